Context: an optimization exercise on an open-source flow, tuned for small area. The choices shown serve that exercise and are no tape-out recipe.
RTL that was checked went through simulation tests only; none was proved equivalent to the original.
Runs are listed by start time; runs that overlapped did not see each other's results, and the first one shown may already differ from the original design.
The series may have gaps, and a smaller design here may also do less where the tests do not look.
No functional check of the RTL was part of runs 5 and 6.
The clock cells of runs 4 to 9 come from the design's own scripts or RTL, not from TritonCTS.
The flow treats the clock pin as an ideal source. Dropping or thinning the clock tree relies on that and would not hold on a real chip.
Power and IR drop assume default switching activity.

==> design/flow/config.mk <==
export PLATFORM = sky130hd
export DESIGN_NAME = main_fpga
export DESIGN_NICKNAME = main_fpga
export VERILOG_FILES = /design/flow/design.v
export SDC_FILE = /design/flow/constraint.sdc
export NUM_CORES = 4
export LEC_CHECK = 0
export CAP_MARGIN = 20
export CORE_MARGIN = 2
export CORE_UTILIZATION = 40
export SLEW_MARGIN = 20
==> design/flow/constraint.sdc <==
create_clock -name core_clock -period 10.0 [get_ports {clk}]
set_input_delay 2.0000 -clock core_clock [delete_from_list [all_inputs] [get_ports {clk}]]
set_output_delay 2.0000 -clock core_clock [all_outputs]
set_load 0.01 [all_outputs]
==> design/flow/design.v <==
`timescale 1ns / 1ps
module main_fpga (
    input clk,
    input rst,
    input btnCenter,
    input btnTop,
    input btnBottom,
    input btnLeft,
    input btnRight,
    input [15:0] sw,
    output [3:0] ssSel,
    output [7:0] ssDisp,
    output [15:0] led
);
    parameter arg0_str = 16'b0000110010111010;
    parameter arg1_str = 16'b0001110010111010;
    parameter op_str = 16'b1110000111010101;
    parameter res_str = 16'b1110010111011011;
    parameter TURN_CYCLES = 2000;
    reg [31:0] counter;
    reg [15:0] gbuf;
    reg [1:0] state;
    reg blinker;
    reg reset;
    reg player_win_temp;
    reg game_over_temp;
    reg [1:0] player_in;
    wire [1:0] comp_in_temp;
    reg [1:0] comp_in;
    wire game_over;
    wire player_win;
    reg [5:0] total;   
    assign led = 16'b0000100110011001;
    led_renderer renderer (
        .graphics(gbuf),
        .clk(clk),
        .rst(rst),
        .segSel(ssSel),
        .seg(ssDisp)
    );
    RandomNumberGenerator random_num (
                .clk(clk),
                .reset(reset),
                .random_number(comp_in_temp)
     );
    always @(posedge clk) begin
        if (rst) begin
        reset <= 1;
        player_in = 0;
        comp_in =0;
        player_win_temp = 0;
        game_over_temp = 0;
        total = 0;
        counter = 0;
        gbuf[3:0]   <= 4'b1111;
        gbuf[7:4]   <= 4'b1111;
        gbuf[11:8]  <= (total / 10);
        gbuf[15:12] <= (total % 10);
        state = 0;
        blinker = 0;
        end else
        if (reset) begin
            counter = 0;
            blinker = 0;
            state = 0;
            reset <= 0;
            total=0;
            player_in =0;
            comp_in =0;
            player_win_temp =0;
            game_over_temp =0;
        end else begin
            counter = counter + 1;
            blinker = counter[24];
            if ((state == 0) && btnCenter&&(!game_over_temp)) begin
                player_in = 2;
                total = total + player_in;   
                state = 1;
                if(total>=31) begin
                player_win_temp = 0;
                game_over_temp = 1;
                end
                counter = 0; 
            end else if ((state == 0) && btnLeft&&(!game_over_temp)) begin
                player_in = 1;
                total = total + player_in;   
                state = 1;
                if(total>=31) begin
                player_win_temp = 0;
                game_over_temp = 1;
                end
                counter = 0; 
            end else if ((state == 0) && btnRight&&(!game_over_temp)) begin
                player_in = 3;
                total = total + player_in;   
                state = 1;
                if(total>=31) begin
                player_win_temp = 0;
                game_over_temp = 1;
                end
                counter = 0; 
            end
            if (state == 1 && counter >= TURN_CYCLES &&(!game_over_temp)) begin
                total = total + comp_in_temp;
                if(total>=31) begin
                player_win_temp = 1;
                game_over_temp = 1;
                end
                state =  0;
                counter = 0;   
            end
            if (game_over_temp && player_win_temp) begin
                gbuf[3:0]   <= 4'b1011; 
                gbuf[7:4]   <= 4'b1100; 
                gbuf[11:8]  <= 1; 
                gbuf[15:12] <= 4'b1110; 
                if(counter>= TURN_CYCLES)begin
                reset <= 1;
                end
            end
            else if(game_over_temp && !player_win_temp) begin
                gbuf[3:0]   <= 4'b1010; 
                gbuf[7:4]   <= 0; 
                gbuf[11:8]  <= 5; 
                gbuf[15:12] <= 4'b1101; 
                if(counter>= TURN_CYCLES)begin
                reset <= 1;
                end
            end
            else begin
                gbuf[3:0]   <= 4'b1111;
                gbuf[7:4]   <= 4'b1111;
                gbuf[11:8]  <= (total / 10);
                gbuf[15:12] <= (total % 10);
            end
        end
    end
endmodule
module led_renderer (
    input [15:0] graphics,
    input clk,
    input rst,
    output reg [3:0] segSel,
    output reg [7:0] seg
);
  parameter REFRESH_CYCLES = 100;
  integer counter;
  wire [7:0] res0, res1, res2, res3;
  bcd_to_7seg pos0 (
      .bcd(graphics[3:0]),
      .seg(res0)
  );
  bcd_to_7seg pos1 (
      .bcd(graphics[7:4]),
      .seg(res1)
  );
  bcd_to_7seg pos2 (
      .bcd(graphics[11:8]),
      .seg(res2)
  );
  bcd_to_7seg pos3 (
      .bcd(graphics[15:12]),
      .seg(res3)
  );
  always @(posedge clk) begin
    if (rst) begin
    counter <= 0;
    segSel <= 14;
    seg <= 8'b11111111;
    end else begin
    counter <= counter + 1;
    if (counter == REFRESH_CYCLES) begin
      counter <= 0;
      case (segSel)
        14: begin
          segSel <= 13;
          seg <= res1;
        end
        13: begin
          segSel <= 11;
          seg <= res2;
        end
        11: begin
          segSel <= 7;
          seg <= res3;
        end
        7: begin
          segSel <= 14;
          seg <= res0;
        end
      endcase
    end
    end
  end
endmodule
module bcd_to_7seg (
    input [3:0] bcd,
    output reg [7:0] seg
);
  always @(*) begin
    case (bcd)
      4'b0000: seg = 8'b11000000;   
      4'b0001: seg = 8'b11111001;   
      4'b0010: seg = 8'b10100100;   
      4'b0011: seg = 8'b10110000;   
      4'b0100: seg = 8'b10011001;   
      4'b0101: seg = 8'b10010010;   
      4'b0110: seg = 8'b10000010;   
      4'b0111: seg = 8'b11111000;   
      4'b1000: seg = 8'b10000000;   
      4'b1001: seg = 8'b10010000;   
      4'b1010: seg = 8'b11000111;   
      4'b1011: seg = 8'b11000011;   
      4'b1100: seg = 8'b11100001;   
      4'b1101: seg = 8'b10000110;   
      4'b1110: seg = 8'b11001000;   
      4'b1111: seg = 8'b11111111;   
      default: seg = 8'b11111111;
    endcase
  end
endmodule
module RandomNumberGenerator (
  input clk,
  input reset,
  output reg [1:0] random_number
);
  reg [1:0] lfsr;
  always @(posedge clk) begin
    if (reset) begin
      lfsr <= 2'b11;
      random_number <= 0;
    end else begin
      if (lfsr == 2'b00) begin
        lfsr <= 2'b11;
        random_number <= 2'b11;
      end else begin
        lfsr <= {lfsr[0], lfsr[1] ^ lfsr[0]};
        random_number <= {lfsr[0], lfsr[1] ^ lfsr[0]};
      end
    end
  end
endmodule
==> design/flow/run.sh <==
#!/bin/bash
# synth_recipe.tcl (not shown) runs the flow's synth.tcl, then flattens the netlist and writes it again
# the make line also repeats each setting of config.mk as NAME=value (left out here)
make -C /OpenROAD-flow-scripts/flow DESIGN_CONFIG=/design/flow/config.mk WORK_HOME=/design/flow/orfs CLKGATE_MAP_FILE= SYNTH_SCRIPT=/design/flow/synth_recipe.tcl finish
==> flow_summary.ini, run 1 <==
[outcome]
status = timing/DRC/antenna clean

[grt]
grt_pass1_vias = 5242
gr-total-overflow = 0
grtUsageTotal_pct = 16.2
grt_max_degree = 33
grt_first_pass_wirelength_um = 26000
antenna_found_initial = 0

[clocking]
cts_resized = 0
cts.sinks = 122
htreeDepth = 4
cts_buffers = 17
hold_buffers = 0
clk_pin_slew_ns = 0.06
cts_setup_buffers = 0
clock-root-buffer = clkbuf_16
cts_buffer_depth = 2
worstSkewPairLatency_ns = 0.42
cts_tree = yes

[worst_setup_path]
crit_path_max_fanout = 18
worst-setup-path-type = in2reg
cp-end-kind = flip-flop
critPathRequiredTime_ns = 10.30
cp.arrival_ns = 8.07
start_kind = primary input

[floorplan]
rows = 49
start_util_pct = 40.6
die_h_um = 139
coreArea_um2 = 17900
die_w_um = 139
dieArea_um2 = 19300
io_pins = 51

[power]
power_leakage_nw = 2.96
powerDensity_nw_per_um2 = 157
vdd_ir_drop_max_mv = 0.127

[drt]
routedWlPerCell_um = 14.0
viasPerCell = 5.30
drtIter0Drc = 335
antenna_left = 0
vias = 5735
drt-total-wl_um = 15200
drtPass1Iterations = 5
drc = 0

[logic_synthesis]
ys_async_sr_fraction_pct = 0
yosysUniqueCellTypes = 92
syn-instance-count = 853
synth-main-ff-cell = dfxtp_1
ys_seq_elements = 122
netlist_area_um2 = 7270
ys_warn_count = 4
syn_avg_cell_area_um2 = 8.52
synth-edff-count = 0
ys_seq_area_share_pct = 33.6

[final_layout]
final_cell_mix = dfxtp_1, nor2_1, nand2_1
finalNonFillerCells = 1083
layout_commonest_cell = dfxtp_1
n_antenna_cell = 0
fillers = 1775
area_growth_pct = 10.3
final_util_pct = 44.8
fin_nets = 894
drive_gt1_share_pct = 10.2

[timing]
slew_headroom_pct = 31.2
finClkSkew_ns = 0.00860
finalHoldViolations = 0
worst_slack_ns = 2.22
setup_violations = 0
max_freq_ghz = 0.129
timing.final.crit_period_ns = 7.78
tightest_slew_ns = 1.02
tns_ns = 0
grt_setup_unrepaired = no
slew_viol_final = 0
fin_crit_sh_pct = 77.8

[place]
hpwl_um = 10800
place_ws_ns = 1.82
portBuffers = 15
dp.cells = 1051
gp_congestion = 0.828

[worst_hold_path]
min_path_type = reg2reg

[run]
drv_cap = 0
[through the flow]
| step | hold slack, ns | instance area, um^2 | power [mW] |
|---|---|---|---|
| 2_1_floorplan | 0.396 | 7330 | 0.618 |
| 3_3_place_gp | 0.415 | 7410 | 0.637 |
| 3_5_place_dp | 0.414 | 7410 | 0.637 |
| 4_1_cts | 0.429 | 8020 | 1.28 |
| 5_1_grt | 0.452 | 8020 | 1.32 |
| 6_report | 0.424 | 8020 | 1.26 |
[kinds of logic after synthesis]
kind of cell | share of synthesized area, %
and+or+nand+nor | 25.6
AOI/OAI and AO/OA | 16.4
DFF | 33.6
other | 0.103
buffers and inverters | 7.43
xor gates and xnor gates | 7.95
adders and majority gates | 5.27
muxes | 3.61
[critical path, cell delays in order]
cell and delay (ns):
clkdlybuf4s50_1 0.72, nor2_1 0.20, a31oi_1 0.06, o31ai_1 0.49
inv_1 0.16, ha_1 0.31, a21o_1 0.12, nand2_2 0.13
a211oi_1 0.45, o211ai_1 0.21, and2_1 0.22, ha_1 0.27
and2b_2 0.22, a311o_1 0.34, o211ai_1 0.10, a21boi_0 0.37
ha_1 0.30, nand2_1 0.06, o41ai_1 0.08, a31oi_2 0.66
mux4_2 0.58
[layout make-up]
class | count | area, um^2 | share of cell area [%]
clock inverter | 14 | 169 | 2.11
clock buffer | 18 | 439 | 5.48
multi-input combinational | 640 | 4340 | 54.2
inverter | 40 | 150 | 1.87
timing repair buffer | 20 | 188 | 2.34
sequential | 122 | 2440 | 30.5
tap | 229 | 287 | 3.57
[cell usage after synthesis (5+ instances only)]
cell,n,area [um^2]
a21oi_1,33,165
xor2_1,36,315
o21ba_2,5,50.1
a211o_1,6,52.6
nand3_1,34,170
ha_1,29,363
and2_1,9,56.3
nor2_1,90,338
mux2i_1,15,150
a31oi_1,9,56.3
and4_1,12,105
o21ai_0,27,135
a21o_1,5,37.5
xnor2_1,30,263
dfxtp_1,122,2440
nor4_1,15,93.8
nor2b_1,11,68.8
nor3_1,24,120
inv_1,40,150
buf_4,23,173
o31ai_1,7,52.6
clkbuf_1,32,120
or3_1,8,50.1
nand4_1,21,131
mux2_2,8,90.1
and3_1,10,62.6
o211ai_1,8,60.1
nand2_1,60,225
[power by group]
part           switching, mW  internal [mW]  leakage [nW]
Sequential            0.0122          0.505         0.993
Clock                  0.236          0.399         0.297
Combinational         0.0669         0.0428          1.67
Total                  0.315          0.947          2.96
[final timing paths]
kind	start	to	slack, ns	depth (start not counted)
worst max-delay path	btnCenter	renderer.res3[0]	2.22	21
worst min register to register	random_num.lfsr[0]	random_num.lfsr[0]	0.42	1
worst min-delay path	random_num.lfsr[0]	random_num.lfsr[0]	0.42	1
worst max register to register	counter[6]	renderer.res3[0]	3.60	18
[registers in the layout (all words and copies together), names as in the netlist]
name / count
counter: 32
renderer.counter: 32
gbuf: 9
renderer.res2: 7
renderer.res3: 7
renderer.seg: 7
total: 6
renderer.res1: 5
renderer.res0: 4
renderer.segSel: 4
random_num.lfsr: 2
random_num.random_number: 2
state: 2
game_over_temp: 1
player_win_temp: 1
reset: 1
[layer usage]
metal  share of wire (%)  routed length (um)  track usage, %  up-vias
met4                 1.4                 205            5.90        0
met1                  51                7730            22.6     2666
met3                 2.4                 368            3.31       13
met2                  45                6870            24.9       64
li1                    -                   -               -     2992
met5                   0                   0               0        -
==> run 2, diff against run 1 <==
==> design/flow/design.v (replaced) <==
`timescale 1ns / 1ps
module main_fpga (
    input clk,
    input rst,
    input btnCenter,
    input btnTop,
    input btnBottom,
    input btnLeft,
    input btnRight,
    input [15:0] sw,
    output [3:0] ssSel,
    output [7:0] ssDisp,
    output [15:0] led
);
    assign led = 16'b0000100110011001;
    reg [1:0] th;      
    reg [3:0] tu;      
    reg S;             
    reg [10:0] C;      
    reg [1:0] g;       
    localparam [10:0] T_SEED = 11'd10;
    localparam [10:0] T_MASK = 11'h3FB;
    wire P1 = ~(g[1] | g[0]);                    
    wire P2 = tu[3] & tu[1];                     
    wire th3 = th[1] & th[0];
    wire over = th3 & ~tu[3] & ~tu[2] & (tu[1] | tu[0]);    
    wire show = th3 & (tu[3] | tu[2] | tu[1] | tu[0]);      
    wire win = ~S;
    wire btn = btnCenter | btnLeft | btnRight;
    wire [1:0] n = {btnCenter | ~btnLeft, ~btnCenter};
    wire tdone = ~|(C & T_MASK);
    wire press = btn & ~P1 & ~over & (~S | P2);
    wire comp = S & ~over & tdone;
    wire timeout = over & tdone;
    wire [1:0] add = ({2{press}} & n) | ({2{comp}} & g);
    wire s0 = tu[0] ^ add[0];
    wire c0 = tu[0] & add[0];
    wire s1 = tu[1] ^ add[1] ^ c0;
    wire c1 = (tu[1] & add[1]) | (c0 & (tu[1] | add[1]));
    wire s2 = tu[2] ^ c1;
    wire c2 = tu[2] & c1;
    wire s3 = tu[3] ^ c2;
    wire carry = s3 & (s2 | s1);                 
    wire [3:0] nu = carry ? {2'b00, s2, s0} : {s3, s2, s1, s0};
    wire [1:0] nh = {th[1] ^ (th[0] & carry), th[0] ^ carry};
    wire gz = tu[1] | tu[0];                     
    always @(posedge clk) begin
        if (rst) begin
            th <= 0;
            tu <= 0;
            S <= 0;
            g <= 0;
        end else begin
            th <= nh;
            tu <= P1 ? {gz, 1'b0, gz, 1'b0} : nu;
            S <= press | (S & ~comp & ~P2);
            g <= timeout ? 2'b00 : {g[0] | ~g[1], ~(g[1] & g[0])};
        end
        C <= (press | comp) ? T_SEED : {C[9:0], C[10] ^ C[1]};
    end
    reg [6:0] rc;      
    reg [1:0] pos;     
    reg [3:0] code;    
    localparam [6:0] R_SEED = 7'd25;
    wire step = ~|rc[4:0];
    wire [1:0] np = {pos[0], ~pos[1]};
    reg [3:0] dg;
    always @* begin
        case (np)
            2'b00: dg = show ? {3'b101, win} : 4'hF;
            2'b01: dg = show ? {win, win, 2'b00} : 4'hF;
            2'b11: dg = show ? {1'b0, ~win, 1'b0, 1'b1} : {2'b00, th};
            default: dg = show ? {2'b11, win, ~win} : tu;
        endcase
    end
    always @(posedge clk) begin
        if (rst) begin
            rc <= R_SEED;
            pos <= 0;
            code <= 4'hF;
        end else begin
            rc <= step ? R_SEED : {rc[5:0], rc[6] ^ rc[0]};
            if (step) begin
                pos <= np;
                code <= dg;
            end
        end
    end
    assign ssSel = {~pos[1] | pos[0], ~(pos[1] & pos[0]), pos[1] | ~pos[0], pos[1] | pos[0]};
    assign ssDisp[7] = 1'b1;
    assign ssDisp[0] = (code[3] & ~code[2] & code[1]) | (code[2] & ~code[1] & ~code[0]) | (code[3] & code[1] & code[0]) | (~code[3] & ~code[2] & ~code[1] & code[0]);
    assign ssDisp[1] = (code[2] & ~code[1] & code[0]) | (code[3] & ~code[2] & code[1]) | (code[3] & code[2] & code[0]) | (~code[3] & code[2] & code[1] & ~code[0]);
    assign ssDisp[2] = (code[3] & code[2] & code[0]) | (~code[2] & code[1] & ~code[0]);
    assign ssDisp[3] = (code[3] & code[2] & code[1]) | (code[2] & code[1] & code[0]) | (~code[3] & ~code[2] & ~code[1] & code[0]) | (~code[3] & code[2] & ~code[1] & ~code[0]);
    assign ssDisp[4] = (~code[3] & code[0]) | (~code[2] & ~code[1] & code[0]) | (~code[3] & code[2] & ~code[1]) | (code[2] & code[1] & code[0]);
    assign ssDisp[5] = (~code[3] & ~code[2] & code[0]) | (code[2] & code[1] & code[0]) | (~code[3] & ~code[2] & code[1]) | (code[3] & code[2] & ~code[1] & ~code[0]);
    assign ssDisp[6] = (code[3] & code[1]) | (~code[3] & ~code[2] & ~code[1]) | (code[3] & code[2] & ~code[0]) | (code[2] & code[1] & code[0]);
endmodule
==> run 2 against run 1 <==
Still clean. Synthesized cell count is 77% lower. Via count decreased by 78%. Sequential share of layout area increased by 5.7 points. Final cell count decreased by 76%. Hold slack got worse by 0.010 ns. Die area fell by 76%. Flip-flop and latch count fell by 89. Global-route usage fell by 1.2 points. Utilization up 1.3 points. Sequential power down about 70%.
==> flow_summary.ini, run 2 <==
[outcome]
status = timing/DRC/antenna clean

[logic_synthesis]
yosys.area.top_type = dfxtp_1
synthTopCellsByCount = dfxtp_1, buf_4, nor2b_1
yosysMostFrequentCell = dfxtp_1
ys_warn_count = 1
yosys.area.top_type_share_pct = 40.2
ys_seq_area_share_pct = 40.2
netlist_area_um2 = 1640
syn_avg_cell_area_um2 = 8.42
syn-instance-count = 195
ys_seq_elements = 33
synth_area_leaders = dfxtp_1, buf_4, nor2b_1, a21oi_1, o21ai_0
synth-edff-count = 0
yosysUniqueCellTypes = 41
ys_async_sr_fraction_pct = 0
synth-main-ff-cell = dfxtp_1

[timing]
tightest_slew_ns = 0.745
fin_crit_sh_pct = 44.6
slew_headroom_pct = 49.9
worst_slack_ns = 5.54
slew_viol_final = 0
max_freq_ghz = 0.224
finClkSkew_ns = 0.00265
timing.final.crit_period_ns = 4.46
grt_setup_unrepaired = no
finalHoldViolations = 0
tns_ns = 0
setup_violations = 0

[final_layout]
fin_nets = 233
final_cell_mix = dfxtp_1, conb_1, nor2b_1
drive_gt1_share_pct = 6.28
layout_commonest_cell = dfxtp_1
fillers = 409
n_antenna_cell = 0
top_register = C
area_growth_pct = 11.4
largest_register_ffs = 11
reg_top3 = C x11, rc x7

[drt]
drtIter0Drc = 30
drc = 0
drtPass1Iterations = 4
antenna_left = 0
viasPerCell = 4.99
drt-total-wl_um = 2970
routedWlPerCell_um = 11.5
vias = 1283

[place]
gp_congestion = 0.867
place_ws_ns = 5.24
portBuffers = 15
hpwl_um = 2220

[clocking]
worstSkewPairLatency_ns = 0.28
clock-root-buffer = clkbuf_8
cts_setup_buffers = 0
cts.sinks = 33
cts_buffers = 5
cts_tree = yes
cts_buffer_depth = 2
htreeDepth = 2
cts_resized = 0
clk_pin_slew_ns = 0.06
hold_buffers = 0

[worst_setup_path]
worst-setup-path-type = in2reg
crit_end = tu[3]
cp.arrival_ns = 4.66
cp-end-kind = flip-flop
r2r-start = th[0]
worstRegToRegCells = 11
rrSetupSlack_ns = 6.96
crit_path_max_fanout = 3
start_kind = primary input
critPathRequiredTime_ns = 10.20
r2r_end = tu[1]
critPathLaunch = btnCenter

[floorplan]
die_w_um = 68.1
io_pins = 51
die_h_um = 68.1
dieArea_um2 = 4630
rows = 23
coreArea_um2 = 3970
start_util_pct = 41.3

[power]
powerDensity_nw_per_um2 = 157
vdd_ir_drop_max_mv = 0.0997
power_leakage_nw = 0.727

[run]
drv_cap = 0

[grt]
antenna_found_initial = 0
grt_max_degree = 22
grt_pass1_vias = 1124
grt_first_pass_wirelength_um = 5110
grtUsageTotal_pct = 15.0
gr-total-overflow = 0

[worst_hold_path]
min_path_type = reg2reg
run 2: changes by cell type after synthesis, moves of 14 or more:
cell      before  now
a21oi_1       33   14
clkbuf_1      32    7
dfxtp_1      122   33
ha_1          29    3
inv_1         40    6
mux2i_1       15    1
nand2_1       60   12
nand3_1       34    1
nand4_1       21    2
nor2_1        90   15
nor3_1        24    8
o21ai_0       27   12
xnor2_1       30    4
xor2_1        36    0
run 2: kinds of logic (layout without fill, tap and decap cells):
kind of cell / count (synthesis) / count (layout) / share of synthesized area, %
other: 2 / 17 / 0.457
AOI/OAI and AO/OA: 43 / 43 / 16.4
muxes: 2 / 2 / 1.30
buffers and inverters: 32 / 29 / 11.4
DFF: 33 / 33 / 40.2
and+or+nand+nor: 75 / 75 / 24.6
xor gates and xnor gates: 4 / 4 / 2.13
adders and majority gates: 4 / 4 / 3.51
run 2: final cells by class:
type | count | area, um^2 | share of cell area (%)
clock inverters | 2 | 10.0 | 0.547
inverters | 6 | 22.5 | 1.23
multi-input cells | 145 | 851 | 46.5
well taps | 50 | 62.6 | 3.42
repair buffers | 15 | 150 | 8.21
flip-flops and latches | 33 | 661 | 36.1
clock buffers | 6 | 72.6 | 3.97
run 2: worst min-delay path by stage:
stage	startpoint	end	slack, ns	depth (start not counted)
finish	C[2]	C[3]	0.41	1
CTS	C[2]	C[3]	0.42	1
floorplan	C[2]	C[3]	0.39	1
detailed placement	C[2]	C[3]	0.41	1
global placement	C[2]	C[3]	0.40	1
global route	C[2]	C[3]	0.43	1
run 2: routing by layer:
metal	routed length [um]	global-route usage, %	part of all wire, %	vias up
met5	0	0	0	-
met4	59	6.75	2.0	0
met3	136	4.93	4.6	5
met2	1440	23.9	48	30
met1	1330	18.3	45	588
li1	-	-	-	660
run 2: metrics by stage:
stage               power, mW  instance area, um^2  util (%)  cells  hold slack [ns]
finish                  0.288                 1830      46.1    257            0.414
global route            0.305                 1830      46.1    257            0.427
CTS                     0.293                 1830      46.1    257            0.421
detailed placement      0.197                 1750      44.0    249            0.409
global placement        0.195                 1750      44.0    249            0.401
floorplan               0.191                 1700         -    210            0.393
run 2: worst max-delay path, stage by stage:
cell             delay (ns)
clkdlybuf4s50_1        0.50
nor3_1                 0.06
or3_1                  0.31
or2_2                  0.31
o2bb2ai_1              0.17
ha_1                   0.18
fa_1                   0.45
or4_1                  0.54
a21oi_1                0.15
run 2: report_power, final:
part           leakage, nW  switching (mW)  total [mW]  internal (mW)
sequential           0.272         0.00960       0.154          0.144
clock               0.0450          0.0458      0.0939         0.0481
combinational        0.410          0.0209      0.0396         0.0187
total                0.727          0.0763       0.288          0.211
==> run 3, diff against run 2 <==
--- a/design/flow/design.v
+++ b/design/flow/design.v
@@ -43,19 +43,19 @@
     wire carry = s3 & (s2 | s1);                 
     wire [3:0] nu = carry ? {2'b00, s2, s0} : {s3, s2, s1, s0};
     wire [1:0] nh = {th[1] ^ (th[0] & carry), th[0] ^ carry};
-    wire gz = tu[1] | tu[0];                     
     always @(posedge clk) begin
-        if (rst) begin
-            th <= 0;
-            tu <= 0;
-            S <= 0;
-            g <= 0;
+        if (P1) begin
+            th <= 2'd3;
+            tu <= 4'd10;
         end else begin
             th <= nh;
-            tu <= P1 ? {gz, 1'b0, gz, 1'b0} : nu;
-            S <= press | (S & ~comp & ~P2);
-            g <= timeout ? 2'b00 : {g[0] | ~g[1], ~(g[1] & g[0])};
+            tu <= nu;
         end
+        S <= press | (S & ~comp & ~P2);
+        if (rst)
+            g <= 0;
+        else
+            g <= (timeout & ~P1) ? 2'b00 : {g[0] | ~g[1], ~(g[1] & g[0])};
         C <= (press | comp) ? T_SEED : {C[9:0], C[10] ^ C[1]};
     end
     reg [6:0] rc;      
==> design/flow/flow/run.sh (new file) <==
#!/bin/bash
# Layout flow: the standard ORFS flow (standard.sh) with
#  - port buffers of the smallest buffer cell;
#  - one clock-tree cluster for the few registers, no dummy loads.
set -euo pipefail
W=$(pwd)
F=$W/flow

# synthesis script: ORFS synth.tcl with its abc call using flow/area.abc
sed -e "s#log_cmd abc {\*}\$abc_args#log_cmd abc -script $F/area.abc {*}\$lib_args {*}\$lib_dont_use_args#" \
  "$FLOW_HOME/scripts/synth.tcl" > "$W/synth_area.tcl"
grep -q "area.abc" "$W/synth_area.tcl"
sed -e "s#\$::env(SCRIPTS_DIR)/synth.tcl#$W/synth_area.tcl#" synth_recipe.tcl > "$W/synth_recipe_area.tcl"
grep -q "synth_area.tcl" "$W/synth_recipe_area.tcl"

ARGS=(
  SYNTH_SCRIPT="$W/synth_recipe_area.tcl"
  ADDER_MAP_FILE=
  BUFFER_PORTS_ARGS="-buffer_cell sky130_fd_sc_hd__buf_1"
  CTS_ARGS="-sink_clustering_enable -repair_clock_nets -sink_clustering_size 50 -sink_clustering_max_diameter 300 -dont_use_dummy_load -buf_list {sky130_fd_sc_hd__clkbuf_4 sky130_fd_sc_hd__clkbuf_8}"
)
bash standard.sh "${ARGS[@]}" finish > "$W/standard_finish.log" 2>&1
==> design/flow/flow/area.abc (new file) <==
strash
dch -f
amap
topo
==> design/flow/standard.sh (new file) <==
#!/bin/bash
# synth_recipe.tcl (not shown) runs the flow's synth.tcl, then flattens the netlist and writes it again
# the make line also repeats each setting of config.mk as NAME=value (left out here)
make -C /OpenROAD-flow-scripts/flow DESIGN_CONFIG=/design/flow/config.mk WORK_HOME=/design/flow/orfs CLKGATE_MAP_FILE= SYNTH_SCRIPT=/design/flow/synth_recipe.tcl "${@:-finish}"
removed: design/flow/run.sh
==> run 3 against run 2 <==
Still clean. Combinational power rose to 3.0 times the previous value. Sequential power grew 27%. Non-clock buffer count unchanged. Clock skew is 0.0054 ns higher. Power is 39% higher. Hold slack gained 0.0023 ns. Clock power fell by 9.1%. Via count fell by 3.2%. Routed wire length down 10%. Sequential share of layout area rose by 4.3 points. Largest cell class unchanged.
==> flow_summary.ini, run 3 <==
[grt]
antenna_found_initial = 0
grt_pass1_vias = 1092
grtUsageTotal_pct = 13.7
grt_first_pass_wirelength_um = 4570
gr-total-overflow = 0
grt_max_degree = 13

[logic_synthesis]
ys_warn_count = 1
ys_seq_area_share_pct = 43.4
synth_area_leaders = dfxtp_1, buf_4, clkinv_1, nor2_1, o21ai_0
yosysUniqueCellTypes = 28
synth-main-ff-cell = dfxtp_1
syn_avg_cell_area_um2 = 7.85
ys_seq_elements = 33
yosys.area.top_type_share_pct = 43.4
yosys.area.top_type = dfxtp_1
netlist_area_um2 = 1520
synth-edff-count = 0
syn-instance-count = 194
synthTopCellsByCount = dfxtp_1, clkinv_1, nor2_1
yosysMostFrequentCell = dfxtp_1
ys_async_sr_fraction_pct = 0

[worst_setup_path]
critPathMaxStageDelay_ns = 0.25
worst-setup-path-type = in2reg
crit_end = th[0]
path_buf_inv = 3
critPathRequiredTime_ns = 10.20
r2r-start = tu[3]
rrSetupSlack_ns = 7.22
start_kind = primary input
cp.arrival_ns = 4.01
critPathLaunch = btnCenter
cp-end-kind = flip-flop
crit_cells = 15
worstRegToRegCells = 16
crit_path_max_fanout = 3
cp_slowest_cell = nor3_1
path_cells = buf_1 -> nor3_1 -> nor3_1 -> clkinv_1 -> o22ai_1 -> nand2_1 -> nand2_1 -> o21ai_0 -> nor2_1 -> nor2_1 -> a21oi_1 -> nor2_1 -> nand2_1 -> clkinv_1 -> o21ai_0
crit_family = simple AND/OR/NAND/NOR gates
r2r_end = th[0]

[drt]
routedWlPerCell_um = 10.2
top_layer = met4
route.met3.wl_um = 137
drc = 0
drt-total-wl_um = 2660
met2WireLength_um = 1120
drtPass1Iterations = 4
vias = 1242
antenna_left = 0
viasPerCell = 4.78
drtIter0Drc = 136
wl_met1_um = 1380

[timing]
setup_violations = 0
tightest_slew_ns = 0.847
worst_slack_ns = 6.19
fin_crit_sh_pct = 38.1
finalHoldViolations = 0
finClkSkew_ns = 0.00807
slew_viol_final = 0
slew_headroom_pct = 42.8
tns_ns = 0
max_freq_ghz = 0.262
grt_setup_unrepaired = no
timing.final.crit_period_ns = 3.81

[clocking]
cts_resized = 0
cts_buffers = 5
cts_buffer_depth = 2
hold_buffers = 0
cts_setup_buffers = 0
cts.sinks = 33
cts_tree = yes
worstSkewPairLatency_ns = 0.28
clk_pin_slew_ns = 0.06
clock-root-buffer = clkbuf_8
htreeDepth = 2

[floorplan]
die_w_um = 65.7
io_pins = 51
start_util_pct = 41.6
die_h_um = 65.7
rows = 22
coreArea_um2 = 3660
dieArea_um2 = 4320

[final_layout]
largest_register_ffs = 11
reg_top3 = C x11, rc x7
layout_commonest_cell = dfxtp_1
drive_gt1_share_pct = 2.36
final_util_pct = 44.7
n_antenna_cell = 0
final_cell_mix = dfxtp_1, clkinv_1, nor2_1
fin_nets = 237
top_register = C
stdcell_area_um2 = 1640
area_growth_pct = 7.48

[power]
power_leakage_nw = 0.620
vdd_ir_drop_max_mv = 0.145
powerDensity_nw_per_um2 = 244
total_power_mw = 0.399

[place]
gp_congestion = 0.813
hpwl_um = 2000
place_ws_ns = 5.94
portBuffers = 15
place_area_um2 = 1570

[worst_hold_path]
min_path_type = reg2reg
worstHoldStart = C[2]

[outcome]
status = timing/DRC/antenna clean

[run]
drv_cap = 0
-- run 3: final cells by class --
class,count,area [um^2]
Clock buffer,5,68.8
Sequential cell,33,661
Timing Repair Buffer,15,56.3
Multi-Input combinational cell,134,697
Fill cell,395,2020
Inverter,25,93.8
Tap cell,48,60.1
-- run 3: power breakdown --
| part | internal [mW] | total, mW | switching, mW |
|---|---|---|---|
| registers | 0.170 | 0.195 | 0.0253 |
| logic | 0.0453 | 0.118 | 0.0726 |
| clock network | 0.0447 | 0.0854 | 0.0407 |
-- run 3: through the flow --
stage,std cells,hold WS (ns)
6_report,260,0.416
5_1_grt,260,0.449
4_1_cts,260,0.421
3_5_place_dp,255,0.418
3_3_place_gp,255,0.396
2_1_floorplan,209,0.394
-- run 3: routing by layer --
layer,GRT usage [%],up-vias
li1,-,660
met1,17.9,558
met2,20.5,21
met3,5.82,3
met4,3.91,0
met5,0,-
-- run 3: worst min-delay path by stage --
stage / endpoint / slack, ns / cells past startpoint
floorplan: C[3] / 0.39 / 1
global placement: C[3] / 0.40 / 1
detailed placement: C[3] / 0.42 / 1
CTS: C[3] / 0.42 / 1
global route: C[3] / 0.45 / 1
finish: C[3] / 0.42 / 1
-- run 3: cells by family after synthesis --
| logic type | synth area share (%) |
|---|---|
| AND/OR/NAND/NOR | 21.2 |
| AO/OA/AOI/OAI | 20.4 |
| buffers and inverters | 14.5 |
| flip-flops | 43.4 |
| other | 0.493 |
==> run 4, diff against run 3 <==
--- a/design/flow/flow/run.sh
+++ b/design/flow/flow/run.sh
@@ -1,7 +1,12 @@
 #!/bin/bash
 # Layout flow: the standard ORFS flow (standard.sh) with
+#  - synthesis as standard, but ABC maps for area (flow/area.abc) and no
+#    adder extraction;
+#  - one tie cell for all constant outputs (flow/ties.tcl);
 #  - port buffers of the smallest buffer cell;
-#  - one clock-tree cluster for the few registers, no dummy loads.
+#  - one clock buffer for the few registers in place of the H-tree
+#    (flow/cts_single.tcl).
+# Each tool's output goes to the ORFS logs under orfs/logs and to *.log here.
 set -euo pipefail
 W=$(pwd)
 F=$W/flow
@@ -16,7 +21,8 @@
 ARGS=(
   SYNTH_SCRIPT="$W/synth_recipe_area.tcl"
   ADDER_MAP_FILE=
+  POST_FLOORPLAN_TCL="$F/ties.tcl"
   BUFFER_PORTS_ARGS="-buffer_cell sky130_fd_sc_hd__buf_1"
-  CTS_ARGS="-sink_clustering_enable -repair_clock_nets -sink_clustering_size 50 -sink_clustering_max_diameter 300 -dont_use_dummy_load -buf_list {sky130_fd_sc_hd__clkbuf_4 sky130_fd_sc_hd__clkbuf_8}"
+  PRE_CTS_TCL="$F/cts_single.tcl"
 )
 bash standard.sh "${ARGS[@]}" finish > "$W/standard_finish.log" 2>&1
==> design/flow/flow/cts_single.tcl (new file) <==
# Clock tree for a design with few registers: one clock buffer drives every
# register clock pin; the clock port drives only that buffer. Replaces
# clock_tree_synthesis in ORFS's cts.tcl (sourced there as PRE_CTS_TCL).
proc clock_tree_synthesis { args } {
  set block [ord::get_db_block]
  set db [ord::get_db]
  set clk_net [$block findNet clk]
  set master [$db findMaster sky130_fd_sc_hd__clkbuf_16]
  set buf [odb::dbInst_create $block $master clkbuf_0_clk]
  set leaf [odb::dbNet_create $block clknet_0_clk]
  $leaf setSigType CLOCK
  $clk_net setSigType CLOCK
  set sx 0; set sy 0; set n 0
  foreach it [$clk_net getITerms] {
    set inst [$it getInst]
    set box [$inst getBBox]
    set sx [expr {$sx + ([$box xMin] + [$box xMax]) / 2}]
    set sy [expr {$sy + ([$box yMin] + [$box yMax]) / 2}]
    incr n
    $it disconnect
    $it connect $leaf
  }
  [$buf findITerm A] connect $clk_net
  [$buf findITerm X] connect $leaf
  $buf setLocation [expr {$sx / $n}] [expr {$sy / $n}]
  $buf setPlacementStatus PLACED
  puts "cts_single: clkbuf_0_clk drives $n clock pins"
}
==> design/flow/flow/ties.tcl (new file) <==
# One tie cell for all constant outputs: the first conb_1 drives every net
# that any tie cell drove, through its HI or LO pin. Sourced as POST_FLOORPLAN_TCL.
proc merge_ties {} {
  set block [ord::get_db_block]
  set keep ""
  set n 0
  foreach inst [$block getInsts] {
    if { [[$inst getMaster] getName] ne "sky130_fd_sc_hd__conb_1" } { continue }
    incr n
    if { $keep eq "" } { set keep $inst; continue }
    foreach pin {HI LO} {
      set net [[$inst findITerm $pin] getNet]
      if { $net eq "NULL" || $net eq "" } { continue }
      [$inst findITerm $pin] disconnect
      set knet [[$keep findITerm $pin] getNet]
      if { $knet eq "NULL" || $knet eq "" } {
        [$keep findITerm $pin] connect $net
      } else {
        foreach it [$net getITerms] { $it disconnect; $it connect $knet }
        foreach bt [$net getBTerms] { $bt disconnect; $bt connect $knet }
        odb::dbNet_destroy $net
      }
    }
    odb::dbInst_destroy $inst
  }
  puts "merge_ties: $n tie cells merged into one"
}
merge_ties
==> run 4 against run 3 <==
Largest power group unchanged. Global-route usage is 2.3 points lower. Combinational power hardly changed. Synthesized cell count stayed put. Register-to-register slack better by 0.08 ns. Critical endpoint unchanged. Still clean. Clock power is 41% lower. Power is 9.3% lower.
==> flow_summary.ini, run 4 <==
[place]
hpwl_um = 1860
place_area_um2 = 1510
dp.cells = 239
gp_congestion = 0.776
portBuffers = 15
place_ws_ns = 5.98

[grt]
antenna_found_initial = 0
gr-total-overflow = 0
grt_max_degree = 34
grt_first_pass_wirelength_um = 4130
grt_pass1_vias = 988
grtUsageTotal_pct = 11.4

[timing]
tns_ns = 0
setup_violations = 0
slew_viol_final = 0
hold_slack_ns = 0.434
finalHoldViolations = 0
worst_slack_ns = 6.15
max_freq_ghz = 0.259
tightest_slew_ns = 0.869
fin_crit_sh_pct = 38.5
timing.final.crit_period_ns = 3.85
finClkSkew_ns = 0.00797
slew_headroom_pct = 41.3
grt_setup_unrepaired = no

[final_layout]
layout_commonest_cell = dfxtp_1
finalNonFillerCells = 240
multi_input_area_um2 = 637
top_register = C
n_antenna_cell = 0
final_util_pct = 41.9
largest_register_ffs = 11
drive_gt1_share_pct = 0.521
seqCellArea_um2 = 661
reg_top3 = C x11, rc x7
stdcell_area_um2 = 1530
final_cell_mix = dfxtp_1, clkinv_1, nor2_1
area_growth_pct = 0.657
fillers = 381
fin_nets = 218

[logic_synthesis]
yosysMostFrequentCell = dfxtp_1
ys_seq_area_share_pct = 43.4
ys_seq_elements = 33
syn_avg_cell_area_um2 = 7.85
ys_async_sr_fraction_pct = 0
yosysUniqueCellTypes = 28
synth-edff-count = 0
synth_area_leaders = dfxtp_1, buf_4, clkinv_1, nor2_1, o21ai_0
synth-main-ff-cell = dfxtp_1
ys_warn_count = 1
netlist_area_um2 = 1520
syn-instance-count = 194
synthTopCellsByCount = dfxtp_1, clkinv_1, nor2_1
yosys.area.top_type = dfxtp_1
yosys.area.top_type_share_pct = 43.4

[drt]
routedWlPerCell_um = 9.93
viasPerCell = 4.85
drc = 0
drtPass1Iterations = 4
antenna_left = 0
drtIter0Drc = 49
vias = 1163
drt-total-wl_um = 2380

[worst_hold_path]
worstHoldStart = C[2]
min_path_cells = 1
min_path_type = reg2reg

[floorplan]
dieArea_um2 = 4320
die_w_um = 65.7
io_pins = 51
rows = 22
start_util_pct = 41.6
die_h_um = 65.7
coreArea_um2 = 3660

[clocking]
cts_setup_buffers = 0
worstSkewPairLatency_ns = 0.18
clk_pin_slew_ns = 0.12
hold_buffers = 0
cts_resized = 0

[worst_setup_path]
critPathRequiredTime_ns = 10.11
start_kind = primary input
r2r-start = tu[3]
rrSetupSlack_ns = 7.30
cp-end-kind = flip-flop
cp.arrival_ns = 3.97
worst-setup-path-type = in2reg
worstRegToRegCells = 16
critPathLaunch = btnCenter
crit_path_max_fanout = 3

[outcome]
status = timing/DRC/antenna clean

[power]
vdd_ir_drop_max_mv = 0.139
powerDensity_nw_per_um2 = 236
power_leakage_nw = 0.545
total_power_mw = 0.362

[run]
drv_cap = 0
run 4: logic make-up after synthesis:
logic type      count (synthesis)  synth area share (%)
simple gates                   69                  21.2
compound gates                 48                  20.4
buf+inv                        42                  14.5
flops                          33                  43.4
other cells                     2                 0.493
run 4: critical path: stages:
cell      delay (ns)
buf_1           0.12
nor3_1          0.07
nor3_1          0.23
clkinv_1        0.15
o22ai_1         0.25
nand2_1         0.13
nand2_1         0.07
o21ai_0         0.11
nor2_1          0.18
nor2_1          0.06
a21oi_1         0.21
nor2_1          0.10
nand2_1         0.10
clkinv_1        0.08
o21ai_0         0.14
run 4: power by group:
part           internal, mW  switching, mW
clock                0.0187         0.0319
sequential            0.170         0.0233
combinational        0.0454         0.0725
total                 0.234          0.128
run 4: path summary, 6_finish.rpt:
| check | to |
|---|---|
| max | th[0] |
| max reg2reg | th[0] |
| min reg2reg | C[3] |
| min | C[3] |
run 4: final cells by class:
| cell class | count | area share (%) |
|---|---|---|
| well taps | 48 | 3.92 |
| repair buffers | 15 | 3.67 |
| inverters | 25 | 6.12 |
| flip-flops and latches | 33 | 43.1 |
| multi-input cells | 118 | 41.6 |
| plain buffers | 1 | 1.63 |
run 4: metal layers:
metal / vias to the layer above / share of wire [%] / track usage [%]
met5: - / 0 / 0
met4: 0 / 1.3 / 1.30
met3: 2 / 4.4 / 1.20
met2: 17 / 43 / 19.9
met1: 500 / 51 / 15.4
li1: 644 / - / -
==> run 5, diff against run 4 <==
--- a/design/flow/design.v
+++ b/design/flow/design.v
@@ -67,17 +67,17 @@
     reg [3:0] dg;
     always @* begin
         case (np)
-            2'b00: dg = show ? {3'b101, win} : 4'hF;
-            2'b01: dg = show ? {win, win, 2'b00} : 4'hF;
-            2'b11: dg = show ? {1'b0, ~win, 1'b0, 1'b1} : {2'b00, th};
-            default: dg = show ? {2'b11, win, ~win} : tu;
+            2'b00: dg = show ? (win ? 4'd6 : 4'd0) : 4'd4;
+            2'b01: dg = show ? (win ? 4'd10 : 4'd0) : 4'd1;
+            2'b11: dg = show ? (win ? 4'd1 : 4'd7) : {2'b00, th};
+            default: dg = show ? (win ? 4'd10 : 4'd12) : tu;
         endcase
     end
     always @(posedge clk) begin
         if (rst) begin
             rc <= R_SEED;
             pos <= 0;
-            code <= 4'hF;
+            code <= 4'd4;
         end else begin
             rc <= step ? R_SEED : {rc[5:0], rc[6] ^ rc[0]};
             if (step) begin
@@ -88,11 +88,11 @@
     end
     assign ssSel = {~pos[1] | pos[0], ~(pos[1] & pos[0]), pos[1] | ~pos[0], pos[1] | pos[0]};
     assign ssDisp[7] = 1'b1;
-    assign ssDisp[0] = (code[3] & ~code[2] & code[1]) | (code[2] & ~code[1] & ~code[0]) | (code[3] & code[1] & code[0]) | (~code[3] & ~code[2] & ~code[1] & code[0]);
-    assign ssDisp[1] = (code[2] & ~code[1] & code[0]) | (code[3] & ~code[2] & code[1]) | (code[3] & code[2] & code[0]) | (~code[3] & code[2] & code[1] & ~code[0]);
-    assign ssDisp[2] = (code[3] & code[2] & code[0]) | (~code[2] & code[1] & ~code[0]);
-    assign ssDisp[3] = (code[3] & code[2] & code[1]) | (code[2] & code[1] & code[0]) | (~code[3] & ~code[2] & ~code[1] & code[0]) | (~code[3] & code[2] & ~code[1] & ~code[0]);
-    assign ssDisp[4] = (~code[3] & code[0]) | (~code[2] & ~code[1] & code[0]) | (~code[3] & code[2] & ~code[1]) | (code[2] & code[1] & code[0]);
-    assign ssDisp[5] = (~code[3] & ~code[2] & code[0]) | (code[2] & code[1] & code[0]) | (~code[3] & ~code[2] & code[1]) | (code[3] & code[2] & ~code[1] & ~code[0]);
-    assign ssDisp[6] = (code[3] & code[1]) | (~code[3] & ~code[2] & ~code[1]) | (code[3] & code[2] & ~code[0]) | (code[2] & code[1] & code[0]);
+    assign ssDisp[0] = (~pos[1] & ~pos[0]) | (~code[3] & ~code[2] & ~code[1] & code[0]) | (~pos[1] & code[3]) | (~code[3] & code[2] & ~code[1] & ~code[0]);
+    assign ssDisp[1] = (~pos[1] & ~pos[0]) | (pos[0] & code[2]) | (~pos[1] & code[0]) | (code[3] & code[2]) | (code[2] & ~code[1] & code[0]) | (code[2] & code[1] & ~code[0]);
+    assign ssDisp[2] = (~pos[1] & ~pos[0] & ~code[1]) | (~code[3] & ~code[2] & code[1] & ~code[0]) | (code[3] & code[2]) | (~pos[1] & code[0]);
+    assign ssDisp[3] = (~code[3] & ~code[2] & ~code[1] & code[0]) | (~code[3] & code[2] & ~code[1] & ~code[0]) | (~pos[0] & code[3] & code[1]) | (~pos[0] & code[2] & code[1] & code[0]);
+    assign ssDisp[4] = (code[0]) | (~code[3] & code[2] & ~code[1]);
+    assign ssDisp[5] = (~code[3] & ~code[2] & code[0]) | (pos[0] & code[1] & ~code[0]) | (~code[3] & ~code[2] & code[1]) | (~pos[1] & code[2] & ~code[1]) | (~pos[0] & code[1] & code[0]);
+    assign ssDisp[6] = (~code[3] & ~code[2] & ~code[1]) | (~pos[1]) | (code[3] & code[1]) | (~pos[0] & code[2] & code[1] & code[0]);
 endmodule
==> design/flow/flow/cts_single.tcl (replaced) <==
# Clock tree for a design with few registers: the clock port drives one small
# inverter, which drives one large inverter, which drives every register clock
# pin. Replaces clock_tree_synthesis in ORFS's cts.tcl (sourced as PRE_CTS_TCL;
# cts.tcl then legalizes the placement and repairs timing as usual).
proc clock_tree_synthesis { args } {
  set block [ord::get_db_block]
  set db [ord::get_db]
  set clk_net [$block findNet clk]
  set leaf [odb::dbNet_create $block clknet_0_clk]
  set mid [odb::dbNet_create $block clknet_1_clk]
  $leaf setSigType CLOCK
  $mid setSigType CLOCK
  $clk_net setSigType CLOCK
  set sx 0; set sy 0; set n 0
  foreach it [$clk_net getITerms] {
    set box [[$it getInst] getBBox]
    set sx [expr {$sx + ([$box xMin] + [$box xMax]) / 2}]
    set sy [expr {$sy + ([$box yMin] + [$box yMax]) / 2}]
    incr n
    $it disconnect
    $it connect $leaf
  }
  set x [expr {$sx / $n}]
  set y [expr {$sy / $n}]
  set i1 [odb::dbInst_create $block [$db findMaster sky130_fd_sc_hd__inv_2] clkinv_1_clk]
  set i0 [odb::dbInst_create $block [$db findMaster sky130_fd_sc_hd__inv_16] clkinv_0_clk]
  [$i1 findITerm A] connect $clk_net
  [$i1 findITerm Y] connect $mid
  [$i0 findITerm A] connect $mid
  [$i0 findITerm Y] connect $leaf
  foreach i [list $i1 $i0] {
    $i setLocation $x $y
    $i setPlacementStatus PLACED
  }
  puts "cts_single: clkinv_0_clk drives $n clock pins"
}
==> run 5 against run 4 <==
Synthesized area decreased by 0.41%. Routed wire length up 11%. Largest power group unchanged. Maximum frequency up 3.7%. Utilization decreased by 0.20 points. Highest routed layer unchanged. Clock skew down 0.0053 ns.
==> flow_summary.ini, run 5 <==
[worst_setup_path]
worst-setup-path-type = in2reg
cp_slowest_cell = o21ai_0
critPathMaxStageDelay_ns = 0.31
critPathLaunch = btnCenter
path_buf_inv = 2
worstRegToRegCells = 15
cp-end-kind = flip-flop
crit_path_max_fanout = 4
start_kind = primary input
cp.arrival_ns = 3.79
r2r-start = C[8]
rrSetupSlack_ns = 7.43
critPathRequiredTime_ns = 10.07
r2r_end = th[0]
cpMostUsedCell = nor2_1
crit_family = simple AND/OR/NAND/NOR gates
path_cells = buf_1 -> nor3_1 -> nor2_1 -> nand3_1 -> o21ai_0 -> nor2_1 -> o21ai_0 -> nand2_1 -> nor2_1 -> a21oi_1 -> clkinv_1 -> nand2_1 -> nor2_1 -> a21oi_1 -> or2_0

[final_layout]
n_antenna_cell = 0
final_cell_mix = dfxtp_1, clkinv_1, nor2_1
drive_gt1_share_pct = 1.04
fin_nets = 219
area_growth_pct = 0.577
reg_top3 = C x11, rc x7
fillers = 380
layout_commonest_cell = dfxtp_1
final_util_pct = 41.7
largest_register_ffs = 11
top_register = C
finalNonFillerCells = 241

[timing]
finClkSkew_ns = 0.00268
finalHoldViolations = 0
max_freq_ghz = 0.269
fin_crit_sh_pct = 37.2
tns_ns = 0
grt_setup_unrepaired = no
setup_violations = 0
hold_slack_ns = 0.428
timing.final.crit_period_ns = 3.72
slew_viol_final = 0

[drt]
viasPerCell = 4.97
drtIter0Drc = 55
drtPass1Iterations = 4
drc = 0
antenna_left = 0
drt-total-wl_um = 2650
routedWlPerCell_um = 11.0
vias = 1197

[grt]
grtUsageTotal_pct = 13.1
grt_max_degree = 34
gr-total-overflow = 0
grt_first_pass_wirelength_um = 4750
grt_pass1_vias = 1138
antenna_found_initial = 0

[logic_synthesis]
synth-edff-count = 0
synth-main-ff-cell = dfxtp_1
synthTopCellsByCount = dfxtp_1, clkinv_1, nor2_1
yosysMostFrequentCell = dfxtp_1
ys_seq_area_share_pct = 43.6
yosysUniqueCellTypes = 29
netlist_area_um2 = 1520
ys_async_sr_fraction_pct = 0
synth-xor-area-share_pct = 0
synth_top_family_by_area = simple AND/OR/NAND/NOR gates
synth_area_leaders = dfxtp_1, buf_4, clkinv_1, nor2_1, o21ai_0
yosys.area.top_type = dfxtp_1
synthMuxAreaShare_pct = 0
synth_fa_ha_area_share_pct = 0
ys_seq_elements = 33
yosys.area.top_type_share_pct = 43.6
syn_avg_cell_area_um2 = 7.82
syn-instance-count = 194
yosys.area_share.simple_pct = 21.3
synth_compound_area_share_pct = 19.8
ys_warn_count = 1

[worst_hold_path]
min_path_type = reg2reg
whs_endpoint = C[3]
worstHoldStart = C[2]
min_path_cells = 1

[clocking]
clk_pin_slew_ns = 0.10
cts_resized = 0
worstSkewPairLatency_ns = 0.18
hold_buffers = 0
cts_setup_buffers = 0

[floorplan]
coreArea_um2 = 3660
rows = 22
io_pins = 51
die_w_um = 65.6
dieArea_um2 = 4300
start_util_pct = 41.4
die_h_um = 65.6

[place]
hpwl_um = 2060
gp_congestion = 0.836
portBuffers = 15
dp.cells = 239

[power]
vdd_ir_drop_max_mv = 0.107
power_leakage_nw = 0.546
powerDensity_nw_per_um2 = 234

[outcome]
status = timing/DRC/antenna clean

[run]
drv_cap = 0
## run 5: cell types whose count changed after synthesis, moves of 2 or more
cell	change
o31ai_1	-3
o32a_1	-2
o22ai_1	+2
or2_0	-4
o221ai_1	+4
a221o_1	-2
or3_1	+2
o21a_1	-2
o311ai_0	-2
nand2_1	+3
a21oi_1	-6
## run 5: cell families after synthesis
logic type	Yosys count
buffers and inverters	43
AOI/OAI and AO/OA	45
and+or+nand+nor	71
other	2
DFF	33
## run 5: how the worst max path moves through the flow
stage	cells after the start	end	slack [ns]
final	15	th[0]	6.28
after global routing	15	th[0]	5.99
after CTS	15	th[0]	6.05
after detailed placement	15	th[0]	6.07
after global placement	15	th[0]	6.08
after floorplan	14	th[0]	6.45
## run 5: cell type report
cell class,count,area (um^2),area share [%]
inverters,28,121,7.96
repair buffers,15,56.3,3.69
flip-flops and latches,33,661,43.3
well taps,48,60.1,3.94
multi-input cells,117,627,41.1
## run 5: power breakdown
group	switching (mW)	internal, mW	leakage (nW)
clock network	0.0432	0.00777	0.0140
logic	0.0718	0.0420	0.258
registers	0.0216	0.170	0.274
total	0.137	0.220	0.546
## run 5: routing by layer
layer	GRT usage, %	vias up	wire length [um]
met5	0	-	0
met4	2.60	0	20
met3	0.685	4	94
met2	21.7	14	1160
met1	18.9	530	1370
li1	-	649	-
## run 5: stage by stage
stage / setup slack [ns] / power (mW) / area (um^2)
6_report: 6.28 / 0.356 / 1530
5_1_grt: 5.99 / 0.394 / 1530
4_1_cts: 6.05 / 0.352 / 1530
3_5_place_dp: 6.07 / 0.310 / 1500
3_3_place_gp: 6.08 / 0.309 / 1500
2_1_floorplan: 6.45 / 0.290 / 1570
==> run 6, diff against run 5 <==
==> design/flow/design.v (replaced) <==
`timescale 1ns / 1ps
module main_fpga (
    input clk,
    input rst,
    input btnCenter,
    input btnTop,
    input btnBottom,
    input btnLeft,
    input btnRight,
    input [15:0] sw,
    output [3:0] ssSel,
    output [7:0] ssDisp,
    output [15:0] led
);
    assign led = 16'b0000100110011001;
    reg [1:0] th;      
    reg [3:0] tu;      
    reg S;             
    reg [10:0] C;      
    reg [1:0] g;       
    localparam [10:0] T_SEED = 11'd10;
    localparam [10:0] T_MASK = 11'h3FB;
    wire P1 = ~(g[1] | g[0]);                    
    wire P2 = tu[3] & tu[1];                     
    wire th3 = th[1] & th[0];
    wire over = th3 & ~tu[3] & ~tu[2] & (tu[1] | tu[0]);    
    wire show = th3 & (tu[3] | tu[2] | tu[1] | tu[0]);      
    wire win = ~S;
    wire btn = btnCenter | btnLeft | btnRight;
    wire [1:0] n = {btnCenter | ~btnLeft, ~btnCenter};
    wire tdone = ~|(C & T_MASK);
    wire press = btn & ~P1 & ~over & (~S | P2);
    wire comp = S & ~over & tdone;
    wire timeout = over & tdone;
    wire [1:0] add = ({2{press}} & n) | ({2{comp}} & g);
    wire s0 = tu[0] ^ add[0];
    wire c0 = tu[0] & add[0];
    wire s1 = tu[1] ^ add[1] ^ c0;
    wire c1 = (tu[1] & add[1]) | (c0 & (tu[1] | add[1]));
    wire s2 = tu[2] ^ c1;
    wire c2 = tu[2] & c1;
    wire s3 = tu[3] ^ c2;
    wire carry = s3 & (s2 | s1);                 
    wire [3:0] nu = carry ? {2'b00, s2, s0} : {s3, s2, s1, s0};
    wire [1:0] nh = {th[1] ^ (th[0] & carry), th[0] ^ carry};
    always @(posedge clk) begin
        if (P1) begin
            th <= 2'd3;
            tu <= 4'd10;
        end else begin
            th <= nh;
            tu <= nu;
        end
        S <= press | (S & ~comp & ~P2);
        if (rst)
            g <= 0;
        else
            g <= (timeout & ~P1) ? 2'b00 : {g[0] | ~g[1], ~(g[1] & g[0])};
        C <= (press | comp) ? T_SEED : {C[9:0], C[10] ^ C[1]};
    end
    localparam [1:0] G0O = 2'd3;
    localparam [1:0] G0W = 2'd0;
    localparam [1:0] G0L = 2'd2;
    localparam [1:0] G1O = 2'd1;
    localparam [1:0] G1W = 2'd0;
    localparam [1:0] G1L = 2'd2;
    localparam [2:0] G2L = 3'd5;
    localparam [3:0] G3W = 4'd12;
    localparam [3:0] G3L = 4'd14;
    reg [6:0] rc;      
    reg [4:0] J;       
    localparam [6:0] R_SEED = 7'd25;
    wire step = ~|rc[4:0];
    wire d3 = J[4];
    wire d2 = ~J[4] & J[3];
    wire d1 = ~J[4] & ~J[3] & J[2];
    wire d0 = ~J[4] & ~J[3] & ~J[2];
    reg [4:0] nj;
    always @* begin
        if (d0)
            nj = {3'b001, show ? (win ? G1W : G1L) : G1O};
        else if (d1)
            nj = {2'b01, show ? (win ? 3'd1 : G2L) : {1'b0, th}};
        else if (d2)
            nj = {1'b1, show ? (win ? G3W : G3L) : tu};
        else
            nj = {3'b000, show ? (win ? G0W : G0L) : G0O};
    end
    always @(posedge clk) begin
        if (rst) begin
            rc <= R_SEED;
            J <= {3'b000, G0O};
        end else begin
            rc <= step ? R_SEED : {rc[5:0], rc[6] ^ rc[0]};
            if (step)
                J <= nj;
        end
    end
    assign ssSel = {~d3, ~d2, ~d1, ~d0};
    assign ssDisp[7] = 1'b1;
    assign ssDisp[0] = (~J[4] & ~J[3] & ~J[2]) | (~J[4] & ~J[3] & ~J[1]) | (~J[3] & J[2] & ~J[1] & ~J[0]) | (~J[4] & ~J[2] & ~J[1] & J[0]) | (~J[3] & ~J[2] & ~J[1] & J[0]);
    assign ssDisp[1] = (J[2] & ~J[1] & J[0]) | (~J[4] & ~J[3] & ~J[2]) | (J[4] & J[2] & J[1] & ~J[0]);
    assign ssDisp[2] = (~J[2] & J[1] & ~J[0]) | (~J[4] & ~J[3] & J[0]) | (J[4] & J[3] & J[1]);
    assign ssDisp[3] = (~J[4] & ~J[3] & J[0]) | (J[4] & J[2] & ~J[1] & ~J[0]) | (J[2] & J[1] & J[0]) | (~J[4] & ~J[2] & ~J[1] & J[0]) | (~J[3] & ~J[2] & ~J[1] & J[0]);
    assign ssDisp[4] = (J[0]) | (J[4] & ~J[3] & J[2] & ~J[1]);
    assign ssDisp[5] = (J[1] & J[0]) | (~J[4] & ~J[3] & J[2] & ~J[1]) | (~J[4] & J[3] & J[1]) | (~J[3] & ~J[2] & J[0]) | (J[4] & ~J[2] & J[1]) | (~J[4] & ~J[2] & J[0]);
    assign ssDisp[6] = (~J[4] & ~J[3]) | (~J[4] & ~J[2] & ~J[1]) | (~J[3] & ~J[2] & ~J[1]) | (J[2] & J[1] & J[0]) | (J[4] & J[3] & J[2] & ~J[1]);
endmodule
==> run 6 against run 5 <==
Clock skew rose by 0.00051 ns. Final cell count fell by 1.7%. Synthesized area fell by 1.9%. Sequential power barely moved. Clock power fell by 2%. Sequential share of layout area fell by 0.51 points. Combinational power barely moved. Routed wire length rose by 5.7%. Flip-flop and latch count fell by 1.
==> flow_summary.ini, run 6 <==
[outcome]
status = timing/DRC/antenna clean

[power]
pwr-share-clk_pct = 14.2
p_seq_share_pct = 54.0
netSwitchingPower_mw = 0.135
pwr-share-comb_pct = 31.8
powerDensity_nw_per_um2 = 235
internal_power_mw = 0.217
switching_share_pct = 38.3
vdd_ir_drop_max_mv = 0.103
power_leakage_nw = 0.531

[drt]
vias = 1209
routedWlPerCell_um = 11.8
drtPass1Iterations = 4
drtIter0Drc = 36
drt-total-wl_um = 2800
antenna_left = 0
viasPerCell = 5.10
drc = 0

[final_layout]
seqCellArea_um2 = 641
largest_register_ffs = 11
area_growth_pct = 0.589
final_util_pct = 41.5
multi_input_area_um2 = 611
final_cell_mix = dfxtp_1, clkinv_1, nor2_1
fin_nets = 215
fillers = 388
top_register = C
finalNonFillerCells = 237
n_antenna_cell = 0
drive_gt1_share_pct = 1.06
reg_top3 = C x11, rc x7, J x5
layout_commonest_cell = dfxtp_1

[timing]
timing.final.crit_period_ns = 3.93
fin_crit_sh_pct = 39.3
setup_violations = 0
slew_headroom_pct = 53.0
finalHoldViolations = 0
tightest_slew_ns = 0.697
max_freq_ghz = 0.255
finClkSkew_ns = 0.00319
grt_setup_unrepaired = no
tns_ns = 0
slew_viol_final = 0
hold_slack_ns = 0.433

[place]
dp.cells = 235
portBuffers = 15
gp_congestion = 0.822
hpwl_um = 2260

[grt]
grt_first_pass_wirelength_um = 4880
antenna_found_initial = 0
gr-total-overflow = 0
grtUsageTotal_pct = 13.9
grt_max_degree = 33
grt_pass1_vias = 1202

[logic_synthesis]
ys_seq_elements = 32
yosysMostFrequentCell = dfxtp_1
synth-edff-count = 0
ys_seq_area_share_pct = 43.1
syn_avg_cell_area_um2 = 7.83
synth-main-ff-cell = dfxtp_1
netlist_area_um2 = 1490
synthTopCellsByCount = dfxtp_1, clkinv_1, nor2_1
synth_area_leaders = dfxtp_1, buf_4, clkinv_1, nor2_1, o21ai_0
ys_async_sr_fraction_pct = 0
syn-instance-count = 190
ys_warn_count = 1
yosys.area.top_type_share_pct = 43.1
yosys.area.top_type = dfxtp_1
yosysUniqueCellTypes = 31

[worst_hold_path]
min_path_type = reg2reg
min_path_cells = 2
whs_endpoint = rc[2]
worstHoldStart = rc[1]

[worst_setup_path]
critPathRequiredTime_ns = 10.10
path_cells = buf_1 -> nor3_1 -> nor3_1 -> clkinv_1 -> o22ai_1 -> nand2_1 -> nand2_1 -> o21ai_0 -> nor2_1 -> nor2_1 -> a21oi_1 -> nor2_1 -> nand2_1 -> clkinv_1 -> o221ai_1
rrSetupSlack_ns = 7.23
worstRegToRegCells = 15
r2r_end = th[1]
start_kind = primary input
crit_path_max_fanout = 3
cp_slowest_cell = o22ai_1
cp.arrival_ns = 4.03
cp-end-kind = flip-flop
worst-setup-path-type = in2reg
r2r-start = C[1]
critPathMaxStageDelay_ns = 0.27

[clocking]
worstSkewPairLatency_ns = 0.17
clk_pin_slew_ns = 0.09
cts_resized = 0
hold_buffers = 0
cts_setup_buffers = 0

[floorplan]
start_util_pct = 41.3
io_pins = 51
coreArea_um2 = 3610
die_h_um = 65.0
rows = 22
die_w_um = 65.0
dieArea_um2 = 4220

[run]
drv_cap = 0
[run 6: cell types whose count changed after synthesis, moves of 2 or more]
cell | before | now
nand2_1 | 19 | 15
a21oi_1 | 6 | 9
o21ai_0 | 15 | 12
clkinv_1 | 26 | 28
nor2_1 | 25 | 23
o221ai_1 | 5 | 3
[run 6: how the worst max path moves through the flow]
| stage | start | depth (start not counted) | slack, ns | to |
|---|---|---|---|---|
| after floorplan | btnLeft | 14 | 6.36 | th[1] |
| after global placement | btnCenter | 15 | 6.03 | th[1] |
| after detailed placement | btnCenter | 15 | 5.93 | th[1] |
| after CTS | btnCenter | 15 | 5.91 | th[1] |
| after global routing | btnCenter | 15 | 5.72 | th[0] |
| final | btnCenter | 15 | 6.07 | th[1] |
[run 6: area by class of cell]
type,instances,share of cell area [%]
Tap cell,48,4.01
Timing Repair Buffer,15,3.76
Inverter,30,8.61
Multi-Input combinational cell,112,40.8
Sequential cell,32,42.8
[run 6: through the flow]
step                setup slack (ns)  area, um^2  power (mW)
finish                          6.07        1500       0.352
global route                    5.72        1500       0.383
CTS                             5.91        1500       0.348
detailed placement              5.93        1470       0.306
global placement                6.03        1470       0.297
floorplan                       6.36        1540       0.282
[run 6: kinds of logic (layout without fill, tap and decap cells)]
logic type	count (synthesis)	count (layout)	share of synthesized area, %
compound gates	46	46	20.4
buf+inv	45	45	15.6
flops	32	32	43.1
other cells	2	1	0.505
simple gates	65	65	20.4
[run 6: power by group through the flow]
stage / Sequential [mW] / Combinational (mW) / Clock [mW]
CTS: 0.194 / 0.114 / 0.0403
detailed placement: 0.194 / 0.112 / 0
global placement: 0.191 / 0.107 / 0
floorplan: 0.185 / 0.0969 / 0
global route: 0.196 / 0.129 / 0.0580
finish: 0.190 / 0.112 / 0.0498
[run 6: layer usage]
layer	global-route usage (%)	part of all wire, %
met3	1.04	4.1
met5	0	0
met1	16.4	46
met4	2.66	1.2
met2	27.2	49
[run 6: critical path, delay by kind of cell]
kind / cells / cell delay [ns]
AO/OA/AOI/OAI: 4 / 0.72
AND/OR/NAND/NOR: 8 / 0.97
buffers and inverters: 3 / 0.34
==> run 7, diff against run 6 <==
--- a/design/flow/design.v
+++ b/design/flow/design.v
@@ -23,8 +23,8 @@
     wire P1 = ~(g[1] | g[0]);                    
     wire P2 = tu[3] & tu[1];                     
     wire th3 = th[1] & th[0];
-    wire over = th3 & ~tu[3] & ~tu[2] & (tu[1] | tu[0]);    
-    wire show = th3 & (tu[3] | tu[2] | tu[1] | tu[0]);      
+    wire over = th3 & ~tu[3] & (tu[1] | tu[0]);   
+    wire show = th3 & (tu[3] | tu[1] | tu[0]);    
     wire win = ~S;
     wire btn = btnCenter | btnLeft | btnRight;
     wire [1:0] n = {btnCenter | ~btnLeft, ~btnCenter};
@@ -98,11 +98,45 @@
     end
     assign ssSel = {~d3, ~d2, ~d1, ~d0};
     assign ssDisp[7] = 1'b1;
-    assign ssDisp[0] = (~J[4] & ~J[3] & ~J[2]) | (~J[4] & ~J[3] & ~J[1]) | (~J[3] & J[2] & ~J[1] & ~J[0]) | (~J[4] & ~J[2] & ~J[1] & J[0]) | (~J[3] & ~J[2] & ~J[1] & J[0]);
-    assign ssDisp[1] = (J[2] & ~J[1] & J[0]) | (~J[4] & ~J[3] & ~J[2]) | (J[4] & J[2] & J[1] & ~J[0]);
-    assign ssDisp[2] = (~J[2] & J[1] & ~J[0]) | (~J[4] & ~J[3] & J[0]) | (J[4] & J[3] & J[1]);
-    assign ssDisp[3] = (~J[4] & ~J[3] & J[0]) | (J[4] & J[2] & ~J[1] & ~J[0]) | (J[2] & J[1] & J[0]) | (~J[4] & ~J[2] & ~J[1] & J[0]) | (~J[3] & ~J[2] & ~J[1] & J[0]);
-    assign ssDisp[4] = (J[0]) | (J[4] & ~J[3] & J[2] & ~J[1]);
-    assign ssDisp[5] = (J[1] & J[0]) | (~J[4] & ~J[3] & J[2] & ~J[1]) | (~J[4] & J[3] & J[1]) | (~J[3] & ~J[2] & J[0]) | (J[4] & ~J[2] & J[1]) | (~J[4] & ~J[2] & J[0]);
-    assign ssDisp[6] = (~J[4] & ~J[3]) | (~J[4] & ~J[2] & ~J[1]) | (~J[3] & ~J[2] & ~J[1]) | (J[2] & J[1] & J[0]) | (J[4] & J[3] & J[2] & ~J[1]);
+    wire dn_00;
+    wire dn_01;
+    wire dn_02;
+    wire dn_03;
+    wire dn_04;
+    wire dn_05;
+    wire dn_06;
+    wire dn_07;
+    wire dn_08;
+    wire dn_09;
+    wire dn_10;
+    wire dn_11;
+    wire dn_12;
+    wire dn_13;
+    wire dn_14;
+    wire dn_15;
+    wire dn_16;
+    assign dn_00 = (~(J[0]));
+    assign dn_01 = (~(J[2]));
+    assign dn_02 = (~(J[1]));
+    assign dn_03 = (~(dn_01)&~(dn_02));
+    assign dn_04 = ((J[4])&(dn_00)&(dn_03));
+    assign dn_05 = (~(J[3])&~(J[4]));
+    assign dn_06 = (~(dn_05));
+    assign dn_07 = (~(J[3])) | (~(J[4]));
+    assign dn_08 = (~(J[2])&~(J[1]));
+    assign dn_09 = (~(dn_07)&~(J[0])&~(dn_05)) | (~(dn_07)&~(dn_03)&~(dn_05)) | (~(dn_08)&~(J[0])&~(dn_05)) | (~(dn_08)&~(dn_03)&~(dn_05));
+    assign dn_10 = (~(dn_00)&~(dn_09));
+    assign dn_11 = (~(J[1])&~(dn_10)) | (~(dn_06)&~(dn_10));
+    assign dn_12 = (~(dn_05)&~(dn_10));
+    assign dn_13 = (~(J[2])) | (~(dn_02));
+    assign ssDisp[5] = (~(dn_12)&~(dn_13)) | (~(dn_04)&~(dn_11));
+    assign dn_14 = (~(J[3])&~(dn_01)) | (~(J[3])&~(dn_00)) | (~(J[4])&~(dn_01)) | (~(J[4])&~(dn_00));
+    assign ssDisp[2] = (~(dn_00)&~(dn_06)) | (~(dn_02)&~(dn_14));
+    assign dn_15 = (~(J[4])) | (~(dn_00)) | (~(J[2])) | (~(dn_02));
+    assign ssDisp[3] = (~(dn_00)&~(dn_09)) | (~(dn_15));
+    assign dn_16 = (~(dn_01)&~(dn_04)) | (~(dn_05)&~(dn_04));
+    assign ssDisp[1] = (~(dn_00)&~(dn_13)) | (~(dn_16));
+    assign ssDisp[0] = (~(J[3])&~(dn_15)) | (~(dn_03)&~(dn_12));
+    assign ssDisp[6] = (~(dn_07)&~(dn_13)) | (~(dn_09));
+    assign ssDisp[4] = (~(J[3])&~(dn_15)) | (~(dn_00));
 endmodule
==> run 7 against run 6 <==
Critical path type unchanged. Maximum frequency is 2.3% lower. Clock power is 4% higher. Largest power group unchanged. Die area fell by 2.7%. Sequential power about the same. Still clean. Clock skew is 0.0034 ns higher.
==> flow_summary.ini, run 7 <==
[outcome]
status = timing/DRC/antenna clean

[worst_setup_path]
cp_slowest_cell = a221o_1
start_kind = primary input
worst-setup-path-type = in2reg
cp-end-kind = flip-flop
critPathMaxStageDelay_ns = 0.34
rrSetupSlack_ns = 7.15
crit_end = th[1]
worstRegToRegCells = 14
path_cells = buf_1 -> nor3_1 -> nor2_1 -> nand3_1 -> o21ai_0 -> nand2_1 -> o21ai_0 -> nand2_1 -> o21ai_0 -> nor2b_1 -> nor2_1 -> nand2_1 -> clkinv_1 -> a221o_1
cp.arrival_ns = 4.09
critPathRequiredTime_ns = 10.07
critPathLaunch = btnCenter
crit_path_max_fanout = 4
r2r-start = C[1]
r2r_end = th[1]

[final_layout]
reg_top3 = C x11, rc x7, J x5
seqCellArea_um2 = 641
area_growth_pct = 0.433
fin_nets = 209
final_cell_mix = dfxtp_1, clkinv_1, nor2_1
layout_commonest_cell = dfxtp_1
multi_input_area_um2 = 583
largest_register_ffs = 11
final_util_pct = 42.5
top_register = C
fillers = 360
drive_gt1_share_pct = 1.09
stdcell_area_um2 = 1450
n_antenna_cell = 0

[timing]
tns_ns = 0
setup_violations = 0
finalHoldViolations = 0
fin_crit_sh_pct = 40.2
slew_viol_final = 0
timing.final.crit_period_ns = 4.02
grt_setup_unrepaired = no
max_freq_ghz = 0.249
finClkSkew_ns = 0.00661
worst_slack_ns = 5.98

[drt]
routedWlPerCell_um = 11.2
antenna_left = 0
vias = 1163
drtPass1Iterations = 4
drtIter0Drc = 52
drc = 0
viasPerCell = 5.08
drt-total-wl_um = 2570

[grt]
grt_busiest_layer = met2
met3_usage_pct = 0.704
antenna_found_initial = 0
grt_first_pass_wirelength_um = 4650
gr-total-overflow = 0
grt_pass1_vias = 1097
met2_usage_pct = 23.3
grtUsageTotal_pct = 13.2
grtUsageMet1_pct = 18.6
grt_max_degree = 33

[clocking]
clk_pin_slew_ns = 0.10
cts_setup_buffers = 0
worstSkewPairLatency_ns = 0.18
cts_resized = 0
hold_buffers = 0

[logic_synthesis]
ys_async_sr_fraction_pct = 0
ys_warn_count = 1
synthTopCellsByCount = dfxtp_1, clkinv_1, nor2_1
ys_seq_elements = 32
synth_area_leaders = dfxtp_1, buf_4, clkinv_1, nor2_1, o21ai_0
yosys.area.top_type = dfxtp_1
yosysMostFrequentCell = dfxtp_1
syn_avg_cell_area_um2 = 7.85
synth-main-ff-cell = dfxtp_1
yosysUniqueCellTypes = 26
yosys.area.top_type_share_pct = 44.3
netlist_area_um2 = 1450
syn-instance-count = 184
ys_seq_area_share_pct = 44.3
synth-edff-count = 0

[floorplan]
rows = 21
dieArea_um2 = 4110
start_util_pct = 42.3
coreArea_um2 = 3420
die_h_um = 64.1
io_pins = 51
die_w_um = 64.1

[place]
place_area_um2 = 1430
gp_congestion = 0.889
place_ws_ns = 5.77
portBuffers = 15
hpwl_um = 2010

[power]
vdd_ir_drop_max_mv = 0.118
power_leakage_nw = 0.513
powerDensity_nw_per_um2 = 241
total_power_mw = 0.350

[run]
drv_cap = 0

[worst_hold_path]
min_path_type = reg2reg
worstHoldStart = C[2]
==> run 7: cells by family (layout without fill, tap and decap cells) <==
logic type / after synthesis / count (layout) / share of synthesized area [%]
simple gates: 68 / 68 / 22.0
compound gates: 41 / 41 / 18.1
buf+inv: 41 / 41 / 15.1
flops: 32 / 32 / 44.3
other cells: 2 / 1 / 0.520
==> run 7: worst min-delay path by stage <==
stage	endpoint	depth (start not counted)
detailed placement	C[3]	1
CTS	C[3]	1
floorplan	C[3]	1
finish	C[3]	1
global route	rc[2]	2
global placement	C[3]	1
==> run 7: final cells by class <==
type / instances / share of cell area, %
tap: 46 / 3.97
inverter: 26 / 7.84
multi-input combinational: 110 / 40.2
timing repair buffer: 15 / 3.88
sequential: 32 / 44.1
==> run 7: worst max-delay path, delay by kind of cell <==
family          cells  cell delay [ns]
compound gates      4             0.95
buf+inv             2             0.18
simple gates        8             0.96
==> run 7: report_power, final <==
| group | switching (mW) | internal, mW | total, mW | leakage [nW] |
|---|---|---|---|---|
| clock network | 0.0438 | 0.00778 | 0.0516 | 0.0140 |
| registers | 0.0249 | 0.166 | 0.191 | 0.266 |
| logic | 0.0642 | 0.0433 | 0.107 | 0.233 |
==> run 7: metrics by stage <==
step,hold WS [ns],cells
after CTS,0.421,229
after global routing,0.464,229
after detailed placement,0.418,227
final,0.441,229
after floorplan,0.394,199
after global placement,0.404,227
==> run 7: metal layers <==
| layer | share of wire (%) | wire [um] | vias to the layer above |
|---|---|---|---|
| met2 | 44 | 1140 | 24 |
| met5 | 0 | 0 | - |
| li1 | - | - | 621 |
| met4 | 0.62 | 16 | 0 |
| met3 | 5.2 | 134 | 2 |
| met1 | 50 | 1280 | 516 |
==> run 8, diff against run 7 <==
==> design/flow/design.v (replaced) <==
`timescale 1ns / 1ps
module main_fpga (
    input clk,
    input rst,
    input btnCenter,
    input btnTop,
    input btnBottom,
    input btnLeft,
    input btnRight,
    input [15:0] sw,
    output [3:0] ssSel,
    output [7:0] ssDisp,
    output [15:0] led
);
    assign led = 16'b0000100110011001;
    reg [1:0] th;      
    wire [1:0] th_v = th ^ 2'd0;   
    reg [3:0] tu;      
    wire [3:0] tu_v = tu ^ 4'd0;   
    reg S;             
    wire [0:0] S_v = S ^ 1'd1;   
    reg [10:0] C;      
    wire [10:0] C_v = C ^ 11'd0;   
    reg [1:0] g;       
    wire [1:0] g_v = g ^ 2'd0;   
    localparam [10:0] T_SEED = 11'd10;
    localparam [10:0] T_MASK = 11'h3FB;
    wire P1 = ~(g_v[1] | g_v[0]);                    
    wire P2 = tu_v[3] & tu_v[1];                     
    wire th3 = th_v[1] & th_v[0];
    wire over = th3 & ~tu_v[3] & (tu_v[1] | tu_v[0]);   
    wire show = th3 & (tu_v[3] | tu_v[1] | tu_v[0]);    
    wire win = ~S_v;
    wire btn = btnCenter | btnLeft | btnRight;
    wire [1:0] n = {btnCenter | ~btnLeft, ~btnCenter};
    wire tdone = ~|(C_v & T_MASK);
    wire press = btn & ~P1 & ~over & (~S_v | P2);
    wire comp = S_v & ~over & tdone;
    wire timeout = over & tdone;
    wire [1:0] add = ({2{press}} & n) | ({2{comp}} & g_v);
    wire s0 = tu_v[0] ^ add[0];
    wire c0 = tu_v[0] & add[0];
    wire s1 = tu_v[1] ^ add[1] ^ c0;
    wire c1 = (tu_v[1] & add[1]) | (c0 & (tu_v[1] | add[1]));
    wire s2 = tu_v[2] ^ c1;
    wire c2 = tu_v[2] & c1;
    wire s3 = tu_v[3] ^ c2;
    wire carry = s3 & (s2 | s1);                 
    wire [3:0] nu = carry ? {2'b00, s2, s0} : {s3, s2, s1, s0};
    wire [1:0] nh = {th_v[1] ^ (th_v[0] & carry), th_v[0] ^ carry};
    always @(posedge clk) begin
        if (P1) begin
            th <= (2'd3) ^ 2'd0;
            tu <= (4'd10) ^ 4'd0;
        end else begin
            th <= (nh) ^ 2'd0;
            tu <= (nu) ^ 4'd0;
        end
        S <= (press | (S_v & ~comp & ~P2)) ^ 1'd1;
        if (rst)
            g <= (0) ^ 2'd0;
        else
            g <= ((timeout & ~P1) ? 2'b00 : {g_v[0] | ~g_v[1], ~(g_v[1] & g_v[0])}) ^ 2'd0;
        C <= ((press | comp) ? T_SEED : {C_v[9:0], C_v[10] ^ C_v[1]}) ^ 11'd0;
    end
    localparam [1:0] G0O = 2'd3;
    localparam [1:0] G0W = 2'd0;
    localparam [1:0] G0L = 2'd2;
    localparam [1:0] G1O = 2'd1;
    localparam [1:0] G1W = 2'd0;
    localparam [1:0] G1L = 2'd2;
    localparam [2:0] G2L = 3'd5;
    localparam [3:0] G3W = 4'd12;
    localparam [3:0] G3L = 4'd14;
    reg [6:0] rc;      
    wire [6:0] rc_v = rc ^ 7'd21;   
    reg [4:0] J;       
    wire [4:0] J_v = J ^ 5'd3;   
    localparam [6:0] R_SEED = 7'd25;
    wire step = ~|rc_v[4:0];
    wire d3 = J_v[4];
    wire d2 = ~J_v[4] & J_v[3];
    wire d1 = ~J_v[4] & ~J_v[3] & J_v[2];
    wire d0 = ~J_v[4] & ~J_v[3] & ~J_v[2];
    reg [4:0] nj;
    always @* begin
        if (d0)
            nj = {3'b001, show ? (win ? G1W : G1L) : G1O};
        else if (d1)
            nj = {2'b01, show ? (win ? 3'd1 : G2L) : {1'b0, th_v}};
        else if (d2)
            nj = {1'b1, show ? (win ? G3W : G3L) : tu_v};
        else
            nj = {3'b000, show ? (win ? G0W : G0L) : G0O};
    end
    always @(posedge clk) begin
        if (rst) begin
            rc <= (R_SEED) ^ 7'd21;
            J <= ({3'b000, G0O}) ^ 5'd3;
        end else begin
            rc <= (step ? R_SEED : {rc_v[5:0], rc_v[6] ^ rc_v[0]}) ^ 7'd21;
            if (step)
                J <= (nj) ^ 5'd3;
        end
    end
    assign ssSel = {~d3, ~d2, ~d1, ~d0};
    assign ssDisp[7] = 1'b1;
    wire dn_00;
    wire dn_01;
    wire dn_02;
    wire dn_03;
    wire dn_04;
    wire dn_05;
    wire dn_06;
    wire dn_07;
    wire dn_08;
    wire dn_09;
    wire dn_10;
    wire dn_11;
    wire dn_12;
    wire dn_13;
    wire dn_14;
    wire dn_15;
    wire dn_16;
    assign dn_00 = (~(J_v[0]));
    assign dn_01 = (~(J_v[2]));
    assign dn_02 = (~(J_v[1]));
    assign dn_03 = (~(dn_01)&~(dn_02));
    assign dn_04 = ((J_v[4])&(dn_00)&(dn_03));
    assign dn_05 = (~(J_v[3])&~(J_v[4]));
    assign dn_06 = (~(dn_05));
    assign dn_07 = (~(J_v[3])) | (~(J_v[4]));
    assign dn_08 = (~(J_v[2])&~(J_v[1]));
    assign dn_09 = (~(dn_07)&~(J_v[0])&~(dn_05)) | (~(dn_07)&~(dn_03)&~(dn_05)) | (~(dn_08)&~(J_v[0])&~(dn_05)) | (~(dn_08)&~(dn_03)&~(dn_05));
    assign dn_10 = (~(dn_00)&~(dn_09));
    assign dn_11 = (~(J_v[1])&~(dn_10)) | (~(dn_06)&~(dn_10));
    assign dn_12 = (~(dn_05)&~(dn_10));
    assign dn_13 = (~(J_v[2])) | (~(dn_02));
    assign ssDisp[5] = (~(dn_12)&~(dn_13)) | (~(dn_04)&~(dn_11));
    assign dn_14 = (~(J_v[3])&~(dn_01)) | (~(J_v[3])&~(dn_00)) | (~(J_v[4])&~(dn_01)) | (~(J_v[4])&~(dn_00));
    assign ssDisp[2] = (~(dn_00)&~(dn_06)) | (~(dn_02)&~(dn_14));
    assign dn_15 = (~(J_v[4])) | (~(dn_00)) | (~(J_v[2])) | (~(dn_02));
    assign ssDisp[3] = (~(dn_00)&~(dn_09)) | (~(dn_15));
    assign dn_16 = (~(dn_01)&~(dn_04)) | (~(dn_05)&~(dn_04));
    assign ssDisp[1] = (~(dn_00)&~(dn_13)) | (~(dn_16));
    assign ssDisp[0] = (~(J_v[3])&~(dn_15)) | (~(dn_03)&~(dn_12));
    assign ssDisp[6] = (~(dn_07)&~(dn_13)) | (~(dn_09));
    assign ssDisp[4] = (~(J_v[3])&~(dn_15)) | (~(dn_00));
endmodule
==> run 8 against run 7 <==
Critical path type unchanged. Critical endpoint is now th[0]. Critical path depth decreased by 1. Clock skew decreased by 0.0031 ns. Final cell count fell by 3.1%.
==> flow_summary.ini, run 8 <==
[outcome]
status = timing/DRC/antenna clean

[final_layout]
seqCellArea_um2 = 641
final_cell_mix = dfxtp_1, nor2_1, o21ai_0
fillers = 369
top_register = C
reg_top3 = C x11, rc x7, J x5
multi_input_area_um2 = 576
area_growth_pct = 0.443
n_antenna_cell = 0
layout_commonest_cell = dfxtp_1
stdcell_area_um2 = 1420
largest_register_ffs = 11
drive_gt1_share_pct = 1.14
fin_nets = 202

[power]
power_leakage_nw = 0.494
netSwitchingPower_mw = 0.132
switching_share_pct = 37.9
powerDensity_nw_per_um2 = 246
pwr-share-clk_pct = 14.2
pwr-share-comb_pct = 30.2
p_seq_share_pct = 55.6
vdd_ir_drop_max_mv = 0.104
internal_power_mw = 0.217

[logic_synthesis]
ys_seq_area_share_pct = 45.4
netlist_area_um2 = 1410
ys_warn_count = 1
yosysMostFrequentCell = dfxtp_1
synthTopCellsByCount = dfxtp_1, nor2_1, o21ai_0
ys_async_sr_fraction_pct = 0
ys_seq_elements = 32
synth-edff-count = 0
syn_avg_cell_area_um2 = 7.97
synth-main-ff-cell = dfxtp_1
yosysUniqueCellTypes = 25
synth_area_leaders = dfxtp_1, buf_4, o21ai_0, nor2_1, clkinv_1
yosys.area.top_type = dfxtp_1
syn-instance-count = 177
yosys.area.top_type_share_pct = 45.4

[grt]
antenna_found_initial = 0
grt_max_degree = 33
gr-total-overflow = 0
grtUsageTotal_pct = 13.2
grt_pass1_vias = 1091
grt_first_pass_wirelength_um = 4540

[place]
portBuffers = 15
hpwl_um = 2140
place_area_um2 = 1390
gp_congestion = 0.823

[floorplan]
coreArea_um2 = 3360
rows = 21
start_util_pct = 42.0
die_w_um = 63.4
dieArea_um2 = 4020
io_pins = 51
die_h_um = 63.4

[timing]
finalHoldViolations = 0
finClkSkew_ns = 0.00354
max_freq_ghz = 0.239
setup_violations = 0
tns_ns = 0
fin_crit_sh_pct = 41.9
timing.final.crit_period_ns = 4.19
slew_viol_final = 0
grt_setup_unrepaired = no

[drt]
drt-total-wl_um = 2670
routedWlPerCell_um = 12.0
drc = 0
drtPass1Iterations = 4
viasPerCell = 5.22
vias = 1158
drtIter0Drc = 41
antenna_left = 0

[run]
drv_cap = 0

[clocking]
cts_resized = 0
cts_setup_buffers = 0
clk_pin_slew_ns = 0.09
worstSkewPairLatency_ns = 0.17
hold_buffers = 0

[worst_setup_path]
critPathRequiredTime_ns = 10.06
start_kind = primary input
crit_path_max_fanout = 4
cp-end-kind = flip-flop
cp.arrival_ns = 4.25
worst-setup-path-type = in2reg

[worst_hold_path]
min_path_type = reg2reg
==> run 8: cell types whose count changed in the layout (fill, tap and decap cells not counted), moves of 2 or more <==
cell	previous run	this run
or3_1	2	0
a21oi_1	5	8
nor3_1	7	5
nor2_1	23	25
a221oi_1	0	2
nand2_1	15	12
clkinv_1	24	17
o21ai_0	14	19
o22ai_1	8	6
==> run 8: cell families (layout without fill, tap and decap cells) <==
family / count (synthesis) / count (layout) / synth area share (%)
compound gates: 45 / 45 / 19.4
buf+inv: 34 / 34 / 13.6
other cells: 2 / 1 / 0.532
simple gates: 64 / 64 / 21.1
flops: 32 / 32 / 45.4
==> run 8: layout make-up <==
class / count / share of cell area, %
Timing Repair Buffer: 15 / 3.97
Inverter: 19 / 6.18
Tap cell: 46 / 4.06
Sequential cell: 32 / 45.2
Multi-Input combinational cell: 110 / 40.6
==> run 8: final timing paths <==
kind	cells past startpoint	from	slack, ns	to
hold reg to reg	1	rc[1]	0.40	rc[2]
hold / removal	1	rc[1]	0.40	rc[2]
setup / recovery	13	btnCenter	5.81	th[0]
setup reg to reg	13	tu[1]	7.10	th[0]
==> run 8: power groups by stage <==
stage / clock [mW] / sequential [mW] / combinational (mW)
final: 0.0496 / 0.194 / 0.106
after global routing: 0.0565 / 0.200 / 0.121
after CTS: 0.0403 / 0.198 / 0.106
after detailed placement: 0 / 0.197 / 0.106
after global placement: 0 / 0.196 / 0.100
after floorplan: 0 / 0.188 / 0.0925
==> run 8: per-layer routing <==
layer	wire [um]	global-route usage (%)
met5	0	0
met4	13	0.543
met3	144	0.893
met1	1210	16.2
met2	1300	26.1
==> run 8: worst max-delay path, stage by stage <==
cell and delay [ns]:
buf_1 0.12, nor3_1 0.07, nor4_1 0.43, clkinv_1 0.15, o21ai_0 0.26, nand2_1 0.15, o21ai_0 0.24, nand2_1 0.12
o21ai_0 0.16, nor2b_1 0.23, nor2_1 0.08, o21ai_0 0.15, o21ai_0 0.09
==> run 8: through the flow <==
| step | utilization [%] | hold slack, ns | setup WS (ns) | power (mW) | instances |
|---|---|---|---|---|---|
| final | 42.2 | 0.396 | 5.81 | 0.349 | 222 |
| after global routing | 42.2 | 0.417 | 5.45 | 0.378 | 222 |
| after CTS | 42.2 | 0.373 | 5.57 | 0.344 | 222 |
| after detailed placement | 41.4 | 0.373 | 5.57 | 0.303 | 220 |
| after global placement | 41.4 | 0.369 | 5.80 | 0.296 | 220 |
| after floorplan | - | 0.358 | 6.15 | 0.281 | 192 |
==> run 9, diff against run 8 <==
--- a/design/flow/flow/run.sh
+++ b/design/flow/flow/run.sh
@@ -4,8 +4,8 @@
 #    adder extraction;
 #  - one tie cell for all constant outputs (flow/ties.tcl);
 #  - port buffers of the smallest buffer cell;
-#  - one clock buffer for the few registers in place of the H-tree
-#    (flow/cts_single.tcl).
+#  - in place of the clock H-tree, two inverters (small, then large) from the
+#    clock port to all the registers (flow/cts_single.tcl).
 # Each tool's output goes to the ORFS logs under orfs/logs and to *.log here.
 set -euo pipefail
 W=$(pwd)
==> run 9 against run 8 <==
Sequential share of layout area did not move. Synthesized cell count did not move. Setup slack did not move. Combinational power barely moved. Critical path depth did not move. Maximum frequency did not move. Sequential power barely moved. Global-route usage did not move. Clock skew did not move.
==> flow_summary.ini, run 9 <==
[clocking]
cts_setup_buffers = 0
cts_resized = 0
worstSkewPairLatency_ns = 0.17
hold_buffers = 0
clk_pin_slew_ns = 0.09

[final_layout]
layout_commonest_cell = dfxtp_1
drive_gt1_share_pct = 1.14
fillers = 369
reg_top3 = C x11, rc x7, J x5
final_cell_mix = dfxtp_1, nor2_1, o21ai_0
largest_register_ffs = 11
n_antenna_cell = 0
area_growth_pct = 0.443
final_util_pct = 42.2
top_register = C
finalNonFillerCells = 222
fin_nets = 202

[worst_setup_path]
worst-setup-path-type = in2reg
path_buf_inv = 2
path_cells = buf_1 -> nor3_1 -> nor4_1 -> clkinv_1 -> o21ai_0 -> nand2_1 -> o21ai_0 -> nand2_1 -> o21ai_0 -> nor2b_1 -> nor2_1 -> o21ai_0 -> o21ai_0
cp.arrival_ns = 4.25
rrSetupSlack_ns = 7.10
worstRegToRegCells = 13
cpMostUsedCell = o21ai_0
crit_family = simple AND/OR/NAND/NOR gates
cp-end-kind = flip-flop
start_kind = primary input
r2r-start = tu[1]
crit_path_max_fanout = 4
critPathRequiredTime_ns = 10.06
r2r_end = th[0]
cp_slowest_cell = nor4_1
critPathMaxStageDelay_ns = 0.43

[logic_synthesis]
ys_seq_area_share_pct = 45.4
syn-instance-count = 177
syn_avg_cell_area_um2 = 7.97
netlist_area_um2 = 1410
ys_async_sr_fraction_pct = 0
synth-edff-count = 0
yosysUniqueCellTypes = 25
yosys.area.top_type = dfxtp_1
synth-main-ff-cell = dfxtp_1
ys_seq_elements = 32
yosysMostFrequentCell = dfxtp_1
yosys.area.top_type_share_pct = 45.4
ys_warn_count = 1
synthTopCellsByCount = dfxtp_1, nor2_1, o21ai_0
synth_area_leaders = dfxtp_1, buf_4, o21ai_0, nor2_1, clkinv_1

[grt]
antenna_found_initial = 0
met3_usage_pct = 0.893
grt_busiest_layer = met2
grt_max_degree = 33
met2_usage_pct = 26.1
gr-total-overflow = 0
grt_pass1_vias = 1091
grt_first_pass_wirelength_um = 4540
grtUsageTotal_pct = 13.2
grtUsageMet1_pct = 16.2

[run]
drv_cap = 0

[drt]
antenna_left = 0
drtIter0Drc = 41
drtPass1Iterations = 4
vias = 1158
drt-total-wl_um = 2670
routedWlPerCell_um = 12.0
viasPerCell = 5.22
drc = 0

[place]
portBuffers = 15
hpwl_um = 2140
gp_congestion = 0.823
dp.cells = 220

[worst_hold_path]
whs_endpoint = rc[2]
worstHoldStart = rc[1]
min_path_cells = 1
min_path_type = reg2reg

[timing]
fin_crit_sh_pct = 41.9
max_freq_ghz = 0.239
finalHoldViolations = 0
timing.final.crit_period_ns = 4.19
slew_viol_final = 0
tns_ns = 0
setup_violations = 0
grt_setup_unrepaired = no
finClkSkew_ns = 0.00354

[outcome]
status = timing/DRC/antenna clean

[power]
power_leakage_nw = 0.494
vdd_ir_drop_max_mv = 0.104
powerDensity_nw_per_um2 = 246

[floorplan]
coreArea_um2 = 3360
dieArea_um2 = 4020
die_h_um = 63.4
start_util_pct = 42.0
rows = 21
die_w_um = 63.4
io_pins = 51
## run 9: cell counts after synthesis
Identical to the previous run, type by type.
## run 9: final cells by class
| cell class | instances | area (um^2) | area share (%) |
|---|---|---|---|
| multi-input combinational | 110 | 576 | 40.6 |
| inverter | 19 | 87.6 | 6.18 |
| timing repair buffer | 15 | 56.3 | 3.97 |
| sequential | 32 | 641 | 45.2 |
| tap | 46 | 57.6 | 4.06 |
## run 9: logic make-up after synthesis
logic type      count (synthesis)  share of synthesized area (%)
buf+inv                        34                           13.6
compound gates                 45                           19.4
other cells                     2                          0.532
flops                          32                           45.4
simple gates                   64                           21.1
## run 9: per-stage QoR
| step | total power, mW | setup slack, ns | cell area [um^2] | hold slack, ns |
|---|---|---|---|---|
| finish | 0.349 | 5.81 | 1420 | 0.396 |
| global route | 0.378 | 5.45 | 1420 | 0.417 |
| CTS | 0.344 | 5.57 | 1420 | 0.373 |
| detailed placement | 0.303 | 5.57 | 1390 | 0.373 |
| global placement | 0.296 | 5.80 | 1390 | 0.369 |
| floorplan | 0.281 | 6.15 | 1470 | 0.358 |
## run 9: worst max-delay path by stage
stage | startpoint | endpoint | slack, ns | depth (start not counted)
after global placement | btnCenter | th[0] | 5.80 | 13
after CTS | btnCenter | th[0] | 5.57 | 13
after detailed placement | btnCenter | th[0] | 5.57 | 13
after floorplan | btnLeft | th[0] | 6.15 | 12
final | btnCenter | th[0] | 5.81 | 13
after global routing | btnCenter | th[0] | 5.45 | 13
## run 9: metal layers
metal | wire [um] | part of all wire, %
met1 | 1210 | 45
met2 | 1300 | 49
met3 | 144 | 5.4
met4 | 13 | 0.49
met5 | 0 | 0
## run 9: power by group
| group | internal (mW) | leakage (nW) | total [mW] | switching (mW) |
|---|---|---|---|---|
| logic | 0.0434 | 0.214 | 0.106 | 0.0621 |
| clock network | 0.00775 | 0.0140 | 0.0496 | 0.0419 |
| registers | 0.166 | 0.266 | 0.194 | 0.0285 |
| total | 0.217 | 0.494 | 0.349 | 0.132 |

separate check: timing with driven ports:
The flow's constraints put no driver on any port. The routed layouts listed below were extracted and timed again, unchanged, in two steps.
Step 1: set_driving_cell puts a clkbuf_16 on clk and a buf_2 on each other input, an assumption about the parent block.
Step 2 moves the port delays by t, midway between the first and last clock arrival at a register: inputs arrive t later, outputs are due t later. That takes back most of the time a late clock gives input paths.
Three values: no drivers, after step 1, after step 2; two values: the first two.
run | shift t [ns] | setup slack, ns | clock arrival spread, ns | worst register clock-pin slew, ns | worst slew at a driven data input, ns
run 1 | 0.459 | 2.222 / 2.233 / 1.774 | 0.009 / 0.009 | 0.06 / 0.06 | 0.04
run 2 | 0.305 | 5.536 / 5.540 / 5.234 | 0.003 / 0.003 | 0.06 / 0.06 | 0.03
run 3 | 0.294 | 6.190 / 6.187 / 5.893 | 0.008 / 0.008 | 0.06 / 0.06 | 0.03
run 4 | 0.203 | 6.146 / 6.154 / 5.951 | 0.012 / 0.012 | 0.12 / 0.12 | 0.03
run 5 | 0.200 | 6.282 / 6.287 / 6.087 | 0.003 / 0.003 | 0.10 / 0.10 | 0.03
run 6 | 0.199 | 6.074 / 6.077 / 5.878 | 0.004 / 0.004 | 0.09 / 0.09 | 0.03
run 7 | 0.202 | 5.983 / 5.987 / 5.785 | 0.007 / 0.006 | 0.10 / 0.10 | 0.03
run 8 | 0.195 | 5.811 / 5.814 / 5.619 | 0.003 / 0.004 | 0.09 / 0.09 | 0.03
run 9 | 0.195 | 5.811 / 5.814 / 5.619 | 0.003 / 0.004 | 0.09 / 0.09 | 0.03
After both steps every run listed still meets setup and hold. The setup slack of run 1, which loses most, moves by +0.011 ns with the drivers and by -0.448 ns with both steps.
